What follows belongs to an exercise in optimizing a design on an open flow for small area; a production flow would make more cautious choices. RTL that was checked went through simulation tests only; none was proved equivalent to the original. The runs stand in the order in which they began. Some may have run side by side, so a run need not build on the results above it, and the first need not be the original design. The series may have gaps, and a smaller design here may also do less where the tests do not look. No functional check of the RTL was part of run 5. Power figures rest on the tool's default switching activity, not on a simulated workload. No driver is modelled on the clock port, so clocking that relies on it looks cheaper here than on a real chip.

File: design/flow/config.mk
export PLATFORM = sky130hd
export DESIGN_NAME = cpu
export DESIGN_NICKNAME = cpu
export VERILOG_FILES = /design/flow/design.v
export SDC_FILE = /design/flow/constraint.sdc
export NUM_CORES = 4
export LEC_CHECK = 0
export CAP_MARGIN = 20
export CORE_MARGIN = 2
export CORE_UTILIZATION = 40
export PLACE_DENSITY = 0.6
export SLEW_MARGIN = 20
File: design/flow/constraint.sdc
create_clock -name core_clock -period 20.0 [get_ports {clk}]
set_input_delay 4.0000 -clock core_clock [delete_from_list [all_inputs] [get_ports {clk}]]
set_output_delay 4.0000 -clock core_clock [all_outputs]
set_load 0.01 [all_outputs]
File: design/flow/design.v
module mux2x1 #(parameter WIDTH = 32) (
    input [WIDTH-1:0] in0, in1,
    input sel,
    output [WIDTH-1:0] out
);
    assign out = (sel == 1'b0) ? in0 : 
                (sel == 1'b1) ? in1:
                {WIDTH{1'b0}};
endmodule
module mux2x1_32 (
    input [31:0] in0, in1,
    input sel,
    output [31:0] out
);
    assign out = (sel == 1'b1) ? in1 : 
                (sel == 1'b0) ? in0 :
                32'b0;
endmodule
module mux3x1 #(parameter WIDTH = 32) (
    input [WIDTH-1:0] in0, in1, in2,
    input [1:0] sel,
    output [WIDTH-1:0] out
);
    assign out = (sel == 2'b00) ? in0 :
                 (sel == 2'b01) ? in1 :
                 (sel == 2'b10) ? in2 :
                 {WIDTH{1'b0}};
endmodule
module mux4x1 #(parameter WIDTH = 32) (
    input [WIDTH-1:0] in0, in1, in2, in3,
    input [1:0] sel,
    output [WIDTH-1:0] out
);
    assign out = (sel == 2'b00) ? in0 :
                 (sel == 2'b01) ? in1 :
                 (sel == 2'b10) ? in2 :
                 (sel == 2'b11) ? in3 :
                 {WIDTH{1'b0}};
endmodule
module mux6x1 #(parameter WIDTH = 32) (
    input [WIDTH-1:0] in0, in1, in2, in3, in4, in5,
    input [2:0] sel,
    output [WIDTH-1:0] out
);
    assign out = (sel == 3'b000) ? in0 :
                 (sel == 3'b001) ? in1 :
                 (sel == 3'b010) ? in2 :
                 (sel == 3'b011) ? in3 :
                 (sel == 3'b100) ? in4 :
                 (sel == 3'b101) ? in5 :
                 {WIDTH{1'b0}};
endmodule
module mux9x1 #(parameter WIDTH = 32) (
    input [WIDTH-1:0] in0, in1, in2, in3, in4, in5, in6, in7, in8,
    input [3:0] sel,
    output [WIDTH-1:0] out
);
    assign out = (sel == 4'b0000) ? in0 :
                 (sel == 4'b0001) ? in1 :
                 (sel == 4'b0010) ? in2 :
                 (sel == 4'b0011) ? in3 :
                 (sel == 4'b0100) ? in4 :
                 (sel == 4'b0101) ? in5 :
                 (sel == 4'b0110) ? in6 :
                 (sel == 4'b0111) ? in7 :
                 (sel == 4'b1000) ? in8  :
                 {WIDTH{1'b0}};
endmodule
module signExtend16x32 (
    input [15:0] in,
    output [31:0] out
);
    assign out = { {16{in[15]}}, in  } ;
endmodule
module Registrador (
    input             Clk,
    input             Reset,
    input             Load,
    input      [31:0] Entrada,
    output reg [31:0] Saida
);
always @(posedge Clk or posedge Reset) begin
    if (Reset)
        Saida <= 32'b0;
    else if (Load)
        Saida <= Entrada;
end
endmodule
module Instr_Reg (
    input             Clk,
    input             Reset,
    input             Load_ir,
    input      [31:0] Entrada,
    output reg [5:0]  Instr31_26,
    output reg [4:0]  Instr25_21,
    output reg [4:0]  Instr20_16,
    output reg [15:0] Instr15_0
);
always @(posedge Clk or posedge Reset) begin
    if (Reset) begin
        Instr31_26 <= 6'b0;
        Instr25_21 <= 5'b0;
        Instr20_16 <= 5'b0;
        Instr15_0  <= 16'b0;
    end else if (Load_ir) begin
        Instr31_26 <= Entrada[31:26];
        Instr25_21 <= Entrada[25:21];
        Instr20_16 <= Entrada[20:16];
        Instr15_0  <= Entrada[15:0];
    end
end
endmodule
module Banco_reg (
    input         Clk,
    input         Reset,
    input         RegWrite,
    input  [4:0]  ReadReg1,
    input  [4:0]  ReadReg2,
    input  [4:0]  WriteReg,
    input  [31:0] WriteData,
    output [31:0] ReadData1,
    output [31:0] ReadData2
);
reg [31:0] Cluster [0:31];
integer i;
assign ReadData1 = Cluster[ReadReg1];
assign ReadData2 = Cluster[ReadReg2];
always @(posedge Clk or posedge Reset) begin
    if (Reset) begin
        for (i = 0; i < 32; i = i + 1)
            Cluster[i] <= 32'b0;
    end else if (RegWrite) begin
        Cluster[WriteReg] <= WriteData;
    end
end
endmodule
module RegDesloc (
    input         Clk,
    input         Reset,
    input  [2:0]  Shift,
    input  [4:0]  N,
    input  [31:0] Entrada,
    output [31:0] Saida
);
reg [31:0] temp;
assign Saida = temp;
always @(posedge Clk or posedge Reset) begin
    if (Reset) begin
        temp <= 32'b0;
    end else begin
        case (Shift)
            3'b000: temp <= temp;
            3'b001: temp <= Entrada;
            3'b010: temp <= temp << N;
            3'b011: temp <= temp >> N;
            3'b100: temp <= $signed(temp) >>> N;
            3'b101: temp <= (temp >> N) | (temp << (6'd32 - {1'b0, N}));
            3'b110: temp <= (temp << N) | (temp >> (6'd32 - {1'b0, N}));
            default: temp <= temp;
        endcase
    end
end
endmodule
module Ula32 (
    input  [31:0] A,
    input  [31:0] B,
    input  [2:0]  Seletor,
    output [31:0] S,
    output        Overflow,
    output        Negativo,
    output        z,
    output        Igual,
    output        Maior,
    output        Menor
);
reg  [31:0] s_temp;
reg  [31:0] novo_B;
wire [31:0] soma_temp;
wire [31:0] carry_temp;
wire        igual_temp;
wire        overflow_temp;
always @(*) begin
    case (Seletor)
        3'b000: s_temp = A;
        3'b001: s_temp = soma_temp;
        3'b010: s_temp = soma_temp;
        3'b011: s_temp = A & B;
        3'b110: s_temp = A ^ B;
        3'b101: s_temp = ~A;
        3'b100: s_temp = soma_temp;
        default: s_temp = 32'b0;
    endcase
end
always @(*) begin
    case (Seletor)
        3'b001: novo_B = B;
        3'b100: novo_B = 32'd1;
        default: novo_B = ~B;
    endcase
end
assign S = s_temp;
assign Negativo = s_temp[31];
assign z = (s_temp == 32'b0);
assign soma_temp[0]  = A[0] ^ novo_B[0] ^ Seletor[1];
assign carry_temp[0] = (Seletor[1] & (A[0] | novo_B[0])) | (A[0] & novo_B[0]);
genvar g;
generate
    for (g = 1; g < 32; g = g + 1) begin : ripple
        assign soma_temp[g]  = A[g] ^ novo_B[g] ^ carry_temp[g-1];
        assign carry_temp[g] = (carry_temp[g-1] & (A[g] | novo_B[g])) | (A[g] & novo_B[g]);
    end
endgenerate
assign overflow_temp = carry_temp[31] ^ carry_temp[30];
assign Overflow = (Seletor == 3'b001 || Seletor == 3'b010 || Seletor == 3'b100) ? overflow_temp : 1'b0;
assign igual_temp = (soma_temp == 32'b0) ? ~overflow_temp : 1'b0;
assign Igual = igual_temp;
assign Maior = ((~soma_temp[31] & ~overflow_temp) | (overflow_temp & ~A[31])) & ~igual_temp;
assign Menor = (soma_temp[31] & ~overflow_temp) | (overflow_temp & A[31]);
endmodule
module multiplier (
    input clk,
    input reset,
    input start,
    input [31:0] a, b,
    output reg [31:0] hi, lo,
    output reg ready
);
reg [31:0] multiplicand, multiplier;
reg [63:0] product;
reg [5:0] count;  
reg active;
reg [63:0] product_step;
reg [95:0] shifted;
always @(*) begin
    case ({multiplier[1:0]})
        2'b01: product_step = product + {multiplicand, 32'b0};
        2'b10: product_step = product - {multiplicand, 32'b0};
        default: product_step = product;  
    endcase
    shifted = {product_step[63], product_step, multiplier} >>> 1;
end
always @(posedge clk) begin
    if (reset) begin
        multiplicand <= 32'b0;
        multiplier <= 32'b0;
        product <= 64'b0;
        count <= 6'b000000;
        active <= 1'b0;
        ready <= 1'b0;
        hi <= 32'b0;
        lo <= 32'b0;
    end else if (start && !active) begin
        multiplicand <= a;
        multiplier <= b;
        product <= 64'b0;
        count <= 6'b000000;
        active <= 1'b1;
        ready <= 1'b0;
    end else if (active) begin
        if (count < 32) begin
            {product, multiplier} <= shifted;
            count <= count + 1;
        end else begin
            active <= 1'b0;
            ready <= 1'b1;
            hi <= product[63:32];
            lo <= product[31:0];
        end
    end else begin
        ready <= 1'b0;
    end
end
endmodule
module divider (
    input clk,
    input reset,
    input start,
    input [31:0] a, b,
    output reg [31:0] hi, lo,
    output reg ready,
    output reg div_zero
);
reg [31:0] dividend, divisor;
reg [63:0] remainder;
reg [5:0] count;
reg active;
reg [63:0] rem_shift;
reg [31:0] rem_sub;
reg [63:0] rem_next;
always @(*) begin
    rem_shift = remainder << 1;
    rem_sub = rem_shift[63:32] - divisor;
    if (rem_sub[31])
        rem_next = {rem_sub + divisor, rem_shift[31:1], 1'b0};
    else
        rem_next = {rem_sub, rem_shift[31:1], 1'b1};
end
always @(posedge clk) begin
    if (reset) begin
        dividend <= 32'b0;
        divisor <= 32'b0;
        remainder <= 64'b0;
        count <= 6'b000000;
        active <= 1'b0;
        ready <= 1'b0;
        div_zero <= 1'b0;
        hi <= 32'b0;
        lo <= 32'b0;
    end else if (start && !active) begin
        if (b == 0) begin
            div_zero <= 1'b1;
            ready <= 1'b1;
            active <= 1'b0;
        end else begin
            dividend <= a;
            divisor <= b;
            remainder <= {32'b0, a};
            count <= 6'b000000;
            active <= 1'b1;
            ready <= 1'b0;
            div_zero <= 1'b0;
        end
    end else if (active) begin
        if (count < 32) begin
            remainder <= rem_next;
            count <= count + 1;
        end else begin
            active <= 1'b0;
            ready <= 1'b1;
            lo <= remainder[31:0];  
            hi <= remainder[63:32];  
        end
    end else begin
        ready <= 1'b0;
        div_zero <= 1'b0;
    end
end
endmodule
module controlUnit (
    input wire clk, reset,
    input wire O,  
    input wire OpCode404_flag,  
    input wire div_zero,  
    input wire [5:0] OpCode, Funct,
    input wire zero, neg, lt, gt, et,  
    input wire mult_ready, div_ready,  
    output reg[2:0] IorD,
    output reg mem_wr,
    output reg[1:0] cause_control,
    output reg ir_wr,
    output reg reg_wr,
    output reg wr_A,
    output reg wr_B,
    output reg[2:0] mem_reg,
    output reg[1:0] reg_dst,
    output reg[1:0] Alu_Src_A,
    output reg[2:0] Alu_Src_B,
    output reg[2:0] Alu_Op,
    output reg PCWriteCond,
    output reg Alu_out_wr,
    output reg[2:0] PC_Source,
    output reg PC_wr,
    output reg EPC_wr,
    output reg [1:0] load_control,
    output reg [1:0] store_control,
    output reg mult_start,
    output reg div_start,
    output reg Lo_wr,
    output reg hi_wr,
    output reg reset_out,
    output reg [2:0] shift_control,
    output reg [3:0] DataSrc,
    output reg RegRs,
    output reg [3:0] mem_wr_byte_enable
);
parameter reset_start = 6'b000000;
parameter fetch = 6'b000001;
parameter decode = 6'b000010;
parameter op404_state = 6'b000011;
parameter overflow_state = 6'b000100;
parameter zero_div_state = 6'b000101;
parameter exception_fetch = 6'b111111;  
parameter R_EXEC_state = 6'b000110;
parameter R_WB_state = 6'b000111;
parameter JR_state = 6'b001000;
parameter MULT_START_state = 6'b001001;
parameter MULT_WAIT_state = 6'b001010;
parameter DIV_START_state = 6'b001011;
parameter DIV_WAIT_state = 6'b001100;
parameter MFHI_state = 6'b001101;
parameter MFLO_state = 6'b001110;
parameter SLL_SRA_EXEC_state = 6'b001111;
parameter I_EXEC_state = 6'b010000;
parameter I_WB_state = 6'b010001;
parameter BEQ_BNE_state = 6'b010010;
parameter LW_SW_ADDR_state = 6'b010011;
parameter LW_MEM_state = 6'b010100;
parameter LW_WB_state = 6'b010101;
parameter SW_MEM_state = 6'b010110;
parameter LUI_WB_state = 6'b100000;
parameter J_state = 6'b010111;
parameter JAL_state = 6'b011000;
parameter PUSH_ADDR_state = 6'b011001;
parameter PUSH_MEM_state = 6'b011010;
parameter PUSH_SP_state = 6'b011011;
parameter POP_ADDR_state = 6'b011100;
parameter POP_MEM_state = 6'b011101;
parameter POP_WB_state = 6'b011110;
parameter POP_SP_state = 6'b011111;
parameter R_TYPE = 6'b000000;
parameter LW_OP = 6'b100011;
parameter LB_OP = 6'b100000;
parameter SW_OP = 6'b101011;
parameter SB_OP = 6'b101000;
parameter ADDI_OP = 6'b001000;
parameter BEQ_OP = 6'b000100;
parameter BNE_OP = 6'b000101;
parameter J_OP = 6'b000010;
parameter JAL_OP = 6'b000011;
parameter LUI_OP = 6'b001111;
parameter ADD_F = 6'b100000;
parameter SUB_F = 6'b100010;
parameter AND_F = 6'b100100;
parameter SLT_F = 6'b101010;
parameter MULT_F = 6'b011000;
parameter DIV_F = 6'b011010;
parameter MFHI_F = 6'b010000;
parameter MFLO_F = 6'b010010;
parameter JR_F = 6'b001000;
parameter SLL_F = 6'b000000;
parameter SRA_F = 6'b000011;
parameter PUSH_F = 6'b000101;
parameter POP_F = 6'b000110;
reg [5:0] state;
always @(posedge clk or posedge reset) begin
    if (reset) begin
        state <= reset_start;
    end else begin
        case (state)
            reset_start: state <= fetch;
            fetch: state <= decode;
            decode: begin
                if (OpCode404_flag) begin
                    state <= op404_state;
                end else begin
                    case (OpCode)
                        R_TYPE: begin
                            case (Funct)
                                ADD_F, SUB_F, AND_F: state <= R_EXEC_state;
                                SLT_F: state <= R_EXEC_state;
                                MULT_F: state <= MULT_START_state;
                                DIV_F: state <= DIV_START_state;
                                MFHI_F: state <= MFHI_state;
                                MFLO_F: state <= MFLO_state;
                                JR_F: state <= JR_state;
                                SLL_F, SRA_F: state <= SLL_SRA_EXEC_state;
                                PUSH_F: state <= PUSH_ADDR_state;
                                POP_F: state <= POP_ADDR_state;
                                default: state <= op404_state;
                            endcase
                        end
                        LW_OP, LB_OP: state <= LW_SW_ADDR_state;
                        SW_OP, SB_OP: state <= LW_SW_ADDR_state;
                        ADDI_OP: state <= I_EXEC_state;
                        BEQ_OP, BNE_OP: state <= BEQ_BNE_state;
                        J_OP: state <= J_state;
                        JAL_OP: state <= JAL_state;
                        LUI_OP: state <= LUI_WB_state;
                        default: state <= op404_state;
                    endcase
                end
            end
            R_EXEC_state: begin
                if (O && (Funct == ADD_F || Funct == SUB_F)) state <= overflow_state;
                else state <= R_WB_state;
            end
            R_WB_state: state <= fetch;
            SLL_SRA_EXEC_state: state <= R_WB_state;
            JR_state: state <= fetch;
            MULT_START_state: state <= MULT_WAIT_state;
            MULT_WAIT_state: begin
                if (mult_ready) state <= fetch;
                else state <= MULT_WAIT_state;
            end
            DIV_START_state: begin
                if (div_zero) state <= zero_div_state;
                else state <= DIV_WAIT_state;
            end
            DIV_WAIT_state: begin
                if (div_ready) state <= fetch;
                else state <= DIV_WAIT_state;
            end
            MFHI_state: state <= R_WB_state;
            MFLO_state: state <= R_WB_state;
            I_EXEC_state: begin
                if (O && OpCode == ADDI_OP) state <= overflow_state;
                else state <= I_WB_state;
            end
            I_WB_state: state <= fetch;
            BEQ_BNE_state: state <= fetch;
            LW_SW_ADDR_state: begin
                if (OpCode == LW_OP || OpCode == LB_OP) state <= LW_MEM_state;
                else state <= SW_MEM_state;
            end
            LW_MEM_state: state <= LW_WB_state;
            LW_WB_state: state <= fetch;
            SW_MEM_state: state <= fetch;
            LUI_WB_state: state <= fetch;
            J_state: state <= fetch;
            JAL_state: state <= fetch;
            PUSH_ADDR_state: state <= PUSH_MEM_state;
            PUSH_MEM_state: state <= PUSH_SP_state;
            PUSH_SP_state: state <= fetch;
            POP_ADDR_state: state <= POP_MEM_state;
            POP_MEM_state: state <= POP_WB_state;
            POP_WB_state: state <= POP_SP_state;
            POP_SP_state: state <= fetch;
op404_state: state <= exception_fetch;  
	        overflow_state: state <= exception_fetch;  
	        zero_div_state: state <= exception_fetch;  
	        exception_fetch: state <= fetch;
            default: state <= fetch;
        endcase
    end
end
always @(*) begin
    IorD = 3'b000; mem_wr = 1'b0; cause_control = 2'b00; ir_wr = 1'b0;
    reg_wr = 1'b0; wr_A = 1'b0; wr_B = 1'b0; mem_reg = 3'b000;
    reg_dst = 2'b00; Alu_Src_A = 2'b00; Alu_Src_B = 3'b000; Alu_Op = 3'b000;
    PCWriteCond = 1'b0; Alu_out_wr = 1'b0; PC_Source = 3'b000; PC_wr = 1'b0;
    EPC_wr = 1'b0; load_control = 2'b00; store_control = 2'b00; mult_start = 1'b0;
    div_start = 1'b0; Lo_wr = 1'b0; hi_wr = 1'b0;
    reset_out = 1'b0; shift_control = 3'b000; DataSrc = 4'b0000; RegRs = 1'b0; mem_wr_byte_enable = 4'b0000;
    case (state)
reset_start: begin
	            reset_out = 1'b1; 
	            PC_wr = 1'b0;
	            ir_wr = 1'b0;
	            reg_wr = 1'b1;       
	            reg_dst = 2'b10;     
	            DataSrc = 4'b1000;   
	            wr_A = 1'b0;
	            wr_B = 1'b0;
	            Alu_out_wr = 1'b0;
	            EPC_wr = 1'b0;
	            mem_wr = 1'b0;
	            hi_wr = 1'b0;
	            Lo_wr = 1'b0;
	        end
        fetch: begin
            Alu_Src_A = 2'b00;  
            Alu_Src_B = 3'b001;  
            Alu_Op = 3'b001;  
            Alu_out_wr = 1'b1;
            IorD = 3'b000;  
            ir_wr = 1'b1;
            PC_Source = 3'b000;  
            PC_wr = 1'b1;  
        end
        decode: begin
            wr_A = 1'b1;
            wr_B = 1'b1;
            Alu_Src_A = 2'b00;  
            Alu_Src_B = 3'b011;  
            Alu_Op = 3'b001;  
Alu_out_wr = 1'b1;
        end
        R_EXEC_state: begin
            Alu_Src_A = 2'b01;  
            Alu_Src_B = 3'b000;  
            case (Funct)
                ADD_F: Alu_Op = 3'b001;  
                SUB_F: Alu_Op = 3'b010;  
                AND_F: Alu_Op = 3'b011;  
                SLT_F: Alu_Op = 3'b010;  
            endcase
            Alu_out_wr = 1'b1;
        end
        R_WB_state: begin
            if (Funct == SLT_F) DataSrc = 4'b0111;
            else DataSrc = 4'b0000;
            reg_dst = 2'b01; 
            reg_wr = 1'b1;
        end
        SLL_SRA_EXEC_state: begin
            case (Funct)
                SLL_F: shift_control = 3'b001;  
                SRA_F: shift_control = 3'b010;  
            endcase
            DataSrc = 4'b0101;  
            reg_dst = 2'b01;  
            reg_wr = 1'b1;
        end
        JR_state: begin
            PC_Source = 3'b010;  
            PC_wr = 1'b1;
        end
        MULT_START_state: begin
            mult_start = 1'b1;
        end
        MULT_WAIT_state: begin
            if (mult_ready) begin
                Lo_wr = 1'b1;
                hi_wr = 1'b1;
            end
        end
        DIV_START_state: begin
            div_start = 1'b1;
        end
        DIV_WAIT_state: begin
            if (div_ready) begin
                Lo_wr = 1'b1;
                hi_wr = 1'b1;
            end
        end
        MFHI_state: begin
            DataSrc = 4'b0010;  
            reg_dst = 2'b01;  
            reg_wr = 1'b1;
        end
        MFLO_state: begin
            DataSrc = 4'b0011;  
            reg_dst = 2'b01;  
            reg_wr = 1'b1;
        end
        I_EXEC_state: begin
            Alu_Src_A = 2'b01;  
            Alu_Src_B = 3'b010;  
            case (OpCode)
                ADDI_OP: Alu_Op = 3'b001;  
            endcase
            Alu_out_wr = 1'b1;
        end
        I_WB_state: begin
            DataSrc = 4'b0000;  
            reg_dst = 2'b00;  
            reg_wr = 1'b1;
        end
        BEQ_BNE_state: begin
            Alu_Src_A = 2'b01;  
            Alu_Src_B = 3'b000;  
            Alu_Op = 3'b010;  
            Alu_out_wr = 1'b1;
            PCWriteCond = 1'b1;  
            PC_Source = 3'b001;  
            if (OpCode == BEQ_OP) begin
                if (zero) PC_wr = 1'b1;
            end else begin
                if (!zero) PC_wr = 1'b1;
            end
        end
        LW_SW_ADDR_state: begin
            Alu_Src_A = 2'b01;  
            Alu_Src_B = 3'b010;  
            Alu_Op = 3'b001;  
            Alu_out_wr = 1'b1;
        end
        LW_MEM_state: begin
            IorD = 3'b001;  
            mem_wr = 1'b0;  
            if (OpCode == LW_OP) load_control = 2'b10;  
            else load_control = 2'b01;  
        end
        LW_WB_state: begin
            DataSrc = 4'b0001;  
            reg_dst = 2'b00;  
            reg_wr = 1'b1;
        end
        SW_MEM_state: begin
            IorD = 3'b001;  
            mem_wr = 1'b1;  
            mem_wr_byte_enable = 4'b1111;  
            if (OpCode == SW_OP) store_control = 2'b10;  
            else store_control = 2'b01;  
        end
        J_state: begin
            PC_Source = 3'b001;  
            PC_wr = 1'b1;
        end
        JAL_state: begin
            DataSrc = 4'b0100;  
            reg_dst = 2'b11;  
            reg_wr = 1'b1;
            PC_Source = 3'b001;  
            PC_wr = 1'b1;
        end
        LUI_WB_state: begin 
            DataSrc = 4'b0110; 
            reg_dst = 2'b00; 
            reg_wr = 1'b1; 
        end
        PUSH_ADDR_state: begin
            Alu_Src_A = 2'b01;  
            Alu_Src_B = 3'b001;  
            Alu_Op = 3'b010;  
            Alu_out_wr = 1'b1;
            RegRs = 1'b1;  
        end
        PUSH_MEM_state: begin
            IorD = 3'b001;  
            mem_wr = 1'b1;  
            mem_wr_byte_enable = 4'b1111;  
            store_control = 2'b10;  
            RegRs = 1'b0;  
        end
        PUSH_SP_state: begin
            DataSrc = 4'b0000;  
            reg_dst = 2'b10;  
            reg_wr = 1'b1;
            RegRs = 1'b1;  
        end
        POP_ADDR_state: begin
            Alu_Src_A = 2'b01;  
            Alu_Src_B = 3'b001;  
            Alu_Op = 3'b001;  
            Alu_out_wr = 1'b1;
            RegRs = 1'b1;  
        end
        POP_MEM_state: begin
            IorD = 3'b001;  
            mem_wr = 1'b0;  
            load_control = 2'b10;  
            RegRs = 1'b1;  
        end
        POP_WB_state: begin
            DataSrc = 4'b0001;  
            reg_dst = 2'b01;  
            reg_wr = 1'b1;
            RegRs = 1'b1;  
        end
        POP_SP_state: begin
            DataSrc = 4'b0000;  
            reg_dst = 2'b10;  
            reg_wr = 1'b1;
            RegRs = 1'b1;  
        end
        op404_state: begin
            EPC_wr = 1'b1;
            cause_control = 2'b10;  
            PC_Source = 3'b011;  
            PC_wr = 1'b1;
        end
        overflow_state: begin
            EPC_wr = 1'b1;
            cause_control = 2'b00;  
            PC_Source = 3'b011;  
            PC_wr = 1'b1;
        end
zero_div_state: begin
	            EPC_wr = 1'b1;
	            cause_control = 2'b01;  
	            PC_Source = 3'b011;  
	            PC_wr = 1'b1;
	        end
	        exception_fetch: begin
	        end
	    endcase
end
endmodule
module cpu (
    input         clk,
    input         reset,       
    input  [31:0] mem_rdata,   
    output [31:0] mem_addr,    
    output [31:0] mem_wdata,   
    output        mem_wr       
);
wire internal_reset = reset;
wire PC_wr, PCWriteCond, ir_wr, reg_wr, wr_A, wr_B;
wire Alu_out_wr, EPC_wr, mult_start, div_start, hi_wr, lo_wr, RegRs;
wire [2:0] IorD, PC_Source, mem_reg, Alu_Op, shift_control;
wire [1:0] reg_dst, Alu_Src_A, load_control, store_control, cause_control;
wire [2:0] Alu_Src_B;
wire [3:0] DataSrc, mem_wr_byte_enable;
wire reset_out;
wire [31:0] PC_out, PC_in, IR_full, MDR_out, A_out, B_out, ALUOut_out;
wire [31:0] HI_out, LO_out, EPC_out, ALU_result, Memory_read_data;
wire [31:0] Regs_read_data1, Regs_read_data2, Write_data_to_regs;
wire [31:0] SignExt_out, ALUSrcA_mux_out, ALUSrcB_mux_out;
wire [31:0] Memory_address; 
wire [31:0] store_data_to_mem;
wire [31:0] loaded_data_final = 32'b0;
wire [31:0] Shift_out, HI_in, LO_in;
wire [27:0] Shift26_out;
wire [4:0] WriteReg_mux_out, ReadReg1_final;
wire mult_ready, div_ready;
wire [5:0] OpCode = IR_full[31:26];
wire [4:0] rs = IR_full[25:21];
wire [4:0] rt = IR_full[20:16];
wire [4:0] rd = IR_full[15:11];
wire [5:0] Funct = IR_full[5:0];
wire [4:0] shamt = IR_full[10:6];
wire zero_flag, overflow_flag, neg_flag, et_flag, gt_flag, lt_flag;
wire div_zero_flag, OpCode404_flag; 
wire [5:0] ir_31_26; wire [4:0] ir_25_21, ir_20_16; wire [15:0] ir_15_0;
reg slt_reg;
always @(posedge clk) begin
    if (internal_reset) begin
        slt_reg <= 1'b0;
    end else if (Alu_out_wr) begin 
        slt_reg <= lt_flag; 
    end
end
controlUnit u_control (
    .clk(clk), .reset(internal_reset),
    .O(overflow_flag), .OpCode404_flag(OpCode404_flag), .div_zero(div_zero_flag),
    .OpCode(OpCode), .Funct(Funct),
    .zero(zero_flag), .neg(neg_flag), .lt(lt_flag), .gt(gt_flag), .et(et_flag),
    .mult_ready(mult_ready), .div_ready(div_ready),
    .reset_out(reset_out),
    .PCWriteCond(PCWriteCond), .IorD(IorD), .mem_wr(mem_wr), .ir_wr(ir_wr),
    .reg_wr(reg_wr), .wr_A(wr_A), .wr_B(wr_B), .reg_dst(reg_dst),
    .Alu_Src_A(Alu_Src_A), .Alu_Src_B(Alu_Src_B), .Alu_Op(Alu_Op),
    .Alu_out_wr(Alu_out_wr), .PC_Source(PC_Source), .PC_wr(PC_wr),
    .EPC_wr(EPC_wr), .cause_control(cause_control), .mem_reg(mem_reg),
    .load_control(load_control), .store_control(store_control),
    .mult_start(mult_start), .div_start(div_start), .hi_wr(hi_wr),
    .Lo_wr(lo_wr), .shift_control(shift_control),
    .DataSrc(DataSrc), .RegRs(RegRs), .mem_wr_byte_enable(mem_wr_byte_enable)
);
    wire PC_enable = PC_wr | (PCWriteCond & zero_flag);
    mux6x1 #(.WIDTH(32)) mux_pc_source ( .sel(PC_Source), .in0(ALUOut_out), .in1({PC_out[31:28], Shift26_out}), .in2(EPC_out), .in3(32'h000000FC), .in4(A_out), .in5(32'b0), .out(PC_in) );
    Registrador PC_reg (.Clk(clk), .Reset(internal_reset), .Load(PC_enable), .Entrada(PC_in), .Saida(PC_out));
    mux2x1_32 mux_mem_addr (.sel(IorD[0]), .in0(PC_out), .in1(ALUOut_out), .out(Memory_address));
    wire [31:0] protected_mem_addr;
    assign protected_mem_addr = internal_reset ? 32'b0 : Memory_address;
    assign mem_addr = protected_mem_addr;
    assign mem_wdata = store_data_to_mem;
    assign Memory_read_data = mem_rdata;
    Instr_Reg ir_reg (.Clk(clk), .Reset(internal_reset), .Load_ir(ir_wr), .Entrada(Memory_read_data), 
                      .Instr31_26(ir_31_26), .Instr25_21(ir_25_21), .Instr20_16(ir_20_16), .Instr15_0(ir_15_0));
    assign IR_full = {ir_31_26, ir_25_21, ir_20_16, ir_15_0};
    mux2x1 #(.WIDTH(5)) mux_read_reg1 (.sel(RegRs), .in0(rs), .in1(5'd29), .out(ReadReg1_final));
    Banco_reg reg_file (.Clk(clk), .Reset(internal_reset), .RegWrite(reg_wr), .ReadReg1(ReadReg1_final), .ReadReg2(rt), .WriteReg(WriteReg_mux_out), .WriteData(Write_data_to_regs), .ReadData1(Regs_read_data1), .ReadData2(Regs_read_data2));
    Registrador A_reg (.Clk(clk), .Reset(internal_reset), .Load(wr_A), .Entrada(Regs_read_data1), .Saida(A_out));
    Registrador B_reg (.Clk(clk), .Reset(internal_reset), .Load(wr_B), .Entrada(Regs_read_data2), .Saida(B_out));
    mux4x1 #(.WIDTH(5)) mux_write_reg (.sel(reg_dst), .in0(rt), .in1(rd), .in2(5'd29), .in3(5'd31), .out(WriteReg_mux_out));
    signExtend16x32 sign_ext (.in(IR_full[15:0]), .out(SignExt_out));
    wire [25:0] shift_in = IR_full[25:0];
    assign Shift26_out = {shift_in, 2'b00};
    mux3x1 #(.WIDTH(32)) mux_alu_src_a (.sel(Alu_Src_A), .in0(PC_out), .in1(A_out), .in2(Regs_read_data1), .out(ALUSrcA_mux_out));
    mux4x1 #(.WIDTH(32)) mux_alu_src_b (.sel(Alu_Src_B[1:0]), .in0(B_out), .in1(32'd4), .in2(SignExt_out), .in3({SignExt_out[29:0], 2'b00}), .out(ALUSrcB_mux_out));
    Ula32 alu (.A(ALUSrcA_mux_out), .B(ALUSrcB_mux_out), .Seletor(Alu_Op), .S(ALU_result), .Overflow(overflow_flag), .Negativo(neg_flag), .z(et_flag), .Igual(zero_flag), .Maior(gt_flag), .Menor(lt_flag));
    Registrador ALUOut_reg (.Clk(clk), .Reset(internal_reset), .Load(Alu_out_wr), .Entrada(ALU_result), .Saida(ALUOut_out));
    mux2x1_32 mux_loaded_data (.sel(load_control[0]), .in0(Memory_read_data), .in1(loaded_data_final), .out(MDR_out)); 
    mux9x1 #(.WIDTH(32)) mux_write_data (.sel(DataSrc), 
        .in0(ALUOut_out), 
        .in1(MDR_out), 
        .in2(HI_out), 
        .in3(LO_out), 
        .in4(PC_out + 32'd4), 
        .in5(Shift_out), 
        .in6({IR_full[15:0],16'b0}), 
        .in7({31'b0, slt_reg}),
        .in8(32'd227),  
        .out(Write_data_to_regs));
    mux2x1_32 mux_store_data (.sel(store_control[0]), .in0(B_out), .in1(Regs_read_data1), .out(store_data_to_mem)); 
    Registrador HI_reg (.Clk(clk), .Reset(internal_reset), .Load(hi_wr), .Entrada(HI_in), .Saida(HI_out));
    Registrador LO_reg (.Clk(clk), .Reset(internal_reset), .Load(lo_wr), .Entrada(LO_in), .Saida(LO_out));
    wire [31:0] mult_hi, mult_lo, div_hi, div_lo;
    multiplier mult (.clk(clk), .reset(internal_reset), .start(mult_start), .a(A_out), .b(B_out), .hi(mult_hi), .lo(mult_lo), .ready(mult_ready));
    divider div (.clk(clk), .reset(internal_reset), .start(div_start), .a(A_out), .b(B_out), .hi(div_hi), .lo(div_lo), .ready(div_ready), .div_zero(div_zero_flag));
    assign HI_in = div_ready ? div_hi : mult_hi;
    assign LO_in = div_ready ? div_lo : mult_lo;
    RegDesloc shifter (.Clk(clk), .Reset(internal_reset), .Entrada(B_out), .N(shamt), .Shift(shift_control), .Saida(Shift_out));
    Registrador EPC_reg (.Clk(clk), .Reset(internal_reset), .Load(EPC_wr), .Entrada(PC_out), .Saida(EPC_out));
    wire ir_has_x = 1'b0;
    wire valid_I_or_J = (OpCode == 6'b100011) || (OpCode == 6'b100000) || (OpCode == 6'b101011) || 
                        (OpCode == 6'b101000) || (OpCode == 6'b001000) || (OpCode == 6'b001100) || 
                        (OpCode == 6'b001101) || (OpCode == 6'b001010) || (OpCode == 6'b000100) || 
                        (OpCode == 6'b000101) || (OpCode == 6'b000010) || (OpCode == 6'b000011) || 
                        (OpCode == 6'b001111);
    wire valid_R = (OpCode == 6'b000000) &&
                   ((Funct == 6'b100000) || (Funct == 6'b100010) || (Funct == 6'b100100) || 
                    (Funct == 6'b100101) || (Funct == 6'b101010) || (Funct == 6'b011000) || 
                    (Funct == 6'b011010) || (Funct == 6'b010000) || (Funct == 6'b010010) || 
                    (Funct == 6'b001000) || (Funct == 6'b000000) || (Funct == 6'b000011) || 
                    (Funct == 6'b000101) || (Funct == 6'b000110));
    assign OpCode404_flag = (ir_has_x) ? 1'b0 : ~(valid_R || valid_I_or_J);
endmodule
File: design/flow/run.sh
#!/bin/bash
# synth_recipe.tcl (not shown) runs the flow's synth.tcl, then flattens the netlist and writes it again
# the make line also repeats each setting of config.mk as NAME=value (left out here)
make -C /OpenROAD-flow-scripts/flow DESIGN_CONFIG=/design/flow/config.mk WORK_HOME=/design/flow/orfs CLKGATE_MAP_FILE= SYNTH_SCRIPT=/design/flow/synth_recipe.tcl finish
==> run_results.csv, run 1 <==
group,metric,value,unit
run_status,outcome,"finished clean",
synthesis,ys_top_cells_by_count,"nand2_1 (1879), o21ai_0 (1405), dfrtp_1 (1318), clkbuf_1 (804), nor2_1 (627)",
cells_and_area,top_register,"reg_file.Cluster",
clock_network,insertion_delay,880,ps
clock_network,holdBufCountCts,0,
cells_and_area,reg.largest.list,"reg_file.Cluster: 1024 flops, div.remainder: 64 flops, mult.product: 63 flops",
flow_run,maxCapViolCount,0,
timing,setup_violations,0,
synthesis,synth-edff-count,0,
grt,grt_overflow,0,
route,drt_wl_total,439,mm
route,first_iter_violations,15450,
setup_path,cp-start-kind,"flop",
clock_network,cts_max_path_buffers,3,
route,drt-vias-per-instance,6.79,
placement,place_congestion,0.997,
die,pin_count,99,
clock_network,cts_num_sinks,1686,
placement,place_inst,12414,
placement,placed_area,91600,um2
die,dieArea,222000,um2
placement,hpwl,268,mm
synthesis,syn_area_per_cell,8.65,um2
synthesis,yosys-top-cells-area,"dfrtp_1 (38%), dfxtp_1 (8.4%), nand2_1 (8.1%)",
clock_network,ctsResizeCount,0,
route,drtAntennaViolNets,0,
timing,finClkSkew,54.6,ps
synthesis,syn_nets,10272,
timing,fin_crit,18230,ps
die,row_count,171,
setup_path,cpPeakStageDelay,890,ps
synthesis,ys_ff_latch,1686,
die,fp.dieW,471,um
timing,fin_crit_sh,91.1,%
synthesis,synth_top_area_cell,"dfrtp_1",
die,die_h,471,um
timing,slew-limit-headroom,4.43,%
clock_network,clk_pin_slew_worst_paths,70,ps
route,drcViolationCount,0,
grt,antenna_found_initial,24,
timing,hold_viol_final,0,
route,wl_per_cell,34.4,um
setup_path,cpMaxStageDelayCell,"o32ai_4",
clock_network,cts_tree,"done",
synthesis,async_flop_share,78.2,%
route,first_pass_iters,11,
cells_and_area,stdcell_area,98000,um2
cells_and_area,drive_above_1_share,8.54,%
setup_path,arrival,19000,ps
grt,grt_pass1_wl,616,mm
setup_path,crit_required,20770,ps
die,core_area,217000,um2
synthesis,seq_area_frac_synth,46.2,%
timing,setup_tns,0,ps
synthesis,synth.top_cell.area_share,37.7,%
synthesis,ys_warn_count,10,
cells_and_area,finalCoreUtilization,45.1,%
clock_network,cts_root_buf,"clkbuf_16",
route,via_count,86724,
synthesis,ys.flop_type,"dfrtp_1",
placement,io_buffers,98,
cells_and_area,nets,9920,
synthesis,synthCells,10098,
setup_path,endpoint_kind,"flop",
setup_path,crit_type,"reg2reg",
grt,grt_pass1_vias,80999,
cells_and_area,largest_reg_flops,1024,
clock_network,h-tree-depth,4,
clock_network,cts_setup_buffers,0,
setup_path,crit_top_cell,"fa_1",
cells_and_area,fin_cells,12764,
clock_network,cts_buffers,182,
cells_and_area,syn_to_final_growth,12.1,%
synthesis,yosysMostFrequentCell,"nand2_1",
timing,fmax,54.9,MHz
timing,tightest_slew,1420,ps
synthesis,syn_area,87400,um2
die,start_util,40.2,%
grt,grt_util_all_layers,38.4,%
min_path,min_path_type,"reg2reg",
grt,grt_max_degree,177,
timing,rsz0062_at_grt,"no",
timing,slew_viol_final,0,
synthesis,synth_cell_types,90,
setup_path,crit_fanout,31,
layout by cell type, fill, tap and decap left out, types with 66 or more instances in the layout:
master	n
ha_1	102
dfxtp_1	367
a21oi_1	573
nor3_1	82
nand2_1	1870
clkbuf_16	188
mux2_2	83
a222oi_1	80
nand3_1	140
nand4_1	180
a221oi_1	208
dfrtp_1	1315
a22oi_1	524
xnor2_1	120
o21ai_1	80
nor2_1	558
o21ai_0	1377
nor2_4	66
inv_1	98
mux2i_1	257
buf_4	241
clkdlybuf4s50_1	97
a22o_1	200
worst paths after layout:
kind,slack [ps],from,end,cells past startpoint
worst max-delay path,1770,u_control.state[4]$_DFF_PP0_,PC_reg.Saida[28]$_DFFE_PP0P_,50
worst min-delay path,450,div.lo[17]$_SDFFE_PP0P_,div.lo[17]$_SDFFE_PP0P_,2
worst max register to register,1770,u_control.state[4]$_DFF_PP0_,PC_reg.Saida[28]$_DFFE_PP0P_,50
worst min register to register,450,div.lo[17]$_SDFFE_PP0P_,div.lo[17]$_SDFFE_PP0P_,2
max in group asynchronous,11850,reset,reg_file.Cluster[14][27]$_DFFE_PP0P_,7
min in group asynchronous,3520,reset,HI_reg.Saida[7]$_DFFE_PP0P_,2
kinds of logic (layout without fill, tap and decap cells):
logic type	count (synthesis)	after routing	synth area share (%)
other	0	18	0
adders and majority gates	140	140	2.31
and+or+nand+nor	3189	3189	15.4
muxes	343	343	4.07
buffers and inverters	988	782	4.32
AOI/OAI and AO/OA	3579	3579	26.0
xor gates and xnor gates	173	173	1.73
DFF	1686	1686	46.2
per-stage QoR:
stage	setup slack [ps]	hold slack, ps
CTS	2020	455
global placement	2000	442
finish	1770	452
global route	993	474
floorplan	-4920	432
detailed placement	2040	447
worst max-delay path: cells and delay by family, from the launching register on:
kind	cells	cell delay (ps)
adder cells (fa/ha/maj)	32	12000
AND/OR/NAND/NOR	9	2680
AO/OA/AOI/OAI	5	1840
flip-flops	1	700
buffers and inverters	3	650
XOR/XNOR	1	190
cell type report:
class,instances,area (um2)
inverters,104,394
diodes,18,45.0
well taps,2854,3570
fillers,20924,119000
repair buffers,348,2940
clock buffers,252,5280
flip-flops and latches,1686,40400
clock inverters,78,947
multi-input cells,7424,44500
routing by layer:
layer,up-vias,GRT usage (%),share of wire (%)
met1,41917,47.6,37
met2,6883,54.0,40
li1,35866,-,-
met3,2044,15.5,14
met5,-,0.173,0.081
met4,14,27.2,9.0
Power of run 1 is not shown: the default activity estimate is doubtful for this run.
==> run 2: changes to the inputs <==
--- a/design/flow/design.v
+++ b/design/flow/design.v
@@ -765,116 +765,207 @@
     output [31:0] mem_wdata,   
     output        mem_wr       
 );
-wire internal_reset = reset;
-wire PC_wr, PCWriteCond, ir_wr, reg_wr, wr_A, wr_B;
-wire Alu_out_wr, EPC_wr, mult_start, div_start, hi_wr, lo_wr, RegRs;
-wire [2:0] IorD, PC_Source, mem_reg, Alu_Op, shift_control;
-wire [1:0] reg_dst, Alu_Src_A, load_control, store_control, cause_control;
-wire [2:0] Alu_Src_B;
-wire [3:0] DataSrc, mem_wr_byte_enable;
-wire reset_out;
-wire [31:0] PC_out, PC_in, IR_full, MDR_out, A_out, B_out, ALUOut_out;
-wire [31:0] HI_out, LO_out, EPC_out, ALU_result, Memory_read_data;
-wire [31:0] Regs_read_data1, Regs_read_data2, Write_data_to_regs;
-wire [31:0] SignExt_out, ALUSrcA_mux_out, ALUSrcB_mux_out;
-wire [31:0] Memory_address; 
-wire [31:0] store_data_to_mem;
-wire [31:0] loaded_data_final = 32'b0;
-wire [31:0] Shift_out, HI_in, LO_in;
-wire [27:0] Shift26_out;
-wire [4:0] WriteReg_mux_out, ReadReg1_final;
-wire mult_ready, div_ready;
-wire [5:0] OpCode = IR_full[31:26];
-wire [4:0] rs = IR_full[25:21];
-wire [4:0] rt = IR_full[20:16];
-wire [4:0] rd = IR_full[15:11];
-wire [5:0] Funct = IR_full[5:0];
-wire [4:0] shamt = IR_full[10:6];
-wire zero_flag, overflow_flag, neg_flag, et_flag, gt_flag, lt_flag;
-wire div_zero_flag, OpCode404_flag; 
-wire [5:0] ir_31_26; wire [4:0] ir_25_21, ir_20_16; wire [15:0] ir_15_0;
-reg slt_reg;
+localparam [4:0]
+    S_RST   = 5'd0,
+    S_FETCH = 5'd1,
+    S_DEC   = 5'd2,
+    S_REXEC = 5'd3,
+    S_RWB   = 5'd4,    
+    S_NOP2  = 5'd5,    
+    S_JR    = 5'd6,
+    S_MDST  = 5'd7,
+    S_WAIT  = 5'd8,
+    S_IEXEC = 5'd9,
+    S_BR    = 5'd10,
+    S_LSADR = 5'd11,
+    S_LWMEM = 5'd12,
+    S_LDWB  = 5'd13,   
+    S_SWMEM = 5'd14,
+    S_LUI   = 5'd15,
+    S_J     = 5'd16,
+    S_JAL   = 5'd17,
+    S_PUSHA = 5'd18,
+    S_PUSHM = 5'd19,
+    S_SPWB  = 5'd20,   
+    S_POPA  = 5'd21,
+    S_POPM  = 5'd22,
+    S_EXC   = 5'd23,
+    S_EXCF  = 5'd24;
+reg  [4:0]  state;
+reg  [31:0] PC, AO, IR, EPC;
+reg         slt_q;
+reg  [5:0]  cnt;
+wire [5:0] op = IR[31:26];
+wire [5:0] fn = IR[5:0];
+wire [4:0] rs = IR[25:21];
+wire [4:0] rt = IR[20:16];
+wire [4:0] rd = IR[15:11];
+wire [15:0] imm = IR[15:0];
+wire [31:0] sext = {{16{imm[15]}}, imm};
+wire st_fetch = state == S_FETCH;
+wire st_dec   = state == S_DEC;
+wire st_rexec = state == S_REXEC;
+wire st_rwb   = state == S_RWB;
+wire st_jr    = state == S_JR;
+wire st_mdst  = state == S_MDST;
+wire st_wait  = state == S_WAIT;
+wire st_iexec = state == S_IEXEC;
+wire st_br    = state == S_BR;
+wire st_lsadr = state == S_LSADR;
+wire st_lwmem = state == S_LWMEM;
+wire st_ldwb  = state == S_LDWB;
+wire st_swmem = state == S_SWMEM;
+wire st_lui   = state == S_LUI;
+wire st_j     = state == S_J;
+wire st_jal   = state == S_JAL;
+wire st_pusha = state == S_PUSHA;
+wire st_pushm = state == S_PUSHM;
+wire st_spwb  = state == S_SPWB;
+wire st_popa  = state == S_POPA;
+wire st_popm  = state == S_POPM;
+wire st_exc   = state == S_EXC;
+wire st_rst   = state == S_RST;
+wire is_r    = op == 6'b000000;
+wire f_add   = fn == 6'b100000;
+wire f_sub   = fn == 6'b100010;
+wire f_and   = fn == 6'b100100;
+wire f_slt   = fn == 6'b101010;
+wire f_mult  = fn == 6'b011000;
+wire f_div   = fn == 6'b011010;
+wire f_mfhi  = fn == 6'b010000;
+wire f_mflo  = fn == 6'b010010;
+wire f_jr    = fn == 6'b001000;
+wire f_sll   = fn == 6'b000000;
+wire f_sra   = fn == 6'b000011;
+wire f_push  = fn == 6'b000101;
+wire f_pop   = fn == 6'b000110;
+wire o_ls    = op == 6'b100011 || op == 6'b100000 || op == 6'b101011 || op == 6'b101000;
+wire o_addi  = op == 6'b001000;
+wire o_br    = op == 6'b000100 || op == 6'b000101;
+wire o_j     = op == 6'b000010;
+wire o_jal   = op == 6'b000011;
+wire o_lui   = op == 6'b001111;
+reg [4:0] dec_next;
+always @(*) begin
+    dec_next = S_EXC;
+    if (is_r) begin
+        if (f_add | f_sub | f_and | f_slt)        dec_next = S_REXEC;
+        else if (f_mult | f_div)                  dec_next = S_MDST;
+        else if (f_mfhi | f_mflo | f_sll | f_sra) dec_next = S_NOP2;
+        else if (f_jr)                            dec_next = S_JR;
+        else if (f_push)                          dec_next = S_PUSHA;
+        else if (f_pop)                           dec_next = S_POPA;
+    end
+    else if (o_ls)   dec_next = S_LSADR;
+    else if (o_addi) dec_next = S_IEXEC;
+    else if (o_br)   dec_next = S_BR;
+    else if (o_j)    dec_next = S_J;
+    else if (o_jal)  dec_next = S_JAL;
+    else if (o_lui)  dec_next = S_LUI;
+end
+wire uses_a = dec_next == S_REXEC || dec_next == S_PUSHA || dec_next == S_POPA ||
+              dec_next == S_LSADR || dec_next == S_IEXEC || dec_next == S_BR;
+reg  [31:0] rf [0:31];
+reg  [31:0] valid;
+wire [4:0]  ra = (st_dec | (st_swmem & ~op[0])) ? rs : rt;
+wire [31:0] rdata = valid[ra] ? rf[ra] : 32'b0;
+reg        we;
+reg [4:0]  wa;
+reg [31:0] wd;
+wire        x_pc = st_fetch | st_dec | st_jal;
+wire [31:0] X = (st_dec & uses_a) ? 32'b0 : (x_pc ? PC : AO);
+reg  [31:0] Y;
+always @(*) begin
+    if (st_fetch | st_jal | st_pusha | st_popa) Y = 32'd4;
+    else if (st_dec)                            Y = uses_a ? rdata : {sext[29:0], 2'b00};
+    else if (st_iexec | st_lsadr)               Y = sext;
+    else                                        Y = rdata;
+end
+wire        sub  = (st_rexec & fn[1]) | st_br | st_pusha;
+wire [31:0] Yx   = sub ? ~Y : Y;
+wire [31:0] sum  = X + Yx + {31'b0, sub};
+wire        ovf  = (X[31] == Yx[31]) & (sum[31] != X[31]);
+wire        lt   = sum[31] ^ ovf;
+wire        zero = sum == 32'b0;
+wire        do_and = st_rexec & f_and;
+wire [31:0] alu  = do_and ? (AO & rdata) : sum;
+wire        ao_wr = st_fetch | st_dec | st_rexec | st_iexec | st_br | st_lsadr | st_pusha | st_popa;
+always @(*) begin
+    we = 1'b0; wa = rt; wd = AO;
+    case (state)
+        S_RST:  begin we = 1'b1; wa = 5'd29; wd = 32'd227; end
+        S_RWB:  begin we = 1'b1; wa = is_r ? rd : rt; wd = (is_r & f_slt) ? {31'b0, slt_q} : AO; end
+        S_LDWB: begin we = 1'b1; wa = is_r ? rd : rt; wd = mem_rdata; end
+        S_LUI:  begin we = 1'b1; wa = rt; wd = {imm, 16'b0}; end
+        S_JAL:  begin we = 1'b1; wa = 5'd31; wd = sum; end
+        S_SPWB: begin we = 1'b1; wa = 5'd29; wd = AO; end
+        default: ;
+    endcase
+end
+integer k;
+always @(posedge clk) begin
+    for (k = 0; k < 32; k = k + 1)
+        if (we && wa == k) rf[k] <= wd;
+end
+always @(posedge clk or posedge reset) begin
+    if (reset) valid <= 32'b0;
+    else if (we) valid[wa] <= 1'b1;
+end
+always @(posedge clk or posedge reset) begin
+    if (reset) begin
+        state <= S_RST;
+    end else begin
+        case (state)
+            S_RST:   state <= S_FETCH;
+            S_FETCH: state <= S_DEC;
+            S_DEC:   state <= dec_next;
+            S_REXEC: state <= (ovf & (f_add | f_sub)) ? S_EXC : S_RWB;
+            S_IEXEC: state <= ovf ? S_EXC : S_RWB;
+            S_NOP2:  state <= S_RWB;
+            S_MDST:  state <= S_WAIT;
+            S_WAIT:  state <= (cnt == 6'd0) ? S_FETCH : S_WAIT;
+            S_LSADR: state <= op[3] ? S_SWMEM : S_LWMEM;
+            S_LWMEM: state <= S_LDWB;
+            S_LDWB:  state <= is_r ? S_SPWB : S_FETCH;
+            S_PUSHA: state <= S_PUSHM;
+            S_PUSHM: state <= S_SPWB;
+            S_POPA:  state <= S_POPM;
+            S_POPM:  state <= S_LDWB;
+            S_EXC:   state <= S_EXCF;
+            default: state <= S_FETCH;
+        endcase
+    end
+end
 always @(posedge clk) begin
-    if (internal_reset) begin
-        slt_reg <= 1'b0;
-    end else if (Alu_out_wr) begin 
-        slt_reg <= lt_flag; 
+    if (st_mdst)
+        cnt <= (fn[1] && rdata == 32'b0) ? 6'd0 : 6'd33;
+    else if (st_wait)
+        cnt <= cnt - 6'd1;
+    if (st_rexec)
+        slt_q <= lt;
+    if (st_fetch)
+        IR <= mem_rdata;
+end
+wire        pc_wr = st_fetch | st_j | st_jal | st_jr | st_exc | (st_br & (op[0] | zero));
+reg  [31:0] pc_in;
+always @(*) begin
+    if (st_fetch)    pc_in = AO;
+    else if (st_jr)  pc_in = EPC;
+    else if (st_exc) pc_in = 32'h000000FC;
+    else             pc_in = {PC[31:28], IR[25:0], 2'b00};
+end
+always @(posedge clk or posedge reset) begin
+    if (reset) begin
+        PC  <= 32'b0;
+        AO  <= 32'b0;
+        EPC <= 32'b0;
+    end else begin
+        if (pc_wr)  PC  <= pc_in;
+        if (ao_wr)  AO  <= alu;
+        if (st_exc) EPC <= PC;
     end
 end
-controlUnit u_control (
-    .clk(clk), .reset(internal_reset),
-    .O(overflow_flag), .OpCode404_flag(OpCode404_flag), .div_zero(div_zero_flag),
-    .OpCode(OpCode), .Funct(Funct),
-    .zero(zero_flag), .neg(neg_flag), .lt(lt_flag), .gt(gt_flag), .et(et_flag),
-    .mult_ready(mult_ready), .div_ready(div_ready),
-    .reset_out(reset_out),
-    .PCWriteCond(PCWriteCond), .IorD(IorD), .mem_wr(mem_wr), .ir_wr(ir_wr),
-    .reg_wr(reg_wr), .wr_A(wr_A), .wr_B(wr_B), .reg_dst(reg_dst),
-    .Alu_Src_A(Alu_Src_A), .Alu_Src_B(Alu_Src_B), .Alu_Op(Alu_Op),
-    .Alu_out_wr(Alu_out_wr), .PC_Source(PC_Source), .PC_wr(PC_wr),
-    .EPC_wr(EPC_wr), .cause_control(cause_control), .mem_reg(mem_reg),
-    .load_control(load_control), .store_control(store_control),
-    .mult_start(mult_start), .div_start(div_start), .hi_wr(hi_wr),
-    .Lo_wr(lo_wr), .shift_control(shift_control),
-    .DataSrc(DataSrc), .RegRs(RegRs), .mem_wr_byte_enable(mem_wr_byte_enable)
-);
-    wire PC_enable = PC_wr | (PCWriteCond & zero_flag);
-    mux6x1 #(.WIDTH(32)) mux_pc_source ( .sel(PC_Source), .in0(ALUOut_out), .in1({PC_out[31:28], Shift26_out}), .in2(EPC_out), .in3(32'h000000FC), .in4(A_out), .in5(32'b0), .out(PC_in) );
-    Registrador PC_reg (.Clk(clk), .Reset(internal_reset), .Load(PC_enable), .Entrada(PC_in), .Saida(PC_out));
-    mux2x1_32 mux_mem_addr (.sel(IorD[0]), .in0(PC_out), .in1(ALUOut_out), .out(Memory_address));
-    wire [31:0] protected_mem_addr;
-    assign protected_mem_addr = internal_reset ? 32'b0 : Memory_address;
-    assign mem_addr = protected_mem_addr;
-    assign mem_wdata = store_data_to_mem;
-    assign Memory_read_data = mem_rdata;
-    Instr_Reg ir_reg (.Clk(clk), .Reset(internal_reset), .Load_ir(ir_wr), .Entrada(Memory_read_data), 
-                      .Instr31_26(ir_31_26), .Instr25_21(ir_25_21), .Instr20_16(ir_20_16), .Instr15_0(ir_15_0));
-    assign IR_full = {ir_31_26, ir_25_21, ir_20_16, ir_15_0};
-    mux2x1 #(.WIDTH(5)) mux_read_reg1 (.sel(RegRs), .in0(rs), .in1(5'd29), .out(ReadReg1_final));
-    Banco_reg reg_file (.Clk(clk), .Reset(internal_reset), .RegWrite(reg_wr), .ReadReg1(ReadReg1_final), .ReadReg2(rt), .WriteReg(WriteReg_mux_out), .WriteData(Write_data_to_regs), .ReadData1(Regs_read_data1), .ReadData2(Regs_read_data2));
-    Registrador A_reg (.Clk(clk), .Reset(internal_reset), .Load(wr_A), .Entrada(Regs_read_data1), .Saida(A_out));
-    Registrador B_reg (.Clk(clk), .Reset(internal_reset), .Load(wr_B), .Entrada(Regs_read_data2), .Saida(B_out));
-    mux4x1 #(.WIDTH(5)) mux_write_reg (.sel(reg_dst), .in0(rt), .in1(rd), .in2(5'd29), .in3(5'd31), .out(WriteReg_mux_out));
-    signExtend16x32 sign_ext (.in(IR_full[15:0]), .out(SignExt_out));
-    wire [25:0] shift_in = IR_full[25:0];
-    assign Shift26_out = {shift_in, 2'b00};
-    mux3x1 #(.WIDTH(32)) mux_alu_src_a (.sel(Alu_Src_A), .in0(PC_out), .in1(A_out), .in2(Regs_read_data1), .out(ALUSrcA_mux_out));
-    mux4x1 #(.WIDTH(32)) mux_alu_src_b (.sel(Alu_Src_B[1:0]), .in0(B_out), .in1(32'd4), .in2(SignExt_out), .in3({SignExt_out[29:0], 2'b00}), .out(ALUSrcB_mux_out));
-    Ula32 alu (.A(ALUSrcA_mux_out), .B(ALUSrcB_mux_out), .Seletor(Alu_Op), .S(ALU_result), .Overflow(overflow_flag), .Negativo(neg_flag), .z(et_flag), .Igual(zero_flag), .Maior(gt_flag), .Menor(lt_flag));
-    Registrador ALUOut_reg (.Clk(clk), .Reset(internal_reset), .Load(Alu_out_wr), .Entrada(ALU_result), .Saida(ALUOut_out));
-    mux2x1_32 mux_loaded_data (.sel(load_control[0]), .in0(Memory_read_data), .in1(loaded_data_final), .out(MDR_out)); 
-    mux9x1 #(.WIDTH(32)) mux_write_data (.sel(DataSrc), 
-        .in0(ALUOut_out), 
-        .in1(MDR_out), 
-        .in2(HI_out), 
-        .in3(LO_out), 
-        .in4(PC_out + 32'd4), 
-        .in5(Shift_out), 
-        .in6({IR_full[15:0],16'b0}), 
-        .in7({31'b0, slt_reg}),
-        .in8(32'd227),  
-        .out(Write_data_to_regs));
-    mux2x1_32 mux_store_data (.sel(store_control[0]), .in0(B_out), .in1(Regs_read_data1), .out(store_data_to_mem)); 
-    Registrador HI_reg (.Clk(clk), .Reset(internal_reset), .Load(hi_wr), .Entrada(HI_in), .Saida(HI_out));
-    Registrador LO_reg (.Clk(clk), .Reset(internal_reset), .Load(lo_wr), .Entrada(LO_in), .Saida(LO_out));
-    wire [31:0] mult_hi, mult_lo, div_hi, div_lo;
-    multiplier mult (.clk(clk), .reset(internal_reset), .start(mult_start), .a(A_out), .b(B_out), .hi(mult_hi), .lo(mult_lo), .ready(mult_ready));
-    divider div (.clk(clk), .reset(internal_reset), .start(div_start), .a(A_out), .b(B_out), .hi(div_hi), .lo(div_lo), .ready(div_ready), .div_zero(div_zero_flag));
-    assign HI_in = div_ready ? div_hi : mult_hi;
-    assign LO_in = div_ready ? div_lo : mult_lo;
-    RegDesloc shifter (.Clk(clk), .Reset(internal_reset), .Entrada(B_out), .N(shamt), .Shift(shift_control), .Saida(Shift_out));
-    Registrador EPC_reg (.Clk(clk), .Reset(internal_reset), .Load(EPC_wr), .Entrada(PC_out), .Saida(EPC_out));
-    wire ir_has_x = 1'b0;
-    wire valid_I_or_J = (OpCode == 6'b100011) || (OpCode == 6'b100000) || (OpCode == 6'b101011) || 
-                        (OpCode == 6'b101000) || (OpCode == 6'b001000) || (OpCode == 6'b001100) || 
-                        (OpCode == 6'b001101) || (OpCode == 6'b001010) || (OpCode == 6'b000100) || 
-                        (OpCode == 6'b000101) || (OpCode == 6'b000010) || (OpCode == 6'b000011) || 
-                        (OpCode == 6'b001111);
-    wire valid_R = (OpCode == 6'b000000) &&
-                   ((Funct == 6'b100000) || (Funct == 6'b100010) || (Funct == 6'b100100) || 
-                    (Funct == 6'b100101) || (Funct == 6'b101010) || (Funct == 6'b011000) || 
-                    (Funct == 6'b011010) || (Funct == 6'b010000) || (Funct == 6'b010010) || 
-                    (Funct == 6'b001000) || (Funct == 6'b000000) || (Funct == 6'b000011) || 
-                    (Funct == 6'b000101) || (Funct == 6'b000110));
-    assign OpCode404_flag = (ir_has_x) ? 1'b0 : ~(valid_R || valid_I_or_J);
+assign mem_addr  = (st_lwmem | st_swmem | st_pushm | st_popm) ? AO : PC;
+assign mem_wr    = st_swmem | st_pushm;
+assign mem_wdata = rdata;
 endmodule
==> run_results.csv, run 2 <==
group,metric,value,unit
cells_and_area,syn_to_final_growth,14.9,%
timing,fin_crit,10680,ps
synthesis,synth_cell_types,109,
die,start_util,40.2,%
synthesis,ys_ff_latch,1196,
synthesis,synth-edff-count,1063,
setup_path,crit_fanout,30,
cells_and_area,drive_above_1_share,14.3,%
clock_network,cts_max_path_buffers,3,
route,drt_wl_total,193,mm
clock_network,cts_num_sinks,1196,
synthesis,synth_top_area_cell,"edfxtp_1",
timing,rsz0062_at_grt,"no",
synthesis,syn_area,51000,um2
synthesis,async_flop_share,11.1,%
min_path,min_from,"valid[24]$_DFFE_PP0N_",
setup_path,crit_type,"reg2out",
clock_network,holdBufCountCts,0,
die,pin_count,99,
synthesis,ys.flop_type,"edfxtp_1",
setup_path,crit_path_cell_trace,"or3b_1 > a22oi_1 > o211ai_1 > buf_4 > nor2_4 > buf_4 > a221oi_1 > nand4_1 > o32ai_1 > nor2_1 > clkdlybuf4s50_1",
clock_network,insertion_delay,750,ps
die,row_count,131,
placement,hpwl,115,mm
clock_network,ctsResizeCount,0,
placement,io_buffers,98,
min_path,hold_depth,1,
route,first_pass_iters,8,
setup_path,rr_startpoint,"state[2]$_DFF_PP0_",
route,drt-vias-per-instance,6.66,
clock_network,cts_buffers,115,
synthesis,yosys-top-cells-area,"edfxtp_1 (63%), dfrtp_1 (6.5%), a22oi_1 (3.6%)",
route,first_iter_violations,5876,
synthesis,ys_warn_count,2,
cells_and_area,fillCellCount,11060,
timing,slew-limit-headroom,15.8,%
setup_path,arrival,6680,ps
clock_network,clk_pin_slew_worst_paths,60,ps
timing,fin_crit_sh,53.4,%
route,wl_per_cell,35.3,um
clock_network,cts_root_buf,"clkbuf_16",
cells_and_area,final_common_cell,"edfxtp_1",
setup_path,rr_worst_depth,26,
grt,grt_util_all_layers,28.9,%
cells_and_area,largest_reg_flops,1024,
timing,finalWorstSetupSlack,9320,ps
setup_path,cpMaxStageDelayCell,"dfrtp_1",
setup_path,r2r_slack,9690,ps
route,via_count,36323,
timing,slew_viol_final,0,
setup_path,reg2reg_to,"PC[14]$_DFFE_PP0P_",
die,core_area,127000,um2
run_status,outcome,"finished clean",
synthesis,syn_nets,3646,
grt,grt_pass1_wl,268,mm
min_path,min_path_type,"reg2reg",
setup_path,critPathLaunch,"state[1]$_DFF_PP0_",
cells_and_area,finalCoreUtilization,46.2,%
cells_and_area,nets,3769,
setup_path,cp-start-kind,"flop",
cells_and_area,top_register,"rf",
synthesis,seq_area_frac_synth,69.1,%
setup_path,cpPeakStageDelay,930,ps
die,fp.dieW,361,um
timing,setup_violations,0,
timing,fmax,93.7,MHz
timing,hold_viol_final,0,
synthesis,synth.top_cell.area_share,62.5,%
grt,antenna_found_initial,5,
clock_network,cts_setup_buffers,0,
flow_run,maxCapViolCount,0,
synthesis,synthCells,3573,
min_path,holdPathEnd,"valid[24]$_DFFE_PP0N_",
die,die_h,361,um
synthesis,ys_top_cells_by_count,"edfxtp_1 (1063), a22oi_1 (242), nor2_1 (190), nand2_1 (185), clkbuf_1 (184)",
timing,tightest_slew,1230,ps
placement,place_congestion,1.01,
setup_path,crit_top_cell,"buf_4",
grt,grt_max_degree,70,
cells_and_area,final_cell_mix,"edfxtp_1 (1063), a22oi_1 (241), nand2_1 (185)",
timing,holdWs,460,ps
timing,finClkSkew,52.4,ps
route,drtAntennaViolNets,0,
grt,grt_overflow,0,
synthesis,syn_area_per_cell,14.3,um2
die,dieArea,130000,um2
clock_network,cts_tree,"done",
grt,grt_pass1_vias,34532,
synthesis,yosysMostFrequentCell,"edfxtp_1",
setup_path,endpoint_kind,"output pin",
timing,setup_tns,0,ps
clock_network,h-tree-depth,3,
placement,dp_slack,9980,ps
setup_path,crit_required,16000,ps
route,drcViolationCount,0,
run 2: cell types whose count changed after synthesis, moves of 103 or more:
cell	before	now
a22o_1	200	97
o21ai_0	1405	105
dfxtp_1	368	0
mux2i_1	257	37
a22oi_1	524	242
clkbuf_1	804	184
nand2_1	1879	185
dfrtp_1	1318	133
nor2_1	627	190
edfxtp_1	0	1063
a21oi_1	581	150
run 2: worst max-delay path, delay by kind of cell, from the launching register on:
family | cells | cell delay (ps)
flops | 1 | 930
compound gates | 4 | 1320
buf+inv | 3 | 1470
simple gates | 4 | 2170
run 2: how the worst max path moves through the flow:
stage / end / slack [ps]
2_1_floorplan: rf[0][25]$_DFFE_PP_ / 12340
3_3_place_gp: PC[19]$_DFFE_PP0P_ / 9740
3_5_place_dp: PC[19]$_DFFE_PP0P_ / 9980
4_1_cts: mem_wdata[13] / 9450
5_1_grt: mem_wdata[13] / 9060
6_report: mem_wdata[20] / 9320
run 2: area by class of cell:
class                   instances  area, um2  area share, %
flip-flops and latches       1196      35200           60.1
multi-input cells            2081      15400           26.2
clock buffers                 135       2980           5.09
well taps                    1662       2080           3.55
repair buffers                238       2050           3.50
clock inverters                74        676           1.15
inverters                      64        245          0.418
diodes                          1       2.50        0.00427
run 2: logic make-up after synthesis:
kind of cell             Yosys count  share of synthesized area (%)
XOR/XNOR                          64                           1.13
AND/OR/NAND/NOR                  752                           7.38
adder cells (fa/ha/maj)           39                          0.971
multiplexers                     132                           2.92
AO/OA/AOI/OAI                   1094                           16.2
flip-flops                      1196                           69.1
buffers and inverters            296                           2.36
run 2: stage by stage:
stage / instance area [um2] / std cells
global placement: 54900 / 5239
finish: 58600 / 5451
floorplan: 51000 / 3573
detailed placement: 54900 / 5239
CTS: 58600 / 5448
global route: 58600 / 5450
run 2: metal layers:
layer,share of wire (%),track usage [%]
met4,4.5,11.7
met3,12,6.36
met1,39,40.2
met2,45,43.8
met5,0.016,0
Power of run 2 is not shown: the default activity estimate is doubtful for this run.
==> run 3: changes to the inputs <==
--- a/design/flow/config.mk
+++ b/design/flow/config.mk
@@ -8,5 +8,6 @@
 export CAP_MARGIN = 20
 export CORE_MARGIN = 2
 export CORE_UTILIZATION = 40
+export CTS_BUF_LIST = sky130_fd_sc_hd__clkbuf_4
 export PLACE_DENSITY = 0.6
 export SLEW_MARGIN = 20
==> run_results.csv, run 3 <==
group,metric,value,unit
timing,fin_crit_sh,56.4,%
synthesis,ys.flop_type,"edfxtp_1",
synthesis,async_flop_share,11.1,%
synthesis,yosys-top-cells-area,"edfxtp_1 (63%), dfrtp_1 (6.5%), a22oi_1 (3.6%)",
synthesis,synth-edff-count,1063,
grt,grt_util_all_layers,29.3,%
synthesis,seq_area_frac_synth,69.1,%
die,dieArea,130000,um2
grt,grt_overflow,0,
synthesis,ys_ff_latch,1196,
clock_network,cts_tree,"done",
timing,slew-limit-headroom,16.9,%
timing,setup_tns,0,ps
route,wl_per_cell,33.9,um
setup_path,crit_fanout,30,
min_path,min_path_type,"reg2reg",
die,die_h,361,um
clock_network,holdBufCountCts,0,
timing,fmax,88.7,MHz
grt,antenna_found_initial,5,
route,via_count,37479,
clock_network,cts_buffers,319,
clock_network,h-tree-depth,5,
setup_path,r2r_slack,9610,ps
min_path,hold_depth,1,
flow_run,maxCapViolCount,0,
synthesis,synthAdderAreaFrac,0.971,%
die,core_area,127000,um2
timing,finClkSkew,143,ps
cells_and_area,final_cell_mix,"edfxtp_1 (1063), clkbuf_4 (436), a22oi_1 (241)",
timing,fin_crit,11270,ps
clock_network,cts_setup_buffers,0,
route,drcViolationCount,0,
synthesis,yosysMostFrequentCell,"edfxtp_1",
synthesis,ys_top_cells_by_count,"edfxtp_1 (1063), a22oi_1 (242), nor2_1 (190), nand2_1 (185), clkbuf_1 (184)",
route,first_pass_iters,10,
cells_and_area,drive_above_1_share,20.3,%
clock_network,cts_num_sinks,1196,
synthesis,synth_top_area_cell,"edfxtp_1",
grt,grt_pass1_vias,36383,
min_path,min_from,"valid[24]$_DFFE_PP0N_",
placement,place_congestion,1.01,
cells_and_area,top_register,"rf",
route,drt_wl_total,195,mm
cells_and_area,stdcell_area,58600,um2
setup_path,rr_startpoint,"state[2]$_DFF_PP0_",
setup_path,cp-start-kind,"flop",
cells_and_area,fin_cells,5747,
clock_network,cts_root_buf,"clkbuf_4",
die,fp.dieW,361,um
grt,grt_max_degree,70,
route,drt-vias-per-instance,6.52,
synthesis,synth.top_cell.area_share,62.5,%
clock_network,ctsResizeCount,0,
synthesis,synth_xor_area_share,1.13,%
timing,hold_viol_final,0,
synthesis,synth-compound-area-share,16.2,%
synthesis,syn_area,51000,um2
grt,grt_pass1_wl,272,mm
setup_path,crit_required,16000,ps
synthesis,synthCells,3573,
cells_and_area,fillCellCount,11250,
synthesis,synth-simple-area-share,7.38,%
synthesis,synth_top_family_by_area,"compound AO/OA/AOI/OAI gates",
synthesis,ys_warn_count,2,
clock_network,clk_pin_slew_worst_paths,60,ps
setup_path,rr_worst_depth,26,
cells_and_area,nets,3973,
cells_and_area,largest_reg_flops,1024,
synthesis,synthMuxAreaShare,2.92,%
placement,hpwl,115,mm
die,start_util,40.2,%
route,first_iter_violations,5353,
timing,setup_violations,0,
cells_and_area,final_common_cell,"edfxtp_1",
cells_and_area,syn_to_final_growth,14.7,%
cells_and_area,seq_area,35200,um2
synthesis,syn_area_per_cell,14.3,um2
synthesis,synth_cell_types,109,
min_path,holdPathEnd,"valid[24]$_DFFE_PP0N_",
clock_network,insertion_delay,1280,ps
clock_network,cts_max_path_buffers,4,
die,row_count,131,
setup_path,arrival,7270,ps
synthesis,syn_nets,3646,
placement,placed_area,54900,um2
timing,slew_viol_final,0,
timing,tightest_slew,1240,ps
placement,place_inst,5239,
setup_path,crit_type,"reg2out",
run_status,outcome,"finished clean",
cells_and_area,multi_input_area,15400,um2
placement,io_buffers,98,
timing,holdWs,461,ps
timing,rsz0062_at_grt,"no",
setup_path,reg2reg_to,"PC[20]$_DFFE_PP0P_",
route,drtAntennaViolNets,0,
die,pin_count,99,
setup_path,endpoint_kind,"output pin",
## run 3: cell counts after synthesis
No cell type changed its count.
## run 3: layout make-up
type / count / share of cell area (%)
Antenna cell: 7 / 0.0299
Clock buffer: 435 / 5.58
Clock inverter: 64 / 0.513
Inverter: 64 / 0.419
Multi-Input combinational cell: 2081 / 26.2
Sequential cell: 1196 / 60.2
Tap cell: 1662 / 3.55
Timing Repair Buffer: 238 / 3.50
## run 3: worst max path at each step
stage	end	from	depth (start not counted)
floorplan	rf[0][25]$_DFFE_PP_	state[0]$_DFF_PP0_	24
global placement	PC[19]$_DFFE_PP0P_	state[1]$_DFF_PP0_	25
detailed placement	PC[19]$_DFFE_PP0P_	state[2]$_DFF_PP0_	27
CTS	mem_wdata[13]	state[2]$_DFF_PP0_	10
global route	mem_wdata[13]	state[2]$_DFF_PP0_	10
finish	mem_wdata[20]	state[1]$_DFF_PP0_	11
## run 3: worst max-delay path, stage by stage (launching register included)
cell and delay [ps]:
dfrtp_1 940, or3b_1 590, a22oi_1 820, o211ai_1 230
buf_4 270, nor2_4 500, buf_4 490, a221oi_1 150
nand4_1 180, o32ai_1 140, nor2_1 990, clkdlybuf4s50_1 720
## run 3: kinds of logic after synthesis
group           after synthesis
compound gates             1094
xor+xnor                     64
fa+ha+maj                    39
buf+inv                     296
flops                      1196
mux                         132
simple gates                752
## run 3: stage by stage
step	utilization (%)	setup slack [ps]
detailed placement	43.2	9980
floorplan	-	12340
finish	46.1	8730
global placement	43.2	9740
global route	46.1	8400
CTS	46.1	8900
## run 3: per-layer routing
metal / routed length [um] / GRT usage [%] / vias up
met5: 50 / 0 / -
met4: 9830 / 14.0 / 6
met3: 23600 / 7.75 / 554
met2: 86100 / 43.8 / 2644
met1: 75200 / 39.7 / 18940
li1: - / - / 15335
Power of run 3 is not shown: the default activity estimate is doubtful for this run.
==> run 4: changes to the inputs <==
--- a/design/flow/config.mk
+++ b/design/flow/config.mk
@@ -7,7 +7,7 @@
 export LEC_CHECK = 0
 export CAP_MARGIN = 20
 export CORE_MARGIN = 2
-export CORE_UTILIZATION = 40
+export CORE_UTILIZATION = 60
 export CTS_BUF_LIST = sky130_fd_sc_hd__clkbuf_4
-export PLACE_DENSITY = 0.6
+export PLACE_DENSITY = 0.75
 export SLEW_MARGIN = 20
==> run_results.csv, run 4 <==
group,metric,value,unit
run_status,outcome,"finished clean",
clock_network,insertion_delay,1260,ps
cells_and_area,drive_above_1_share,20.6,%
min_path,holdPathEnd,"valid[23]$_DFFE_PP0N_",
placement,placed_area,54300,um2
route,drcViolationCount,0,
cells_and_area,final_common_cell,"edfxtp_1",
synthesis,ys_ff_latch,1196,
synthesis,synthCells,3573,
placement,io_buffers,98,
setup_path,cpPeakStageDelay,1030,ps
clock_network,cts_tree,"done",
synthesis,synth_cell_types,109,
setup_path,crit_type,"reg2reg",
synthesis,async_flop_share,11.1,%
grt,grt_max_degree,71,
timing,tightest_slew,1210,ps
timing,setup_violations,0,
timing,slew_viol_final,0,
cells_and_area,top_register,"rf",
clock_network,cts_root_buf,"clkbuf_4",
synthesis,syn_area_per_cell,14.3,um2
setup_path,crit_fanout,31,
route,drt_wl_total,192,mm
die,die_h,296,um
grt,grt_util_all_layers,43.9,%
die,row_count,106,
clock_network,cts_buffers,310,
grt,grt_overflow,0,
placement,hpwl,118,mm
cells_and_area,stdcell_area,58000,um2
placement,place_congestion,1.00,
timing,fmax,90.2,MHz
die,fp.dieW,296,um
cells_and_area,nets,3968,
die,dieArea,87400,um2
synthesis,syn_nets,3646,
die,core_area,84000,um2
clock_network,ctsResizeCount,0,
setup_path,r2r_slack,8910,ps
timing,fin_crit,11090,ps
setup_path,cp-start-kind,"flop",
clock_network,cts_setup_buffers,0,
timing,setup_tns,0,ps
clock_network,holdBufCountCts,0,
synthesis,syn_area,51000,um2
die,start_util,60.8,%
setup_path,rr_worst_depth,26,
synthesis,synth-edff-count,1063,
synthesis,yosys-top-cells-area,"edfxtp_1 (63%), dfrtp_1 (6.5%), a22oi_1 (3.6%)",
setup_path,reg2reg_to,"PC[2]$_DFFE_PP0P_",
route,first_pass_iters,10,
setup_path,arrival,12120,ps
setup_path,endpoint_kind,"flop",
route,wl_per_cell,36.7,um
synthesis,synth.top_cell.area_share,62.5,%
synthesis,ys.flop_type,"edfxtp_1",
setup_path,crit_required,21030,ps
synthesis,seq_area_frac_synth,69.1,%
synthesis,ys_top_cells_by_count,"edfxtp_1 (1063), a22oi_1 (242), nor2_1 (190), nand2_1 (185), clkbuf_1 (184)",
route,drt-vias-per-instance,7.43,
timing,slew-limit-headroom,19.1,%
min_path,min_path_type,"reg2reg",
timing,fin_crit_sh,55.5,%
timing,finClkSkew,151,ps
grt,antenna_found_initial,16,
setup_path,rr_startpoint,"IR[26]$_DFFE_PP_",
route,via_count,38948,
setup_path,cpMaxStageDelayCell,"a2111oi_1",
clock_network,cts_max_path_buffers,4,
route,first_iter_violations,7211,
clock_network,h-tree-depth,5,
cells_and_area,final_cell_mix,"edfxtp_1 (1063), clkbuf_4 (438), a22oi_1 (241)",
clock_network,clk_pin_slew_worst_paths,60,ps
min_path,hold_depth,2,
synthesis,ys_warn_count,2,
setup_path,critPathLaunch,"IR[26]$_DFFE_PP_",
grt,grt_pass1_vias,37881,
flow_run,maxCapViolCount,0,
cells_and_area,largest_reg_flops,1024,
timing,rsz0062_at_grt,"no",
synthesis,synth_top_area_cell,"edfxtp_1",
die,pin_count,99,
route,drtAntennaViolNets,0,
min_path,min_from,"valid[23]$_DFFE_PP0N_",
clock_network,cts_num_sinks,1196,
cells_and_area,syn_to_final_growth,13.6,%
timing,hold_viol_final,0,
grt,grt_pass1_wl,268,mm
synthesis,yosysMostFrequentCell,"edfxtp_1",
-- run 4: cell counts after synthesis --
Identical to the previous run, type by type.
-- run 4: area by class of cell --
cell class                      instances  area [um2]
Sequential cell                      1196       35200
Fill cell                            5581       26000
Multi-Input combinational cell       2081       15400
Clock buffer                          438        3290
Timing Repair Buffer                  242        2080
Tap cell                             1134        1420
Clock inverter                         77         308
Inverter                               64         245
Antenna cell                           10        25.0
-- run 4: worst max-delay path: cells and delay by family (launching register included) --
family                   cells  cell delay [ps]
adder cells (fa/ha/maj)      1              390
buffers and inverters        2              760
AND/OR/NAND/NOR              7             1970
flip-flops                   1              680
AO/OA/AOI/OAI               12             5370
multiplexers                 2             1010
XOR/XNOR                     2              740
-- run 4: cells by family (layout without fill, tap and decap cells) --
kind of cell | after synthesis | after routing | synth area share (%)
buffers and inverters | 296 | 821 | 2.36
multiplexers | 132 | 132 | 2.92
XOR/XNOR | 64 | 64 | 1.13
other | 0 | 10 | 0
AO/OA/AOI/OAI | 1094 | 1094 | 16.2
AND/OR/NAND/NOR | 752 | 752 | 7.38
adder cells (fa/ha/maj) | 39 | 39 | 0.971
flip-flops | 1196 | 1196 | 69.1
-- run 4: per-stage QoR --
step	std cells	util (%)	setup WS [ps]	hold WS, ps
detailed placement	4717	64.7	9360	448
global route	5238	69.0	8740	481
finish	5242	69.0	8910	457
floorplan	3573	-	12340	422
global placement	4716	64.6	9300	445
CTS	5232	69.0	9180	462
-- run 4: how the worst max path moves through the flow --
| stage | endpoint | slack (ps) | cells after the start |
|---|---|---|---|
| after detailed placement | PC[3]$_DFFE_PP0P_ | 9360 | 27 |
| final | PC[2]$_DFFE_PP0P_ | 8910 | 26 |
| after CTS | mem_wdata[21] | 9180 | 10 |
| after global routing | PC[27]$_DFFE_PP0P_ | 8740 | 26 |
| after floorplan | rf[0][25]$_DFFE_PP_ | 12340 | 24 |
| after global placement | PC[17]$_DFFE_PP0P_ | 9300 | 27 |
-- run 4: layer usage --
layer | vias to the layer above | GRT usage (%) | wire (um)
met3 | 804 | 17.3 | 33100
met2 | 4006 | 63.2 | 82100
met4 | 18 | 22.1 | 10700
met5 | - | 0 | 223
li1 | 15339 | - | -
met1 | 18781 | 58.3 | 66200
Power of run 4 is not shown: the default activity estimate is doubtful for this run.
==> run 5: changes to the inputs <==
--- a/design/flow/design.v
+++ b/design/flow/design.v
@@ -866,9 +866,8 @@
 wire uses_a = dec_next == S_REXEC || dec_next == S_PUSHA || dec_next == S_POPA ||
               dec_next == S_LSADR || dec_next == S_IEXEC || dec_next == S_BR;
 reg  [31:0] rf [0:31];
-reg  [31:0] valid;
 wire [4:0]  ra = (st_dec | (st_swmem & ~op[0])) ? rs : rt;
-wire [31:0] rdata = valid[ra] ? rf[ra] : 32'b0;
+wire [31:0] rdata = rf[ra];
 reg        we;
 reg [4:0]  wa;
 reg [31:0] wd;
@@ -902,15 +901,14 @@
         default: ;
     endcase
 end
-integer k;
-always @(posedge clk) begin
-    for (k = 0; k < 32; k = k + 1)
-        if (we && wa == k) rf[k] <= wd;
-end
-always @(posedge clk or posedge reset) begin
-    if (reset) valid <= 32'b0;
-    else if (we) valid[wa] <= 1'b1;
-end
+genvar gk;
+generate for (gk = 0; gk < 32; gk = gk + 1) begin : g_rf
+    reg [31:0] r;
+    wire wek = we && wa == gk;
+    wire hold = ~wek & ~reset;
+    always @(posedge clk) r <= (wd & {32{wek}}) | (r & {32{hold}});
+    always @(*) rf[gk] = r;
+end endgenerate
 always @(posedge clk or posedge reset) begin
     if (reset) begin
         state <= S_RST;
==> design/flow/flow/run.sh (new file) <==
#!/bin/bash
here=$(pwd)
rm -rf scripts_mod
cp -r "$FLOW_HOME/scripts" scripts_mod
cp flow/abc_map.script scripts_mod/abc_speed.script
export SCRIPTS_DIR="$here/scripts_mod"
export BUFFER_PORTS_ARGS="-buffer_cell sky130_fd_sc_hd__buf_1"
export CTS_ARGS="-sink_clustering_enable -repair_clock_nets -dont_use_dummy_load -sink_clustering_size 30 -sink_clustering_max_diameter 150"
bash standard.sh > standard_flow.log 2>&1
==> design/flow/flow/abc_map.script (new file) <==
&get -n
&st
&dch -f
&nf -R 1000 -p
&put
topo
stime -c
dnsize -c
==> design/flow/standard.sh (new file) <==
#!/bin/bash
# synth_recipe.tcl (not shown) runs the flow's synth.tcl, then flattens the netlist and writes it again
# the make line also repeats each setting of config.mk as NAME=value (left out here)
make -C /OpenROAD-flow-scripts/flow DESIGN_CONFIG=/design/flow/config.mk WORK_HOME=/design/flow/orfs CLKGATE_MAP_FILE= SYNTH_SCRIPT=/design/flow/synth_recipe.tcl "${@:-finish}"
--- a/design/flow/config.mk
+++ b/design/flow/config.mk
@@ -7,7 +7,6 @@
 export LEC_CHECK = 0
 export CAP_MARGIN = 20
 export CORE_MARGIN = 2
-export CORE_UTILIZATION = 60
-export CTS_BUF_LIST = sky130_fd_sc_hd__clkbuf_4
-export PLACE_DENSITY = 0.75
+export CORE_UTILIZATION = 40
+export PLACE_DENSITY = 0.6
 export SLEW_MARGIN = 20
removed: design/flow/run.sh
==> run_results.csv, run 5 <==
group,metric,value,unit
run_status,outcome,"finished clean",
timing,fin_crit,11290,ps
setup_path,crit_type,"reg2reg",
clock_network,cts_root_buf,"clkbuf_16",
route,first_iter_violations,5879,
placement,place_congestion,1.02,
synthesis,yosysMostFrequentCell,"nand2_1",
timing,fin_crit_sh,56.4,%
die,row_count,123,
pwr,p_per_area,165,nW/um2
timing,setup_violations,0,
setup_path,rr_startpoint,"state[4]$_DFF_PP0_",
cells_and_area,syn_to_final_growth,12.3,%
clock_network,holdBufCountCts,0,
die,pin_count,99,
die,start_util,40.3,%
setup_path,endpoint_kind,"flop",
timing,tightest_slew,1230,ps
synthesis,ys.flop_type,"dfxtp_1",
clock_network,cts_setup_buffers,0,
cells_and_area,final_common_cell,"nand2_1",
grt,grt_max_degree,60,
synthesis,async_flop_share,8.68,%
cells_and_area,largest_reg_flops,1024,
synthesis,synth_cell_types,53,
die,dieArea,116000,um2
setup_path,arrival,11870,ps
route,wl_per_cell,27.2,um
synthesis,ys_warn_count,2,
cells_and_area,top_register,"g_rf.r",
timing,hold_viol_final,0,
timing,fmax,88.6,MHz
clock_network,h-tree-depth,2,
cells_and_area,finalCoreUtilization,45.2,%
route,drtAntennaViolNets,0,
die,die_h,341,um
grt,antenna_found_initial,11,
synthesis,syn_area,45300,um2
cells_and_area,drive_above_1_share,5.78,%
grt,grt_pass1_vias,39116,
route,via_count,42946,
setup_path,rr_worst_depth,44,
route,drt-vias-per-instance,6.14,
synthesis,syn_area_per_cell,8.74,um2
setup_path,cpMaxStageDelayCell,"dfrtp_1",
clock_network,insertion_delay,700,ps
clock_network,cts_max_path_buffers,3,
timing,finClkSkew,65.9,ps
synthesis,synthCells,5187,
min_path,min_from,"g_rf[0].r[22]$_DFF_P_",
route,drt_wl_total,190,mm
pwr,p_leak,17.8,nW
pwr,vdd_drop_max,0.000118,V
synthesis,seq_area_frac_synth,53.4,%
synthesis,synth.top_cell.area_share,45.2,%
setup_path,r2r_slack,8710,ps
placement,io_buffers,98,
grt,grt_util_all_layers,31.6,%
setup_path,cp-start-kind,"flop",
grt,grt_pass1_wl,276,mm
clock_network,cts_num_sinks,1164,
min_path,min_path_type,"reg2reg",
min_path,hold_depth,2,
synthesis,syn_nets,5253,
timing,slew-limit-headroom,17.0,%
timing,rsz0062_at_grt,"no",
route,first_pass_iters,10,
placement,hpwl,122,mm
clock_network,cts_buffers,45,
synthesis,synth-edff-count,39,
synthesis,ys_top_cells_by_count,"nand2_1 (1369), o21ai_0 (1133), dfxtp_1 (1024), nor2_1 (302), a21oi_1 (194)",
setup_path,reg2reg_to,"PC[14]$_DFFE_PP0P_",
flow_run,maxCapViolCount,0,
timing,slew_viol_final,0,
setup_path,crit_required,20590,ps
die,fp.dieW,341,um
die,core_area,112000,um2
synthesis,yosys-top-cells-area,"dfxtp_1 (45%), o21ai_0 (13%), nand2_1 (11%)",
cells_and_area,final_cell_mix,"nand2_1 (1368), o21ai_0 (1121), dfxtp_1 (1024)",
setup_path,cpPeakStageDelay,750,ps
setup_path,crit_fanout,54,
synthesis,ys_ff_latch,1164,
clock_network,cts_tree,"done",
route,drcViolationCount,0,
timing,setup_tns,0,ps
clock_network,clk_pin_slew_worst_paths,110,ps
min_path,holdPathEnd,"g_rf[0].r[22]$_DFF_P_",
synthesis,synth_top_area_cell,"dfxtp_1",
grt,grt_overflow,0,
clock_network,ctsResizeCount,0,
cells_and_area,nets,5556,
## run 5: cell count changes in the layout (fill, tap and decap cells not counted), sizes merged, moves of 70 or more
cell / previous run / this run
nand2: 185 / 1369
o21ai: 108 / 1133
clkbuf: 438 / 45
a221oi: 144 / 60
edfxtp: 1063 / 39
dfxtp: 0 / 1024
clkdlybuf4s50: 98 / 0
a222oi: 54 / 169
inv: 71 / 1
buf: 144 / 256
a22oi: 243 / 168
nor2: 192 / 302
## run 5: critical path: cells and delay by family, from the launching register on
family | cells | cell delay (ps)
AO/OA/AOI/OAI | 18 | 3830
XOR/XNOR | 1 | 290
adder cells (fa/ha/maj) | 1 | 480
buffers and inverters | 3 | 1060
flip-flops | 1 | 750
multiplexers | 2 | 1010
AND/OR/NAND/NOR | 19 | 3770
## run 5: cells by family after synthesis
logic type	Yosys count	share of synthesized area [%]
AOI/OAI and AO/OA	1925	25.7
buffers and inverters	16	0.133
xor gates and xnor gates	68	1.31
muxes	52	1.25
and+or+nand+nor	1930	17.3
DFF	1164	53.4
adders and majority gates	32	0.900
## run 5: how the worst max path moves through the flow
stage | slack, ps | startpoint | to | cells after the start
2_1_floorplan | 6700 | state[3]$_DFF_PP0_ | PC[0]$_DFFE_PP0P_ | 38
3_3_place_gp | 9180 | state[4]$_DFF_PP0_ | PC[10]$_DFFE_PP0P_ | 44
4_1_cts | 8900 | state[4]$_DFF_PP0_ | PC[14]$_DFFE_PP0P_ | 44
6_report | 8710 | state[4]$_DFF_PP0_ | PC[14]$_DFFE_PP0P_ | 44
5_1_grt | 8010 | state[4]$_DFF_PP0_ | PC[8]$_DFFE_PP0P_ | 44
3_5_place_dp | 8950 | state[4]$_DFF_PP0_ | PC[14]$_DFFE_PP0P_ | 44
## run 5: metal layers
layer	wire length, um	GRT usage, %
met2	82100	48.5
met1	79000	43.1
met3	18200	5.97
met5	43	0
met4	10600	14.8
## run 5: through the flow
step | setup WS, ps | std cells | total power, mW | area, um2 | hold slack (ps)
2_1_floorplan | 6700 | 5187 | 5.03 | 45300 | 420
6_report | 8710 | 6990 | 8.39 | 50900 | 459
3_5_place_dp | 8950 | 6934 | 7.12 | 49500 | 440
5_1_grt | 8010 | 6988 | 8.73 | 50900 | 478
4_1_cts | 8900 | 6979 | 8.24 | 50600 | 459
3_3_place_gp | 9180 | 6926 | 7.10 | 49400 | 430
## run 5: area by class of cell
cell class,instances,area (um2)
repair buffers,256,1800
multi-input cells,4007,21800
well taps,1500,1880
inverters,16,62.6
flip-flops and latches,1164,24200
clock buffers,45,1130
fillers,11159,61600
diodes,2,5.00
## run 5: where the power goes
group / leakage (nW) / switching, mW / internal [mW]
logic: 7.41 / 3.23 / 1.04
clock network: 0.555 / 0.728 / 0.408
registers: 9.83 / 0.306 / 2.67
==> run 6: changes to the inputs <==
--- a/design/flow/design.v
+++ b/design/flow/design.v
@@ -794,7 +794,6 @@
 reg  [4:0]  state;
 reg  [31:0] PC, AO, IR, EPC;
 reg         slt_q;
-reg  [5:0]  cnt;
 wire [5:0] op = IR[31:26];
 wire [5:0] fn = IR[5:0];
 wire [4:0] rs = IR[25:21];
@@ -871,14 +870,19 @@
 reg        we;
 reg [4:0]  wa;
 reg [31:0] wd;
+wire        rwb_slt = st_rwb & is_r & f_slt;
 wire        x_pc = st_fetch | st_dec | st_jal;
-wire [31:0] X = (st_dec & uses_a) ? 32'b0 : (x_pc ? PC : AO);
+wire        x_0  = (st_dec & uses_a) | st_lui | st_rst | rwb_slt;
+wire [31:0] X = x_0 ? 32'b0 : (x_pc ? PC : AO);
 reg  [31:0] Y;
 always @(*) begin
     if (st_fetch | st_jal | st_pusha | st_popa) Y = 32'd4;
     else if (st_dec)                            Y = uses_a ? rdata : {sext[29:0], 2'b00};
     else if (st_iexec | st_lsadr)               Y = sext;
-    else                                        Y = rdata;
+    else if (st_rexec | st_br)                  Y = rdata;
+    else if (st_lui)                            Y = {imm, 16'b0};
+    else if (st_rst)                            Y = 32'd227;
+    else                                        Y = {31'b0, rwb_slt & slt_q};
 end
 wire        sub  = (st_rexec & fn[1]) | st_br | st_pusha;
 wire [31:0] Yx   = sub ? ~Y : Y;
@@ -890,16 +894,17 @@
 wire [31:0] alu  = do_and ? (AO & rdata) : sum;
 wire        ao_wr = st_fetch | st_dec | st_rexec | st_iexec | st_br | st_lsadr | st_pusha | st_popa;
 always @(*) begin
-    we = 1'b0; wa = rt; wd = AO;
+    we = 1'b0; wa = rt;
     case (state)
-        S_RST:  begin we = 1'b1; wa = 5'd29; wd = 32'd227; end
-        S_RWB:  begin we = 1'b1; wa = is_r ? rd : rt; wd = (is_r & f_slt) ? {31'b0, slt_q} : AO; end
-        S_LDWB: begin we = 1'b1; wa = is_r ? rd : rt; wd = mem_rdata; end
-        S_LUI:  begin we = 1'b1; wa = rt; wd = {imm, 16'b0}; end
-        S_JAL:  begin we = 1'b1; wa = 5'd31; wd = sum; end
-        S_SPWB: begin we = 1'b1; wa = 5'd29; wd = AO; end
+        S_RST:  begin we = 1'b1; wa = 5'd29; end
+        S_RWB:  begin we = 1'b1; wa = is_r ? rd : rt; end
+        S_LDWB: begin we = 1'b1; wa = is_r ? rd : rt; end
+        S_LUI:  begin we = 1'b1; wa = rt; end
+        S_JAL:  begin we = 1'b1; wa = 5'd31; end
+        S_SPWB: begin we = 1'b1; wa = 5'd29; end
         default: ;
     endcase
+    wd = st_ldwb ? mem_rdata : sum;
 end
 genvar gk;
 generate for (gk = 0; gk < 32; gk = gk + 1) begin : g_rf
@@ -921,7 +926,7 @@
             S_IEXEC: state <= ovf ? S_EXC : S_RWB;
             S_NOP2:  state <= S_RWB;
             S_MDST:  state <= S_WAIT;
-            S_WAIT:  state <= (cnt == 6'd0) ? S_FETCH : S_WAIT;
+            S_WAIT:  state <= (IR[5:0] == 6'd0) ? S_FETCH : S_WAIT;
             S_LSADR: state <= op[3] ? S_SWMEM : S_LWMEM;
             S_LWMEM: state <= S_LDWB;
             S_LDWB:  state <= is_r ? S_SPWB : S_FETCH;
@@ -935,14 +940,14 @@
     end
 end
 always @(posedge clk) begin
-    if (st_mdst)
-        cnt <= (fn[1] && rdata == 32'b0) ? 6'd0 : 6'd33;
-    else if (st_wait)
-        cnt <= cnt - 6'd1;
     if (st_rexec)
         slt_q <= lt;
     if (st_fetch)
         IR <= mem_rdata;
+    else if (st_mdst)
+        IR[5:0] <= (fn[1] && rdata == 32'b0) ? 6'd0 : 6'd33;
+    else if (st_wait)
+        IR[5:0] <= IR[5:0] - 6'd1;
 end
 wire        pc_wr = st_fetch | st_j | st_jal | st_jr | st_exc | (st_br & (op[0] | zero));
 reg  [31:0] pc_in;
==> design/flow/flow/run.sh (replaced) <==
#!/bin/bash
here=$(pwd)
rm -rf scripts_mod
cp -r "$FLOW_HOME/scripts" scripts_mod
cp flow/abc_map.script scripts_mod/abc_speed.script
export SCRIPTS_DIR="$here/scripts_mod"
export BUFFER_PORTS_ARGS="-buffer_cell sky130_fd_sc_hd__buf_1"
export CTS_ARGS="-sink_clustering_enable -repair_clock_nets -dont_use_dummy_load -sink_clustering_size 25 -sink_clustering_max_diameter 120"
bash standard.sh > standard_flow.log 2>&1
==> run_results.csv, run 6 <==
group,metric,value,unit
clock_network,cts_max_path_buffers,3,
timing,rsz0062_at_grt,"no",
cells_and_area,fillCellCount,11050,
synthesis,async_flop_share,8.72,%
grt,grt_pass1_wl,270,mm
setup_path,cpMaxStageDelayCell,"nor4_1",
timing,finalWorstSetupSlack,8710,ps
grt,grt_util_all_layers,30.9,%
die,fp.dieW,339,um
route,first_pass_iters,9,
cells_and_area,stdcell_area,50500,um2
die,core_area,111000,um2
synthesis,synthMuxAreaShare,1.63,%
die,die_h,339,um
synthesis,ys_warn_count,2,
synthesis,synth-compound-area-share,24.8,%
route,via_count,42627,
synthesis,synth_top_family_by_area,"compound AO/OA/AOI/OAI gates",
synthesis,yosys-top-cells-area,"dfxtp_1 (46%), o21ai_0 (12%), nand2_1 (11%)",
timing,setup_tns,0,ps
clock_network,cts_setup_buffers,0,
cells_and_area,top_register,"g_rf.r",
flow_run,maxCapViolCount,0,
setup_path,crit_fanout,54,
timing,slew_viol_final,0,
timing,hold_viol_final,0,
grt,grt_pass1_vias,38739,
synthesis,syn_area,44900,um2
clock_network,holdBufCountCts,0,
placement,io_buffers,98,
grt,antenna_found_initial,8,
route,wl_per_cell,26.4,um
setup_path,arrival,11910,ps
timing,fmax,88.6,MHz
route,drt_wl_total,183,mm
clock_network,clk_pin_slew_worst_paths,110,ps
grt,grt_overflow,0,
setup_path,crit_type,"reg2reg",
clock_network,cts_root_buf,"clkbuf_16",
synthesis,synthCells,5141,
synthesis,yosysMostFrequentCell,"nand2_1",
placement,place_congestion,1.02,
synthesis,synth_top_area_cell,"dfxtp_1",
placement,hpwl,116,mm
clock_network,cts_buffers,52,
timing,tightest_slew,1160,ps
placement,dp_slack,9120,ps
setup_path,endpoint_kind,"flop",
synthesis,syn_area_per_cell,8.72,um2
synthesis,ys.flop_type,"dfxtp_1",
clock_network,cts_tree,"done",
setup_path,cp-start-kind,"flop",
timing,fin_crit_sh,56.4,%
synthesis,synth_cell_types,54,
setup_path,cpPeakStageDelay,860,ps
route,drcViolationCount,0,
die,row_count,122,
die,dieArea,115000,um2
die,pin_count,99,
synthesis,syn_nets,5211,
min_path,min_path_type,"reg2reg",
clock_network,insertion_delay,700,ps
placement,placed_area,49000,um2
clock_network,ctsResizeCount,0,
synthesis,synthAdderAreaFrac,1.02,%
cells_and_area,final_cell_mix,"nand2_1 (1374), o21ai_0 (1111), dfxtp_1 (1024)",
run_status,outcome,"finished clean",
route,drt-vias-per-instance,6.16,
grt,grt_max_degree,64,
synthesis,seq_area_frac_synth,53.5,%
clock_network,cts_num_sinks,1158,
synthesis,ys_ff_latch,1158,
synthesis,synth-simple-area-share,17.6,%
timing,fin_crit,11290,ps
cells_and_area,drive_above_1_share,5.61,%
timing,finClkSkew,36.4,ps
timing,slew-limit-headroom,22.3,%
synthesis,ys_top_cells_by_count,"nand2_1 (1374), o21ai_0 (1119), dfxtp_1 (1024), nor2_1 (295), a21oi_1 (203)",
cells_and_area,syn_to_final_growth,12.5,%
die,start_util,40.4,%
route,first_iter_violations,5945,
timing,setup_violations,0,
cells_and_area,final_common_cell,"nand2_1",
cells_and_area,finalCoreUtilization,45.5,%
synthesis,synth_xor_area_share,1.35,%
cells_and_area,largest_reg_flops,1024,
synthesis,synth-edff-count,33,
clock_network,h-tree-depth,2,
cells_and_area,nets,5505,
synthesis,synth.top_cell.area_share,45.7,%
route,drtAntennaViolNets,0,
setup_path,crit_required,20620,ps
-- run 6: cell families (layout without fill, tap and decap cells) --
kind of cell | Yosys count | in the layout
buffers and inverters | 13 | 305
flip-flops | 1158 | 1158
AND/OR/NAND/NOR | 1950 | 1950
AO/OA/AOI/OAI | 1846 | 1846
adder cells (fa/ha/maj) | 36 | 36
multiplexers | 69 | 69
XOR/XNOR | 69 | 69
other | 0 | 3
-- run 6: final cells by class --
type | count | area [um2] | share of cell area (%)
inverter | 13 | 51.3 | 0.102
clock buffer | 52 | 1300 | 2.58
timing repair buffer | 240 | 1550 | 3.08
antenna | 3 | 7.51 | 0.0149
tap | 1488 | 1860 | 3.69
sequential | 1158 | 24000 | 47.6
multi-input combinational | 3970 | 21700 | 43.0
-- run 6: path summary, 6_finish.rpt --
kind,slack [ps],start,cells after the start,to
max,8710,state[4]$_DFF_PP0_,40,PC[26]$_DFFE_PP0P_
max in group asynchronous,14730,reset,4,EPC[2]$_DFFE_PP0P_
max reg2reg,8710,state[4]$_DFF_PP0_,40,PC[26]$_DFFE_PP0P_
min,460,g_rf[12].r[25]$_DFF_P_,2,g_rf[12].r[25]$_DFF_P_
min reg2reg,460,g_rf[12].r[25]$_DFF_P_,2,g_rf[12].r[25]$_DFF_P_
min in group asynchronous,3870,reset,3,AO[2]$_DFFE_PP0P_
-- run 6: stage by stage --
stage          cells  hold slack (ps)
6_report        6924              460
3_3_place_gp    6862              429
3_5_place_dp    6863              440
5_1_grt         6921              482
2_1_floorplan   5141              420
4_1_cts         6915              463
-- run 6: metal layers --
metal / vias up / part of all wire, % / global-route usage, %
li1: 19408 / - / -
met1: 20771 / 41 / 42.7
met2: 2122 / 44 / 47.1
met3: 322 / 10 / 5.37
met4: 4 / 4.9 / 13.6
met5: - / 0.016 / 0
-- run 6: worst max-delay path, delay by kind of cell, from the launching register on --
family | cells | cell delay (ps)
AND/OR/NAND/NOR | 17 | 4900
multiplexers | 1 | 300
adder cells (fa/ha/maj) | 1 | 470
flip-flops | 1 | 810
AO/OA/AOI/OAI | 15 | 2860
XOR/XNOR | 2 | 410
buffers and inverters | 4 | 1330
Power of run 6 is not shown: default switching activity piles up to over one toggle a cycle in this logic, so the estimate is an artifact.
==> run 7: changes to the inputs <==
--- a/design/flow/config.mk
+++ b/design/flow/config.mk
@@ -7,6 +7,6 @@
 export LEC_CHECK = 0
 export CAP_MARGIN = 20
 export CORE_MARGIN = 2
-export CORE_UTILIZATION = 40
-export PLACE_DENSITY = 0.6
+export CORE_UTILIZATION = 55
+export PLACE_DENSITY = 0.85
 export SLEW_MARGIN = 20
==> run_results.csv, run 7 <==
group,metric,value,unit
cells_and_area,final_common_cell,"nand2_1",
cells_and_area,largest_reg_flops,1024,
clock_network,cts_setup_buffers,0,
route,via_count,44243,
grt,grt_util_all_layers,40.2,%
timing,fin_crit_sh,60.2,%
clock_network,insertion_delay,690,ps
min_path,min_path_type,"reg2reg",
synthesis,ys_warn_count,2,
route,wl_per_cell,26.6,um
die,die_h,290,um
setup_path,cpMaxStageDelayCell,"dfrtp_1",
synthesis,seq_area_frac_synth,53.5,%
clock_network,holdBufCountCts,0,
die,core_area,80700,um2
clock_network,cts_num_sinks,1158,
timing,hold_viol_final,0,
grt,grt_max_degree,70,
timing,finalWorstSetupSlack,7950,ps
synthesis,ys_top_cells_by_count,"nand2_1 (1374), o21ai_0 (1119), dfxtp_1 (1024), nor2_1 (295), a21oi_1 (203)",
synthesis,ys.flop_type,"dfxtp_1",
synthesis,syn_area,44900,um2
placement,hpwl,110,mm
synthesis,synthCells,5141,
synthesis,yosys-top-cells-area,"dfxtp_1 (46%), o21ai_0 (12%), nand2_1 (11%)",
die,pin_count,99,
setup_path,rr_startpoint,"state[4]$_DFF_PP0_",
synthesis,yosysMostFrequentCell,"nand2_1",
timing,tightest_slew,1320,ps
timing,slew-limit-headroom,11.4,%
placement,io_buffers,98,
setup_path,crit_fanout,32,
setup_path,endpoint_kind,"flop",
die,fp.dieW,290,um
cells_and_area,drive_above_1_share,5.74,%
die,start_util,55.6,%
cells_and_area,nets,5504,
synthesis,synth.top_cell.area_share,45.7,%
route,drcViolationCount,0,
route,drt-vias-per-instance,6.81,
setup_path,cpPeakStageDelay,780,ps
timing,rsz0062_at_grt,"no",
grt,grt_pass1_vias,40740,
route,drtAntennaViolNets,0,
clock_network,cts_buffers,52,
setup_path,cp-start-kind,"flop",
timing,slew_viol_final,0,
cells_and_area,top_register,"g_rf.r",
synthesis,synth_cell_types,54,
placement,place_congestion,1.06,
grt,antenna_found_initial,11,
synthesis,ys_ff_latch,1158,
grt,grt_pass1_wl,257,mm
flow_run,maxCapViolCount,0,
route,drt_wl_total,173,mm
clock_network,cts_max_path_buffers,3,
timing,fin_crit,12050,ps
cells_and_area,final_cell_mix,"nand2_1 (1366), o21ai_0 (1111), dfxtp_1 (1024)",
route,first_pass_iters,10,
cells_and_area,fillCellCount,6859,
run_status,outcome,"finished clean",
clock_network,cts_root_buf,"clkbuf_16",
setup_path,crit_required,20570,ps
setup_path,critPathLaunch,"state[4]$_DFF_PP0_",
timing,fmax,83.0,MHz
synthesis,synth-edff-count,33,
timing,setup_violations,0,
clock_network,cts_tree,"done",
cells_and_area,syn_to_final_growth,10.9,%
grt,grt_overflow,0,
clock_network,clk_pin_slew_worst_paths,100,ps
timing,setup_tns,0,ps
placement,dp_slack,8550,ps
synthesis,syn_area_per_cell,8.72,um2
synthesis,syn_nets,5211,
setup_path,arrival,12610,ps
route,first_iter_violations,7142,
setup_path,crit_type,"reg2reg",
synthesis,synth_top_area_cell,"dfxtp_1",
die,row_count,104,
synthesis,async_flop_share,8.72,%
die,dieArea,83900,um2
clock_network,ctsResizeCount,0,
clock_network,h-tree-depth,2,
min_path,min_from,"g_rf[14].r[18]$_DFF_P_",
timing,finClkSkew,79.4,ps
-- run 7: layout make-up --
cell class                 count  area, um2  share of cell area, %
sequential                  1158      24000                   48.3
multi-input combinational   3970      21500                   43.2
tap                         1060       1330                   2.67
antenna                        5       12.5                 0.0252
clock buffer                  52       1300                   2.62
inverter                      13       51.3                  0.103
timing repair buffer         239       1560                   3.13
-- run 7: logic make-up after synthesis --
group / Yosys count / synth area share (%)
xor gates and xnor gates: 69 / 1.35
and+or+nand+nor: 1950 / 17.6
buffers and inverters: 13 / 0.109
adders and majority gates: 36 / 1.02
muxes: 69 / 1.63
AOI/OAI and AO/OA: 1846 / 24.8
DFF: 1158 / 53.5
-- run 7: path summary, 6_finish.rpt --
check / endpoint / slack, ps / cells past startpoint
setup / recovery: PC[27]$_DFFE_PP0P_ / 7950 / 41
hold / removal: g_rf[14].r[18]$_DFF_P_ / 460 / 2
setup reg to reg: PC[27]$_DFFE_PP0P_ / 7950 / 41
hold reg to reg: g_rf[14].r[18]$_DFF_P_ / 460 / 2
max in group asynchronous: AO[10]$_DFFE_PP0P_ / 14870 / 4
min in group asynchronous: AO[19]$_DFFE_PP0P_ / 3820 / 3
-- run 7: layer usage --
layer	vias up	track usage (%)	part of all wire (%)
met1	20935	51.7	36
met4	8	26.6	7.9
li1	19410	-	-
met3	681	11.4	14
met5	-	0	0.033
met2	3209	59.2	42
-- run 7: worst max-delay path: cells and delay by family, from the launching register on --
family,cells,cell delay (ps)
AOI/OAI and AO/OA,16,3890
xor gates and xnor gates,1,290
adders and majority gates,1,480
buffers and inverters,5,1410
DFF,1,780
muxes,2,610
and+or+nand+nor,16,4430
-- run 7: through the flow --
stage                     hold slack (ps)  instance area [um2]  std cells  util [%]
after floorplan                       420                44900       5141         -
after global placement                430                48200       6432      59.8
after detailed placement              441                48400       6437      59.9
after CTS                             461                49700       6489      61.6
after global routing                  483                49700       6492      61.6
final                                 462                49700       6497      61.7
Power of run 7 is left out for the same reason.
==> run 8: changes to the inputs <==
--- a/design/flow/design.v
+++ b/design/flow/design.v
@@ -957,16 +957,13 @@
     else if (st_exc) pc_in = 32'h000000FC;
     else             pc_in = {PC[31:28], IR[25:0], 2'b00};
 end
-always @(posedge clk or posedge reset) begin
-    if (reset) begin
-        PC  <= 32'b0;
-        AO  <= 32'b0;
-        EPC <= 32'b0;
-    end else begin
-        if (pc_wr)  PC  <= pc_in;
-        if (ao_wr)  AO  <= alu;
-        if (st_exc) EPC <= PC;
-    end
+wire pc_hold  = ~pc_wr & ~reset;
+wire ao_hold  = ~ao_wr & ~reset;
+wire epc_hold = ~st_exc & ~reset;
+always @(posedge clk) begin
+    PC  <= (pc_in & {32{pc_wr  & ~reset}}) | (PC  & {32{pc_hold}});
+    AO  <= (alu   & {32{ao_wr  & ~reset}}) | (AO  & {32{ao_hold}});
+    EPC <= (PC    & {32{st_exc & ~reset}}) | (EPC & {32{epc_hold}});
 end
 assign mem_addr  = (st_lwmem | st_swmem | st_pushm | st_popm) ? AO : PC;
 assign mem_wr    = st_swmem | st_pushm;
==> design/flow/flow/abc_map.script (replaced) <==
&get -n
&st
&dch -f
&nf -R 1000 -p -F 10 -A 10
&put
topo
stime -c
dnsize -c
--- a/design/flow/config.mk
+++ b/design/flow/config.mk
@@ -7,6 +7,6 @@
 export LEC_CHECK = 0
 export CAP_MARGIN = 20
 export CORE_MARGIN = 2
-export CORE_UTILIZATION = 55
-export PLACE_DENSITY = 0.85
+export CORE_UTILIZATION = 40
+export PLACE_DENSITY = 0.6
 export SLEW_MARGIN = 20
==> run_results.csv, run 8 <==
group,metric,value,unit
placement,place_congestion,1.01,
cells_and_area,stdcell_area,50200,um2
clock_network,cts_num_sinks,1158,
die,start_util,40.3,%
timing,fin_crit_sh,59.2,%
synthesis,ys.flop_type,"dfxtp_1",
die,core_area,110000,um2
setup_path,cpPeakStageDelay,900,ps
synthesis,synthMuxAreaShare,1.22,%
clock_network,h-tree-depth,2,
min_path,hold_depth,2,
synthesis,ys_ff_latch,1158,
cells_and_area,top_register,"g_rf.r",
setup_path,crit_fanout,32,
timing,hold_viol_final,0,
timing,fmax,84.5,MHz
synthesis,yosysMostFrequentCell,"nand2_1",
synthesis,synth_top_area_cell,"dfxtp_1",
clock_network,cts_tree,"done",
grt,grt_util_all_layers,30.7,%
synthesis,synth_xor_area_share,1.34,%
clock_network,cts_root_buf,"clkbuf_16",
timing,setup_violations,0,
synthesis,synth-edff-count,33,
cells_and_area,final_common_cell,"nand2_1",
setup_path,rr_worst_depth,42,
synthesis,ys_top_cells_by_count,"nand2_1 (1362), o21ai_0 (1176), dfxtp_1 (1120), a21oi_1 (178), a222oi_1 (151)",
setup_path,crit_required,20620,ps
cells_and_area,fin_cells,6860,
placement,placed_area,48600,um2
pwr,p_leak,17.0,nW
synthesis,async_flop_share,0.432,%
synthesis,synthAdderAreaFrac,1.03,%
route,wl_per_cell,26.1,um
synthesis,syn_area_per_cell,8.76,um2
setup_path,crit_top_cell,"nor2_1",
synthesis,synthCells,5073,
grt,grt_overflow,0,
placement,place_inst,6794,
synthesis,synth-simple-area-share,16.6,%
clock_network,cts_setup_buffers,0,
synthesis,yosys-top-cells-area,"dfxtp_1 (50%), o21ai_0 (13%), nand2_1 (12%)",
synthesis,synth_top_family_by_area,"compound AO/OA/AOI/OAI gates",
route,drcViolationCount,0,
cells_and_area,largest_reg_flops,1024,
synthesis,synth-compound-area-share,26.6,%
clock_network,insertion_delay,710,ps
cells_and_area,syn_to_final_growth,13.0,%
die,pin_count,99,
timing,slew_viol_final,0,
timing,setup_tns,0,ps
die,row_count,122,
setup_path,cp-start-kind,"flop",
route,drt_wl_total,179,mm
synthesis,syn_nets,5143,
synthesis,ys_warn_count,2,
setup_path,cpMaxStageDelayCell,"a211oi_1",
grt,grt_pass1_vias,38323,
clock_network,cts_max_path_buffers,3,
run_status,outcome,"finished clean",
timing,tightest_slew,1160,ps
grt,grt_max_degree,51,
die,die_h,337,um
route,drtAntennaViolNets,0,
route,first_iter_violations,5150,
die,dieArea,114000,um2
placement,hpwl,113,mm
clock_network,ctsResizeCount,0,
clock_network,cts_buffers,52,
pwr,vdd_drop_max,0.000130,V
route,drt-vias-per-instance,6.10,
grt,antenna_found_initial,4,
min_path,min_path_type,"reg2reg",
pwr,p_per_area,158,nW/um2
synthesis,synth_cell_types,53,
setup_path,arrival,12450,ps
route,via_count,41848,
timing,rsz0062_at_grt,"no",
timing,slew-limit-headroom,22.4,%
cells_and_area,drive_above_1_share,5.83,%
timing,finClkSkew,57.8,ps
die,fp.dieW,337,um
flow_run,maxCapViolCount,0,
route,first_pass_iters,8,
synthesis,syn_area,44400,um2
grt,grt_pass1_wl,263,mm
synthesis,synth.top_cell.area_share,50.5,%
clock_network,holdBufCountCts,0,
synthesis,seq_area_frac_synth,53.0,%
setup_path,endpoint_kind,"flop",
placement,io_buffers,98,
timing,fin_crit,11840,ps
setup_path,crit_type,"reg2reg",
clock_network,clk_pin_slew_worst_paths,100,ps
cells_and_area,nets,5441,
cells_and_area,final_cell_mix,"nand2_1 (1359), o21ai_0 (1176), dfxtp_1 (1120)",
run 8: cell types whose count changed in the layout (fill, tap and decap cells not counted), sizes merged, moves of 22 or more:
cell | previous run | this run
a22o | 42 | 97
a21oi | 203 | 178
a31oi | 35 | 7
nor3 | 48 | 25
nor2 | 295 | 147
dfrtp | 101 | 5
o21ai | 1119 | 1176
dfxtp | 1024 | 1120
mux2i | 38 | 16
o211ai | 6 | 28
run 8: final timing paths:
check | end | start | slack [ps]
hold / removal | g_rf[10].r[27]$_DFF_P_ | g_rf[10].r[27]$_DFF_P_ | 460
setup / recovery | PC[0]$_DFF_P_ | state[4]$_DFF_PP0_ | 8160
hold reg to reg | g_rf[10].r[27]$_DFF_P_ | g_rf[10].r[27]$_DFF_P_ | 460
setup reg to reg | PC[0]$_DFF_P_ | state[4]$_DFF_PP0_ | 8160
max in group asynchronous | state[0]$_DFF_PP0_ | reset | 16370
min in group asynchronous | state[4]$_DFF_PP0_ | reset | 3410
run 8: cell type report:
cell class | instances | area, um2
repair buffers | 244 | 1760
fillers | 10958 | 60200
multi-input cells | 3896 | 21700
flip-flops and latches | 1158 | 23500
inverters | 19 | 71.3
well taps | 1488 | 1860
diodes | 3 | 7.51
clock buffers | 52 | 1300
run 8: logic make-up after synthesis:
group	after synthesis
compound gates	1944
xor+xnor	68
fa+ha+maj	36
buf+inv	19
flops	1158
mux	50
simple gates	1798
run 8: routing by layer:
| metal | global-route usage (%) | vias to the layer above | wire, um | part of all wire [%] |
|---|---|---|---|---|
| met1 | 41.0 | 20497 | 75600 | 42 |
| met3 | 5.41 | 342 | 14700 | 8.2 |
| met5 | 0 | - | 21 | 0.012 |
| met4 | 17.4 | 4 | 11300 | 6.3 |
| li1 | - | 19276 | - | - |
| met2 | 46.7 | 1729 | 77600 | 43 |
run 8: worst max-delay path: cells and delay by family (launching register included):
kind / cells / cell delay (ps)
AOI/OAI and AO/OA: 13 / 4150
adders and majority gates: 1 / 370
and+or+nand+nor: 23 / 4960
muxes: 1 / 420
DFF: 1 / 720
xor gates and xnor gates: 2 / 320
buffers and inverters: 2 / 730
run 8: per-stage QoR:
step	total power [mW]	hold slack (ps)	setup WS, ps	utilization (%)
5_1_grt	8.22	481	7450	45.5
3_3_place_gp	6.54	429	8830	43.9
6_report	7.94	459	8160	45.5
3_5_place_dp	6.58	440	8610	44.1
4_1_cts	7.76	460	8520	45.2
2_1_floorplan	4.47	420	9370	-
run 8: power by group:
group	internal, mW	total [mW]	switching (mW)
sequential	2.55	2.77	0.216
combinational	0.866	3.97	3.10
clock	0.466	1.21	0.740
==> run 9: changes to the inputs <==
==> design/flow/flow/abc_map.script (replaced) <==
&get -n
&st
&dch -f
&nf -R 1000 -p -F 20 -A 20 -C 32
&st
&synch2
&nf -R 1000 -p -F 20 -A 20 -C 32
&put
topo
stime -c
dnsize -c
--- a/design/flow/config.mk
+++ b/design/flow/config.mk
@@ -7,6 +7,6 @@
 export LEC_CHECK = 0
 export CAP_MARGIN = 20
 export CORE_MARGIN = 2
-export CORE_UTILIZATION = 40
-export PLACE_DENSITY = 0.6
+export CORE_UTILIZATION = 55
+export PLACE_DENSITY = 0.85
 export SLEW_MARGIN = 20
==> run_results.csv, run 9 <==
group,metric,value,unit
run_status,outcome,"finished clean",
synthesis,synth.top_cell.area_share,50.8,%
placement,hpwl,117,mm
clock_network,cts_setup_buffers,0,
die,die_h,287,um
cells_and_area,final_common_cell,"nand2_1",
synthesis,yosysMostFrequentCell,"nand2_1",
clock_network,cts_max_path_buffers,3,
die,row_count,103,
synthesis,syn_nets,5091,
setup_path,crit_type,"reg2reg",
grt,grt_pass1_vias,43122,
cells_and_area,syn_to_final_growth,12.0,%
timing,slew-limit-headroom,9.47,%
timing,finClkSkew,97.2,ps
synthesis,ys_top_cells_by_count,"nand2_1 (1208), dfxtp_1 (1120), o21ai_0 (1061), a22oi_1 (301), nor2_1 (201)",
die,pin_count,99,
setup_path,cp-start-kind,"flop",
timing,hold_viol_final,0,
synthesis,ys.flop_type,"dfxtp_1",
setup_path,crit_fanout,37,
placement,io_buffers,98,
grt,antenna_found_initial,22,
clock_network,cts_buffers,52,
pwr,p_per_area,171,nW/um2
die,dieArea,82500,um2
cells_and_area,drive_above_1_share,6.79,%
timing,fin_crit,13430,ps
synthesis,syn_area,44100,um2
grt,grt_pass1_wl,290,mm
route,first_pass_iters,14,
route,drt-vias-per-instance,7.39,
setup_path,crit_required,20530,ps
clock_network,holdBufCountCts,0,
route,via_count,47335,
cells_and_area,stdcell_area,49400,um2
synthesis,async_flop_share,0.432,%
synthesis,synth_top_area_cell,"dfxtp_1",
clock_network,clk_pin_slew_worst_paths,120,ps
min_path,min_path_type,"reg2reg",
timing,holdWs,460,ps
pwr,power,8.45,mW
timing,tightest_slew,1350,ps
setup_path,critPathLaunch,"state[0]$_DFF_PP0_",
setup_path,cpPeakStageDelay,810,ps
timing,rsz0062_at_grt,"no",
synthesis,seq_area_frac_synth,53.3,%
pwr,p_leak,16.9,nW
pwr,vdd_drop_max,0.000153,V
synthesis,yosys-top-cells-area,"dfxtp_1 (51%), o21ai_0 (12%), nand2_1 (10%)",
timing,fmax,74.4,MHz
timing,slew_viol_final,0,
setup_path,endpoint_kind,"flop",
clock_network,h-tree-depth,2,
synthesis,ys_ff_latch,1158,
clock_network,cts_root_buf,"clkbuf_16",
grt,grt_overflow,0,
route,wl_per_cell,31.9,um
clock_network,cts_num_sinks,1158,
grt,grt_max_degree,61,
setup_path,cpMaxStageDelayCell,"a31oi_2",
placement,placed_area,48000,um2
flow_run,maxCapViolCount,0,
synthesis,synth_cell_types,59,
cells_and_area,top_register,"g_rf.r",
die,start_util,55.7,%
min_path,min_from,"g_rf[0].r[24]$_DFF_P_",
synthesis,synth-edff-count,33,
synthesis,synthCells,5021,
synthesis,ys_warn_count,2,
clock_network,insertion_delay,730,ps
synthesis,syn_area_per_cell,8.79,um2
grt,grt_util_all_layers,47.9,%
die,core_area,79300,um2
cells_and_area,final_cell_mix,"nand2_1 (1198), dfxtp_1 (1120), o21ai_0 (1060)",
cells_and_area,largest_reg_flops,1024,
route,drcViolationCount,0,
placement,place_congestion,0.989,
timing,setup_tns,0,ps
clock_network,cts_tree,"done",
setup_path,arrival,13960,ps
setup_path,crit_top_cell,"nand2_1",
route,drtAntennaViolNets,0,
cells_and_area,fillCellCount,6781,
setup_path,rr_startpoint,"state[0]$_DFF_PP0_",
timing,fin_crit_sh,67.2,%
timing,setup_violations,0,
clock_network,ctsResizeCount,0,
route,first_iter_violations,9543,
route,drt_wl_total,204,mm
die,fp.dieW,287,um
cells_and_area,nets,5401,
## run 9: cell count changes after synthesis, sizes merged, moves of 44 or more
cell | previous run | this run
a22oi | 147 | 301
nand2 | 1362 | 1208
o21ai | 1176 | 1061
a222oi | 151 | 78
nor2 | 147 | 201
nand4 | 58 | 102
## run 9: final cells by class
cell class / count / area [um2] / area share, %
clock buffer: 52 / 1300 / 2.63
tap: 1050 / 1310 / 2.66
sequential: 1158 / 23500 / 47.6
antenna: 24 / 60.1 / 0.121
timing repair buffer: 256 / 1570 / 3.17
multi-input combinational: 3809 / 21500 / 43.4
inverter: 54 / 203 / 0.410
## run 9: final timing paths
check	endpoint	slack [ps]	depth (start not counted)
max reg2reg	PC[7]$_DFF_P_	6570	49
min reg2reg	g_rf[0].r[24]$_DFF_P_	460	2
min in group asynchronous	state[4]$_DFF_PP0_	3470	2
min	g_rf[0].r[24]$_DFF_P_	460	2
max	PC[7]$_DFF_P_	6570	49
max in group asynchronous	state[2]$_DFF_PP0_	16330	2
## run 9: kinds of logic (layout without fill, tap and decap cells)
logic type	Yosys count	after routing	share of synthesized area, %
other	0	24	0
AND/OR/NAND/NOR	1723	1723	16.2
flip-flops	1158	1158	53.3
AO/OA/AOI/OAI	1961	1961	27.1
buffers and inverters	54	362	0.459
multiplexers	23	23	0.541
adder cells (fa/ha/maj)	36	36	1.04
XOR/XNOR	66	66	1.31
## run 9: power breakdown
group          internal [mW]  switching [mW]  leakage (nW)
Clock                  0.465           0.739         0.641
Sequential              2.57           0.215          9.40
Combinational          0.922            3.54          6.81
## run 9: through the flow
step	worst slack [ps]	std cells	util [%]
finish	6570	6403	62.4
global route	6040	6381	62.3
CTS	6710	6377	62.2
detailed placement	6790	6325	60.6
global placement	6810	6323	60.5
floorplan	8460	5021	-
## run 9: critical path, delay by kind of cell, from the launching register on
| family | cells | cell delay [ps] |
|---|---|---|
| buffers and inverters | 5 | 1540 |
| and+or+nand+nor | 23 | 4780 |
| xor gates and xnor gates | 1 | 240 |
| AOI/OAI and AO/OA | 18 | 5310 |
| muxes | 1 | 380 |
| DFF | 1 | 520 |
| adders and majority gates | 1 | 480 |
## run 9: layer usage
layer / global-route usage [%] / vias up / part of all wire [%]
met5: 1.69 / - / 0.14
met1: 58.0 / 21731 / 33
li1: - / 19232 / -
met2: 66.1 / 4807 / 39
met3: 22.5 / 1549 / 18
met4: 34.6 / 16 / 9.8
==> run 10: changes to the inputs <==
==> design/flow/flow/run.sh (replaced) <==
#!/bin/bash
here=$(pwd)
rm -rf scripts_mod
cp -r "$FLOW_HOME/scripts" scripts_mod
cp flow/abc_map.script scripts_mod/abc_speed.script
export SCRIPTS_DIR="$here/scripts_mod"
export BUFFER_PORTS_ARGS="-buffer_cell sky130_fd_sc_hd__buf_1"
export CTS_ARGS="-sink_clustering_enable -repair_clock_nets -dont_use_dummy_load -sink_clustering_size 28 -sink_clustering_max_diameter 125"
bash standard.sh > standard_flow.log 2>&1
--- a/design/flow/config.mk
+++ b/design/flow/config.mk
@@ -7,6 +7,6 @@
 export LEC_CHECK = 0
 export CAP_MARGIN = 20
 export CORE_MARGIN = 2
-export CORE_UTILIZATION = 55
-export PLACE_DENSITY = 0.85
+export CORE_UTILIZATION = 40
+export PLACE_DENSITY = 0.6
 export SLEW_MARGIN = 20
==> run_results.csv, run 10 <==
group,metric,value,unit
grt,grt_pass1_vias,41311,
synthesis,syn_area,44100,um2
timing,holdWs,462,ps
grt,grt_pass1_wl,314,mm
setup_path,cp-start-kind,"flop",
cells_and_area,syn_to_final_growth,13.2,%
pwr,p_per_area,171,nW/um2
setup_path,crit_fanout,26,
synthesis,synth_top_area_cell,"dfxtp_1",
cells_and_area,final_common_cell,"nand2_1",
clock_network,cts_setup_buffers,0,
clock_network,cts_buffers,47,
run_status,outcome,"finished clean",
placement,io_buffers,98,
timing,slew_viol_final,0,
clock_network,h-tree-depth,2,
clock_network,holdBufCountCts,0,
die,fp.dieW,336,um
synthesis,synthCells,5021,
cells_and_area,nets,5400,
setup_path,r2r_slack,6250,ps
die,dieArea,113000,um2
die,row_count,121,
flow_run,maxCapViolCount,0,
route,via_count,45367,
setup_path,crit_required,20570,ps
min_path,min_from,"g_rf[9].r[30]$_DFF_P_",
timing,finClkSkew,59.8,ps
grt,grt_overflow,0,
cells_and_area,top_register,"g_rf.r",
route,first_pass_iters,10,
synthesis,yosys-top-cells-area,"dfxtp_1 (51%), o21ai_0 (12%), nand2_1 (10%)",
setup_path,reg2reg_to,"PC[25]$_DFF_P_",
timing,tightest_slew,1230,ps
cells_and_area,finalCoreUtilization,45.8,%
synthesis,ys_ff_latch,1158,
route,drcViolationCount,0,
route,drtAntennaViolNets,0,
synthesis,syn_area_per_cell,8.79,um2
die,core_area,109000,um2
min_path,holdPathEnd,"g_rf[9].r[30]$_DFF_P_",
timing,fmax,72.7,MHz
setup_path,arrival,14320,ps
synthesis,seq_area_frac_synth,53.3,%
timing,rsz0062_at_grt,"no",
grt,grt_util_all_layers,38.7,%
die,die_h,336,um
timing,setup_tns,0,ps
clock_network,ctsResizeCount,0,
setup_path,cpPeakStageDelay,890,ps
route,wl_per_cell,33.0,um
timing,slew-limit-headroom,17.5,%
min_path,hold_depth,2,
setup_path,critPathLaunch,"state[0]$_DFF_PP0_",
setup_path,rr_startpoint,"state[0]$_DFF_PP0_",
synthesis,ys_top_cells_by_count,"nand2_1 (1208), dfxtp_1 (1120), o21ai_0 (1061), a22oi_1 (301), nor2_1 (201)",
min_path,min_path_type,"reg2reg",
synthesis,async_flop_share,0.432,%
synthesis,synth-edff-count,33,
die,start_util,40.4,%
clock_network,insertion_delay,710,ps
setup_path,crit_type,"reg2reg",
placement,hpwl,132,mm
placement,place_congestion,0.964,
clock_network,cts_max_path_buffers,3,
setup_path,endpoint_kind,"flop",
synthesis,synth_cell_types,59,
timing,hold_viol_final,0,
synthesis,synth.top_cell.area_share,50.8,%
timing,setup_violations,0,
route,first_iter_violations,7054,
clock_network,cts_root_buf,"clkbuf_16",
clock_network,cts_tree,"done",
setup_path,critPathBufInv,3,
synthesis,ys.flop_type,"dfxtp_1",
grt,grt_max_degree,64,
pwr,vdd_drop_max,0.000144,V
cells_and_area,drive_above_1_share,6.83,%
route,drt_wl_total,225,mm
setup_path,crit_top_cell,"nand2_1",
synthesis,syn_nets,5091,
setup_path,rr_worst_depth,47,
route,drt-vias-per-instance,6.66,
timing,fin_crit,13750,ps
setup_path,cpMaxStageDelayCell,"nor4_1",
setup_path,crit_family,"simple AND/OR/NAND/NOR gates",
synthesis,ys_warn_count,2,
synthesis,yosysMostFrequentCell,"nand2_1",
pwr,p_leak,16.8,nW
timing,fin_crit_sh,68.8,%
cells_and_area,largest_reg_flops,1024,
cells_and_area,final_cell_mix,"nand2_1 (1193), dfxtp_1 (1120), o21ai_0 (1060)",
clock_network,cts_num_sinks,1158,
grt,antenna_found_initial,14,
die,pin_count,99,
clock_network,clk_pin_slew_worst_paths,110,ps
==> run 10: cell counts after synthesis <==
Identical to the previous run, type by type.
==> run 10: per-stage QoR <==
stage | cell area [um2] | worst slack [ps] | power (mW) | std cells
6_report | 50000 | 6250 | 8.56 | 6816
5_1_grt | 49900 | 5770 | 8.79 | 6804
4_1_cts | 49900 | 6620 | 8.34 | 6802
3_5_place_dp | 48700 | 6760 | 7.20 | 6755
3_3_place_gp | 48700 | 6700 | 7.22 | 6755
2_1_floorplan | 44100 | 8460 | 4.85 | 5021
==> run 10: report_power, final <==
group          leakage (nW)  total (mW)  switching [mW]  internal, mW
combinational          6.84        4.58            3.68         0.908
sequential             9.40        2.80           0.225          2.57
clock                 0.579        1.18           0.755         0.425
total                  16.8        8.56            4.66          3.90
==> run 10: how the worst max path moves through the flow <==
stage / endpoint / cells past startpoint
after global routing: PC[25]$_DFF_P_ / 48
final: PC[25]$_DFF_P_ / 47
after detailed placement: PC[25]$_DFF_P_ / 47
after global placement: PC[21]$_DFF_P_ / 47
after CTS: PC[16]$_DFF_P_ / 47
after floorplan: PC[10]$_DFF_P_ / 45
==> run 10: metal layers <==
| layer | track usage [%] | part of all wire [%] | up-vias |
|---|---|---|---|
| met5 | 0 | 0.012 | - |
| met4 | 22.1 | 6.7 | 4 |
| met3 | 10.6 | 14 | 882 |
| met2 | 58.6 | 43 | 3410 |
| met1 | 49.4 | 37 | 21860 |
| li1 | - | - | 19211 |
==> run 10: cell type report <==
cell class / instances / area, um2
diodes: 12 / 30.0
repair buffers: 260 / 1620
inverters: 54 / 203
flip-flops and latches: 1158 / 23500
multi-input cells: 3809 / 21500
well taps: 1476 / 1850
clock buffers: 47 / 1180
fillers: 10916 / 59200
==> run 10: worst register-to-register path: cells and delay by family, from the launching register on <==
kind                       cells  cell delay (ps)
xor gates and xnor gates       1              250
DFF                            1              520
buffers and inverters          3              650
and+or+nand+nor               22             6010
muxes                          1              320
adders and majority gates      1              470
AOI/OAI and AO/OA             19             5450
==> run 10: kinds of logic after synthesis <==
kind of cell	after synthesis	share of synthesized area [%]
flops	1158	53.3
compound gates	1961	27.1
buf+inv	54	0.459
xor+xnor	66	1.31
simple gates	1723	16.2
fa+ha+maj	36	1.04
mux	23	0.541
==> run 11: changes to the inputs <==
==> design/flow/flow/run.sh (replaced) <==
#!/bin/bash
here=$(pwd)
rm -rf scripts_mod
cp -r "$FLOW_HOME/scripts" scripts_mod
cp flow/abc_map.script scripts_mod/abc_speed.script
export SCRIPTS_DIR="$here/scripts_mod"
export BUFFER_PORTS_ARGS="-buffer_cell sky130_fd_sc_hd__buf_1"
export CTS_ARGS="-sink_clustering_enable -repair_clock_nets -dont_use_dummy_load -sink_clustering_size 25 -sink_clustering_max_diameter 120"
bash standard.sh > standard_flow.log 2>&1
==> run_results.csv, run 11 <==
group,metric,value,unit
synthesis,ys_warn_count,2,
clock_network,holdBufCountCts,0,
die,row_count,121,
grt,grt_max_degree,64,
clock_network,cts_tree,"done",
timing,slew-limit-headroom,13.8,%
setup_path,cp-start-kind,"flop",
die,core_area,109000,um2
pwr,p_per_area,172,nW/um2
timing,finClkSkew,135,ps
synthesis,yosys-top-cells-area,"dfxtp_1 (51%), o21ai_0 (12%), nand2_1 (10%)",
clock_network,cts_buffers,52,
route,drt-vias-per-instance,6.65,
min_path,min_path_type,"reg2reg",
cells_and_area,final_common_cell,"nand2_1",
pwr,swShare,54.2,%
synthesis,synth-edff-count,33,
route,drtAntennaViolNets,0,
clock_network,ctsResizeCount,0,
timing,hold_viol_final,0,
clock_network,cts_setup_buffers,0,
setup_path,endpoint_kind,"flop",
synthesis,seq_area_frac_synth,53.3,%
timing,setup_tns,0,ps
timing,fin_crit,13790,ps
clock_network,cts_max_path_buffers,3,
placement,hpwl,132,mm
synthesis,async_flop_share,0.432,%
placement,place_congestion,0.964,
cells_and_area,fillCellCount,10936,
setup_path,cpMaxStageDelayCell,"nor4_1",
synthesis,synthCells,5021,
pwr,combPwrFrac,53.2,%
clock_network,insertion_delay,770,ps
route,wl_per_cell,33.1,um
pwr,p_leak,16.9,nW
timing,fin_crit_sh,69.0,%
route,drcViolationCount,0,
setup_path,cpPeakStageDelay,880,ps
synthesis,syn_nets,5091,
route,drt_wl_total,225,mm
synthesis,syn_area,44100,um2
cells_and_area,syn_to_final_growth,13.4,%
pwr,vdd_drop_max,0.000144,V
synthesis,ys_top_cells_by_count,"nand2_1 (1208), dfxtp_1 (1120), o21ai_0 (1061), a22oi_1 (301), nor2_1 (201)",
grt,antenna_found_initial,13,
run_status,outcome,"finished clean",
timing,slew_viol_final,0,
pwr,p_int,3.94,mW
cells_and_area,drive_above_1_share,6.88,%
cells_and_area,top_register,"g_rf.r",
clock_network,clk_pin_slew_worst_paths,120,ps
clock_network,h-tree-depth,2,
die,dieArea,113000,um2
grt,grt_pass1_vias,41306,
pwr,pwr-share-clk,14.3,%
synthesis,ys.flop_type,"dfxtp_1",
synthesis,ys_ff_latch,1158,
setup_path,crit_required,20530,ps
synthesis,synth_cell_types,59,
synthesis,yosysMostFrequentCell,"nand2_1",
route,first_pass_iters,10,
pwr,p_sw,4.66,mW
grt,grt_util_all_layers,38.7,%
cells_and_area,nets,5404,
clock_network,cts_num_sinks,1158,
timing,holdWs,460,ps
setup_path,crit_fanout,26,
synthesis,synth_top_area_cell,"dfxtp_1",
pwr,power_frac_seq,32.5,%
grt,grt_pass1_wl,314,mm
timing,setup_violations,0,
synthesis,syn_area_per_cell,8.79,um2
die,pin_count,99,
setup_path,crit_top_cell,"nand2_1",
die,start_util,40.4,%
timing,fmax,72.5,MHz
clock_network,cts_root_buf,"clkbuf_16",
cells_and_area,final_cell_mix,"nand2_1 (1194), dfxtp_1 (1120), o21ai_0 (1060)",
die,die_h,336,um
synthesis,synth.top_cell.area_share,50.8,%
placement,io_buffers,98,
setup_path,arrival,14320,ps
flow_run,maxCapViolCount,0,
die,fp.dieW,336,um
setup_path,crit_type,"reg2reg",
timing,tightest_slew,1280,ps
cells_and_area,largest_reg_flops,1024,
timing,rsz0062_at_grt,"no",
route,via_count,45329,
grt,grt_overflow,0,
route,first_iter_violations,7066,
run 11: cell counts after synthesis:
No cell type changed its count.
run 11: path summary, 6_finish.rpt:
check	from	end	slack (ps)	cells past startpoint
max	state[0]$_DFF_PP0_	PC[10]$_DFF_P_	6210	47
min	g_rf[16].r[30]$_DFF_P_	g_rf[16].r[30]$_DFF_P_	460	2
max reg2reg	state[0]$_DFF_PP0_	PC[10]$_DFF_P_	6210	47
min reg2reg	g_rf[16].r[30]$_DFF_P_	g_rf[16].r[30]$_DFF_P_	460	2
max in group asynchronous	reset	state[3]$_DFF_PP0_	16120	2
min in group asynchronous	reset	state[4]$_DFF_PP0_	3680	2
run 11: area by class of cell:
| cell class | count | area (um2) | area share (%) |
|---|---|---|---|
| diodes | 7 | 17.5 | 0.0350 |
| clock buffers | 52 | 1300 | 2.60 |
| inverters | 54 | 203 | 0.405 |
| multi-input cells | 3809 | 21500 | 43.1 |
| flip-flops and latches | 1158 | 23500 | 47.0 |
| well taps | 1476 | 1850 | 3.69 |
| repair buffers | 259 | 1590 | 3.17 |
run 11: worst max-delay path, delay by kind of cell (launching register included):
kind,cells,cell delay [ps]
XOR/XNOR,1,250
flip-flops,1,520
buffers and inverters,3,660
multiplexers,1,320
adder cells (fa/ha/maj),1,470
AO/OA/AOI/OAI,19,5440
AND/OR/NAND/NOR,22,5970
run 11: per-stage QoR:
step	power [mW]	instance area, um2	setup slack, ps	util, %	instances
5_1_grt	8.84	50000	5730	45.8	6809
2_1_floorplan	4.85	44100	8460	-	5021
6_report	8.61	50000	6210	45.8	6815
4_1_cts	8.39	50000	6570	45.8	6807
3_3_place_gp	7.22	48700	6700	44.6	6755
3_5_place_dp	7.20	48700	6760	44.6	6755
run 11: layer usage:
layer  global-route usage (%)  wire, um
met5                        0        56
met4                     23.1     16400
met3                     11.3     30600
met2                     58.1     94800
met1                     49.2     83600
run 11: logic make-up after synthesis:
group	synth area share, %
AOI/OAI and AO/OA	27.1
xor gates and xnor gates	1.31
adders and majority gates	1.04
buffers and inverters	0.459
DFF	53.3
muxes	0.541
and+or+nand+nor	16.2
run 11: power groups by stage:
stage | clock network, mW | registers [mW] | logic [mW]
6_report | 1.23 | 2.80 | 4.58
5_1_grt | 1.30 | 2.82 | 4.72
4_1_cts | 1.23 | 2.79 | 4.38
3_5_place_dp | 0 | 2.84 | 4.36
3_3_place_gp | 0 | 2.84 | 4.38
2_1_floorplan | 0 | 2.74 | 2.11

re-timing with driven ports:
How much do the figures lean on ideal ports? The routed layouts below were timed once more, with nothing changed but the port constraints.
Step 1, drivers: a clkbuf_16 drives clk and a buf_2 each remaining input, both assumed.
Step 2 also shifts input and output timing later by t, the mid clock arrival at the registers, as if the neighbouring blocks saw the same clock.
Three values: ideal ports, drivers, drivers and shift; two values: the first two.
| run | t (ns) | setup slack, ns | hold WS [ns] | pins driven straight from the clock port |
|---|---|---|---|---|
| run 1 | 0.953 | 1.772 / 1.772 / 1.772 | 0.452 / 0.452 / 0.452 | 1 |
| run 2 | 0.796 | 9.324 / 9.255 / 9.689 | 0.460 / 0.460 / 0.460 | 1 |
| run 3 | 1.271 | 8.725 / 8.661 / 9.610 | 0.461 / 0.461 / 0.461 | 1 |
| run 4 | 1.248 | 8.908 / 8.845 / 8.908 | 0.457 / 0.457 / 0.457 | 1 |
| run 5 | 0.733 | 8.712 / 8.712 / 8.712 | 0.459 / 0.459 / 0.459 | 1 |
| run 6 | 0.754 | 8.712 / 8.712 / 8.712 | 0.460 / 0.460 / 0.460 | 1 |
| run 7 | 0.723 | 7.955 / 7.955 / 7.955 | 0.462 / 0.462 / 0.462 | 1 |
| run 8 | 0.752 | 8.163 / 8.163 / 8.163 | 0.459 / 0.459 / 0.459 | 1 |
| run 9 | 0.754 | 6.568 / 6.568 / 6.568 | 0.460 / 0.460 / 0.460 | 1 |
| run 10 | 0.766 | 6.250 / 6.250 / 6.250 | 0.462 / 0.462 / 0.462 | 1 |
| run 11 | 0.778 | 6.209 / 6.209 / 6.209 | 0.460 / 0.460 / 0.460 | 1 |
After both steps setup and hold are still met in every run listed.
